Context: an optimization exercise on an open-source flow, tuned for small area. The choices shown serve that exercise and are no tape-out recipe. RTL that was checked went through simulation tests only; none was proved equivalent to the original. Order is by start time. A run may have started before the one above it ended, and the first run may already hold edits. Some runs may be left out. An edit can pass the tests and still lose a function that they never use. Function not checked in runs 2 and 10: the RTL went through the layout flow alone. The clock port is modelled as an ideal driver; clocking choices that lean on that would not hold on a real chip. Power is estimated from default activity; no workload was simulated.

### flow/config.mk
export PLATFORM = sky130hd
export DESIGN_NAME = SDR_tx_rx_ctr
export DESIGN_NICKNAME = SDR_tx_rx_ctr
export VERILOG_FILES = /design/flow/design.v
export SDC_FILE = /design/flow/constraint.sdc
export NUM_CORES = 4
export LEC_CHECK = 0
export CAP_MARGIN = 20
export CORE_MARGIN = 2
export CORE_UTILIZATION = 40
export PLACE_DENSITY = 0.6
export SLEW_MARGIN = 20
### flow/constraint.sdc
create_clock -name core_clock -period 10.0 [get_ports {clk}]
set_input_delay 2.0000 -clock core_clock [delete_from_list [all_inputs] [get_ports {clk}]]
set_output_delay 2.0000 -clock core_clock [all_outputs]
set_load 0.01 [all_outputs]
### flow/design.v
module SDR_tx_rx_ctr(
					input clk,                                   
					input rst,    			                     
					input [20:0] tod_h,					         
					input [10:0] tod_l,                   
					input TEST_EN,
					output reg tx_rx_switch,					 
					output reg[7:0] read_addr_0,                 
					input read_ram0_en,
					input [31:0] read_data_0,
					input [9:0] data_addr_in,
					input [9:0] freq_addr_in,
					output reg[9:0] data_addr_out,
					output reg[9:0] freq_addr_out,
					output reg [31:0]  Tl_r,                     
					output reg [15:0]  Tr,                        
					output reg PTT,                              
					output reg AD_SHDN,							 
					output reg led1								 
					);
parameter sdr_idle = 3'b001;          
parameter sdr_rx   = 3'b010;          
parameter sdr_tx   = 3'b100;          
reg [2:0] sdr_state;  
reg [31:0] Tx,Tl;                
reg [9:0] Tx_r;
reg [20:0] Tx_begin;             
reg [20:0] Tx_end;               
always@(posedge clk or posedge rst)
begin
	if(rst)
		begin
			read_addr_0 <= 8'd0;
		end
	else
		begin
			if(read_ram0_en)
				begin
					read_addr_0 <= read_addr_0 + 8'd1;
					if(read_addr_0 == 8'd10)
						begin
							read_addr_0 <= read_addr_0;
						end
				end
			else
				begin
					read_addr_0 <= 8'd0;
				end
		end
end
always@(posedge clk or posedge rst)
begin
	if(rst)
		begin
			Tx <= 32'd0;
			Tl <= 32'd0;
		end
	else
		begin
			if(TEST_EN)
				begin
					Tl <= 32'hFFFF0380;    
					Tx <= 32'h03800000;
				end
			else
				begin
					if(read_ram0_en)
						begin
							case(read_addr_0)
						9'd2:  Tl <= read_data_0;                        
						9'd5:  Tx <= read_data_0;		    
							endcase
						end
					else
						begin
							Tx <= Tx;
							Tl <= Tl;
						end
				end
		end
end
always@(posedge clk or posedge rst)
	begin
		if(rst)
			begin
				sdr_state <= sdr_idle;
				Tx_r <= 10'd0;
				Tl_r <= 32'd0;
				Tr   <= 16'd0;
				Tx_begin <= 21'd0;
				Tx_end <= 21'd0;				
			end
		else
			begin
				if((tod_h == 21'd975) && (tod_l == 11'd0))               
				    begin
					    Tx_r <= Tx[9:0];
						Tl_r <= Tl;
						Tr   <= Tx[31:16];
						if (Tx[9:0] == 10'd0)                                 
						    Tx_begin <= 21'd976;
						else
						    Tx_begin <= Tx[9:0] - 21'd1; 
						Tx_end <= Tx[9:0] + Tl[9:0];                     
					end
				else
				    begin 
					    Tx_r <= Tx_r;
						Tl_r <= Tl_r;
						Tr   <= Tr;
						Tx_begin <= Tx_begin;
						Tx_end <= Tx_end;
					end
				case(sdr_state)
			sdr_idle:
				begin
					if(Tl_r[31:16] == 16'hffff)       
						begin
							if(Tl_r[15:0] == 16'h0)  
								begin
									sdr_state <= sdr_rx;
								end
							else
								begin
									if((tod_h == 21'd976) && (tod_l < 11'd449))           
										begin
											sdr_state <= sdr_idle;         
										end
									else
										begin
											sdr_state <= sdr_tx;			 
										end
								end
						end
					else
						begin
							sdr_state <= sdr_idle;
						end				
				end
			sdr_rx:
				begin
					if(Tl_r[15:0] == 16'h0)			                           
						begin	
							sdr_state <= sdr_state;
                        end
					else
						if((tod_h == Tx_begin) && (tod_l == 11'd0))           
						    begin
							    sdr_state <= sdr_tx;
						    end
					    else
						    begin
							    sdr_state <= sdr_state;
						    end
				end
			sdr_tx:
				begin
					if((tod_h == Tx_end) && (tod_l == 11'd0))               
						begin
							sdr_state <= sdr_rx;
						end
					else
						begin
							sdr_state <= sdr_state;	
						end
				end
			default:
				begin
					sdr_state <= sdr_idle;	
				end
				endcase
			end
	end
always@(posedge clk or posedge rst)
	begin
		if(rst)
			begin
			    tx_rx_switch <= 1'b0;
				PTT <= 1'b0;
                AD_SHDN <= 1'b0;
				data_addr_out <= 10'd0;			
                freq_addr_out <= 10'd0;				
			end
		else 
			begin
			case(sdr_state)
		sdr_idle:
					begin
			            tx_rx_switch <= 1'b0;
				        PTT <= 1'b0;
                        AD_SHDN <= 1'b0;
				        data_addr_out <= data_addr_in;			
                        freq_addr_out <= freq_addr_in;							    
					end
		sdr_rx:		
					begin
			            tx_rx_switch <= 1'b0;
				        PTT <= 1'b0;
                        AD_SHDN <= 1'b0;
				        data_addr_out <= data_addr_in;			
                        freq_addr_out <= freq_addr_in;							
					end
		sdr_tx:
					begin
			            tx_rx_switch <= 1'b1;
				        PTT <= 1'b1;
                        AD_SHDN <= 1'b0;
				        data_addr_out <= data_addr_in - Tx_r;			
                        freq_addr_out <= freq_addr_in - Tx_r;							
					end
			endcase
			end
	end
reg [25:0] led_cnt;									 
always@(posedge clk or posedge rst)
	begin
		if(rst)
			begin
				led1 <= 1'b1;
				led_cnt <= 26'd0;
			end
		else 
			begin
			case(sdr_state)
		sdr_idle:
					begin
					if(led_cnt == 26'd20000000)
						begin
							led_cnt <= 26'd0;
							led1 <= ~led1;
						end
					else
						begin
							led_cnt <= led_cnt +26'd1;
						end
					end
		sdr_rx:		
					begin
						led_cnt <= 26'd0;
						led1 <= 1'b1;
					end
		sdr_tx:
					begin
						led_cnt <= 26'd0;
						led1 <= 1'b0;
					end
			endcase
			end
	end
endmodule 
### flow/run.sh
#!/bin/bash
# synth_recipe.tcl (not shown) runs the flow's synth.tcl, then flattens the netlist and writes it again
# the make line also repeats each setting of config.mk as NAME=value (left out here)
make -C /OpenROAD-flow-scripts/flow DESIGN_CONFIG=/design/flow/config.mk WORK_HOME=/design/flow/orfs CLKGATE_MAP_FILE= SYNTH_SCRIPT=/design/flow/synth_recipe.tcl finish
==> results of run 1 <==
## final cells by class
cell class | count | area share [%]
clock buffers | 17 | 3.42
flip-flops and latches | 197 | 39.6
multi-input cells | 744 | 37.7
inverters | 29 | 0.934
clock inverters | 14 | 1.14
diodes | 1 | 0.0201
well taps | 324 | 3.25
repair buffers | 176 | 13.9
## cell usage after synthesis, types with 2 or more instances
cell type / n / share of area, %
dfrtp_1: 195 / 49
nand2_1: 189 / 7.1
a21oi_1: 68 / 3.4
nor2_1: 68 / 2.6
mux2_2: 57 / 6.4
o21ai_0: 45 / 2.3
xnor2_1: 39 / 3.4
xor2_1: 38 / 3.3
ha_1: 34 / 4.3
clkbuf_1: 31 / 1.2
inv_1: 29 / 1.1
nand3b_1: 28 / 2.1
nand4_1: 21 / 1.3
nand3_1: 18 / 0.90
nor3_1: 15 / 0.75
nor4_1: 15 / 0.94
and3_1: 12 / 0.75
and2_1: 10 / 0.63
o21ai_1: 9 / 0.45
nand2b_1: 7 / 0.44
a31oi_1: 6 / 0.38
buf_6: 6 / 0.68
o21a_1: 6 / 0.45
or4_1: 6 / 0.45
a211oi_1: 4 / 0.30
a21o_1: 4 / 0.30
buf_2: 4 / 0.20
and4_1: 3 / 0.26
buf_4: 3 / 0.23
fa_1: 3 / 0.60
nor2b_1: 3 / 0.19
nor3b_1: 3 / 0.23
a22o_1: 2 / 0.18
dfstp_2: 2 / 0.53
nor2_2: 2 / 0.13
nor4b_1: 2 / 0.18
o21bai_1: 2 / 0.15
o41ai_1: 2 / 0.18
or2_2: 2 / 0.13
or3_1: 2 / 0.13
## path summary, 6_finish.rpt
path / start / to / slack (ns) / depth (start not counted)
max: tod_h[16] / Tx_begin[7] / 5.33 / 8
min: data_addr_out[2] / data_addr_out[2] / 0.48 / 2
max reg2reg: sdr_state[2] / led_cnt[22] / 7.21 / 8
min reg2reg: data_addr_out[2] / data_addr_out[2] / 0.48 / 2
max in group asynchronous: rst / Tl_r[25] / 6.35 / 3
min in group asynchronous: rst / Tr[15] / 2.12 / 2
## report_power, final
group | leakage, nW | switching [mW] | internal [mW]
logic | 2.55 | 0.0750 | 0.0757
clock network | 0.273 | 0.336 | 0.330
registers | 2.57 | 0.0108 | 0.811
## flip-flops by register name, summed over array words and instances (netlist names)
name	cells
Tl	32
freq_addr_out	10
led1	1
Tx_end	11
Tx_r	10
read_addr_0	8
Tx	26
Tx_begin	11
Tl_r	32
PTT	1
Tr	16
sdr_state	3
data_addr_out	10
led_cnt	26
## per-layer routing
metal  track usage [%]  vias up
met3              5.44       23
met4              4.71        0
li1                  -     3796
met1              26.0     3610
met5                 0        -
met2              31.4      136
## cells by family after synthesis
| group | count (synthesis) | share of synthesized area [%] |
|---|---|---|
| flops | 197 | 49.5 |
| buf+inv | 75 | 3.45 |
| simple gates | 410 | 19.6 |
| other cells | 1 | 0.0376 |
| compound gates | 161 | 9.30 |
| fa+ha+maj | 37 | 4.87 |
| xor+xnor | 77 | 6.76 |
| mux | 58 | 6.54 |
## worst register-to-register path, delay by kind of cell (launching register included)
| family | cells | cell delay [ns] |
|---|---|---|
| buffers and inverters | 1 | 0.27 |
| flip-flops | 1 | 0.47 |
| XOR/XNOR | 1 | 0.17 |
| AND/OR/NAND/NOR | 5 | 1.68 |
| AO/OA/AOI/OAI | 1 | 0.11 |
==> summary.md, run 1 <==
| Metric | Value |
|---|---|
| Total power | `1.64 mW` |
| CP Data Required Time | `10.28 ns` |
| Final-report setup violation count | `0` |
| Largest net degree at the start of global routing | `128` |
| First-pass GRT wire length | `40600 µm` |
| Syn_area_per_cell | `9.81 µm²` |
| Uppermost layer routed | `met4` |
| Place WS | `4.89 ns` |
| Layout Utilization | `51.1%` |
| H-tree depth | `4` |
| Setup ws final | `5.33 ns` |
| Peak VDD IR | `0.0000909 V` |
| Root buffer cell | `clkbuf_16` |
| Status | `complete, no violations` |
| Post-synthesis sequential area ratio | `49.5%` |
| Leak | `5.39 nW` |
| Fin cells | `1502` |
| Final nets | `1290` |
| Final period util | `46.7%` |
| WL met3 | `1270 µm` |
| YS warnings | `1` |
| Vias in the first global route | `7696` |
| Core ar. | `0.0244 mm²` |
| Fmax | `0.214 GHz` |
| Commonest non-fill, non-tap cell in the layout | `dfrtp_1` |
| Final min period | `4.67 ns` |
| Post-CTS Hold Fix Bufs | `0` |
| Hold Vio Cnt, Final | `0` |
| Crit path kind | `in -> reg` |
| Row cnt | `57` |
| Placed cell count | `1470` |
| Via-per-instance ratio | `5.04` |
| Clk latency of the worst-skew pair | `0.44 ns` |
| WL/cell | `16.6 µm` |
| Crit path capture type | `register` |
| CP startpoint kind | `input pin` |
| Post-route clock skew | `0.0161 ns` |
| Cell Pwr Density | `132 mW/mm²` |
| # port buffers | `166` |
| Clock Sinks | `197` |
| Most frequent cells in the layout | `dfrtp_1 (195), nand2_1 (189), clkdlybuf4s50_1 (165)` |
| Cells along the critical path | `clkdlybuf4s50_1, or4_1, nor2_2, nand3_1, or4_4, buf_4, a31o_4, a2bb2oi_1` |
| Wl on met1 | `11600 µm` |
| Routed WL | `24900 µm` |
| DRC | `0` |
| Share of cells above drive strength 1 | `9.43%` |
| Ys async rst share | `100%` |
| Die Height | `162 µm` |
| Number of synthesized flops with an enable pin | `0` |
| Post-CTS Resized | `0` |
| Main flop type after synthesis | `dfrtp_1` |
| Slew headroom | `26.7%` |
| Critical Path Fanout Max | `52` |
| CTS tree | `yes` |
| Filler instances | `2294` |
| Area of the die | `0.0262 mm²` |
| Worst-path clk slew | `0.07 ns` |
| Max Slew Vio Count | `0` |
| Slowest cell on crit path | `or4_4` |
| Clk buf depth | `2` |
| Synth-to-Final Area Change | `24.9%` |
| Synth Register Bits | `197` |
| Ports | `168` |
| Top Family by Delay on Critical Path | `simple AND/OR/NAND/NOR gates` |
| Fin Hold WS | `0.478 ns` |
| Setup TNS Final | `0 ns` |
| GRT Residual Overflow | `0` |
| FF+latch area | `0.00493 mm²` |
| Mapped Area | `0.00997 mm²` |
| Initial antenna violation count | `0` |
| Area of the multi-input gates | `0.00470 mm²` |
| Slowest stage delay, CP | `0.78 ns` |
| Postcts setup bufs | `0` |
| Hold Path Class | `reg -> reg` |
| First-pass DRT Iterations | `5` |
| Max-cap violations | `0` |
| Initial Util | `40.9%` |
| Routability cong. | `0.830` |
| Antenna Violating Nets Remaining | `0` |
| Worst path bufs/invs | `2` |
| Inserted Clock Buffers | `17` |
| DIE WIDTH | `162 µm` |
| Hpwl dp | `17400 µm` |
| Met2 wire length | `11600 µm` |
| Cells after synthesis | `1016` |
| Arr. time, crit path | `4.95 ns` |
| Worst-margin pin slew | `1.10 ns` |
| Drt initial violations | `342` |
| Dpl cell area | `0.0119 mm²` |
| Cell area after layout | `0.0125 mm²` |
| Unrepaired setup endpoints after global routing | `false` |
| Gr usage total | `19.4%` |
| Via count | `7565` |
| Netlist cell types | `61` |
==> inputs of run 2 (changes only) <==
==> flow/design.v (replaced) <==
module SDR_tx_rx_ctr(
	input clk,
	input rst,
	input [20:0] tod_h,
	input [10:0] tod_l,
	input TEST_EN,
	output tx_rx_switch,
	output [7:0] read_addr_0,
	input read_ram0_en,
	input [31:0] read_data_0,
	input [9:0] data_addr_in,
	input [9:0] freq_addr_in,
	output reg [9:0] data_addr_out,
	output reg [9:0] freq_addr_out,
	output reg [31:0] Tl_r,
	output reg [15:0] Tr,
	output PTT,
	output AD_SHDN,
	output reg led1
	);
reg [3:0] ra;
reg [31:0] Tl;
reg [15:0] Tx_hi;
reg [9:0] Tx_lo;
reg [9:0] Tx_r;
reg st_idle, st_tx;        
reg sw;
reg [24:0] lfsr;
assign read_addr_0 = {4'd0, ra};
assign tx_rx_switch = sw;
assign PTT = sw;
assign AD_SHDN = 1'b0;
always @(posedge clk or posedge rst)
	if (rst)
		ra <= 4'd0;
	else if (!read_ram0_en)
		ra <= 4'd0;
	else if (ra != 4'd10)
		ra <= ra + 4'd1;
always @(posedge clk or posedge rst)
	if (rst) begin
		Tl <= 32'd0;
		Tx_hi <= 16'd0;
		Tx_lo <= 10'd0;
	end else if (TEST_EN) begin
		Tl <= 32'hFFFF0380;
		Tx_hi <= 16'h0380;
		Tx_lo <= 10'd0;
	end else if (read_ram0_en) begin
		if (ra == 4'd2) Tl <= read_data_0;
		if (ra == 4'd5) begin
			Tx_hi <= read_data_0[31:16];
			Tx_lo <= read_data_0[9:0];
		end
	end
wire tod_l0 = (tod_l == 11'd0);
wire ev = (tod_h == 21'd975) && tod_l0;
always @(posedge clk or posedge rst)
	if (rst) begin
		Tl_r <= 32'd0;
		Tr <= 16'd0;
	end else if (ev) begin
		Tl_r <= Tl;
		Tr <= Tx_hi;
	end
always @(posedge clk)
	if (ev)
		Tx_r <= Tx_lo;
function [10:0] add10;           
	input [9:0] a, b;
	integer i;
	reg c;
	begin
		c = 1'b0;
		for (i = 0; i < 10; i = i + 1) begin
			add10[i] = a[i] ^ b[i] ^ c;
			c = (a[i] & b[i]) | (c & (a[i] ^ b[i]));
		end
		add10[10] = c;
	end
endfunction
function [9:0] sub10;            
	input [9:0] a, b;
	integer i;
	reg c;
	begin
		c = 1'b1;
		for (i = 0; i < 10; i = i + 1) begin
			sub10[i] = a[i] ^ ~b[i] ^ c;
			c = (a[i] & ~b[i]) | (c & (a[i] ^ ~b[i]));
		end
	end
endfunction
function [9:0] dec10;            
	input [9:0] a;
	integer i;
	reg z;
	begin
		z = 1'b1;
		for (i = 0; i < 10; i = i + 1) begin
			dec10[i] = a[i] ^ z;
			z = z & ~a[i];
		end
	end
endfunction
wire txr0 = (Tx_r == 10'd0);
wire [9:0] Tx_begin = txr0 ? 10'd976 : dec10(Tx_r);
wire [10:0] Tx_end = add10(Tx_r, Tl_r[9:0]);
wire tod_h_hi0 = (tod_h[20:11] == 10'd0);
wire begin_hit = tod_h_hi0 && !tod_h[10] && (tod_h[9:0] == Tx_begin) && tod_l0;
wire end_hit = tod_h_hi0 && (tod_h[10:0] == Tx_end) && tod_l0;
wire hi_ff = (Tl_r[31:16] == 16'hffff);
wire lo_0 = (Tl_r[15:0] == 16'h0);
wire hold976 = (tod_h == 21'd976) && (tod_l < 11'd449);
always @(posedge clk or posedge rst)
	if (rst) begin
		st_idle <= 1'b1;
		st_tx <= 1'b0;
	end else if (st_idle) begin
		if (hi_ff) begin
			if (lo_0) begin
				st_idle <= 1'b0;
			end else if (!hold976) begin
				st_idle <= 1'b0;
				st_tx <= 1'b1;
			end
		end
	end else if (st_tx) begin
		if (end_hit) st_tx <= 1'b0;
	end else begin
		if (!lo_0 && begin_hit) st_tx <= 1'b1;
	end
wire [9:0] off = st_tx ? Tx_r : 10'd0;
always @(posedge clk or posedge rst)
	if (rst) begin
		sw <= 1'b0;
		data_addr_out <= 10'd0;
		freq_addr_out <= 10'd0;
	end else begin
		sw <= st_tx;
		data_addr_out <= sub10(data_addr_in, off);
		freq_addr_out <= sub10(freq_addr_in, off);
	end
wire led_hit = (lfsr == 25'h0126024);
always @(posedge clk or posedge rst)
	if (rst) begin
		lfsr <= 25'h024c049;
		led1 <= 1'b1;
	end else begin
		lfsr <= {lfsr[23:0], lfsr[24] ^ lfsr[21] ^ led_hit};
		if (st_idle)
			led1 <= led1 ^ led_hit;
		else
			led1 <= !st_tx;
	end
endmodule
==> flow/flow/run.sh (new file) <==
#!/bin/bash
# Standard ORFS layout with area-oriented knobs: ports buffered with buf_1,
# clock tree without dummy loads, power/area recovery after global route.
set -euo pipefail
bash standard.sh \
  "BUFFER_PORTS_ARGS=-buffer_cell sky130_fd_sc_hd__buf_1" \
  "CTS_ARGS=-sink_clustering_enable -repair_clock_nets -dont_use_dummy_load" \
  RECOVER_POWER=100 \
  finish > flow_make.log 2>&1
==> flow/standard.sh (new file) <==
#!/bin/bash
# synth_recipe.tcl (not shown) runs the flow's synth.tcl, then flattens the netlist and writes it again
# the make line also repeats each setting of config.mk as NAME=value (left out here)
make -C /OpenROAD-flow-scripts/flow DESIGN_CONFIG=/design/flow/config.mk WORK_HOME=/design/flow/orfs CLKGATE_MAP_FILE= SYNTH_SCRIPT=/design/flow/synth_recipe.tcl "${@:-finish}"
removed: flow/run.sh
==> run 2 against run 1 <==
  * Now fails the layout checks on capacitance limit, slew limit
  * Combinational power shrank about 50%
  * Setup slack worse by 0.92 ns
  * Die area fell by 23%
  * Wire length decreased by 30%
  * Count of clock-buffer cells in the layout is the same
  * Hold slack worse by 0.11 ns
  * Via count is 32% lower
  * Clock skew about the same
  * Critical path depth decreased by 1
  * Synthesized area decreased by 24%
  * Sequential power fell by 14%
==> summary.md, run 2 <==
| Metric | Value |
|---|---|
| Root buffer cell | `clkbuf_16 (unchanged)` |
| CP Data Required Time | `10.05 ns (was 10.28 ns)` |
| Post-synth top area share | `49.6% (was 48.9%)` |
| GRT Residual Overflow | `0 (unchanged)` |
| RR Startpoint | `Tx_r[0] (was sdr_state[2])` |
| Number of synthesized flops with an enable pin | `10 (was 0)` |
| Initial antenna violation count | `4 (was 0)` |
| Synth-to-Final Area Change | `15.6% (was 24.9%)` |
| Synth Register Bits | `169 (was 197)` |
| Status | `complete, but fails checks (was complete, no violations)` |
| Via-per-instance ratio | `4.94 (was 5.04)` |
| Area contributors post-synth | `dfrtp_1 (50%), fa_1 (6.6%), nand2_1 (6.2%), mux2_2 (5.8%), edfxtp_1 (4.0%) (was dfrtp_1 (49%), nand2_1 (7.1%), mux2_2 (6.4%), ha_1 (4.3%), xnor2_1 (3.4%))` |
| Max Slew Vio Count | `176 (was 0)` |
| Final-report setup violation count | `0 (unchanged)` |
| Area of the die | `0.0201 mm² (was 0.0262 mm²)` |
| FF-to-FF path depth | `19 (was 8)` |
| Dpl cell area | `0.00838 mm² (was 0.0119 mm²)` |
| Count leader, synth | `dfrtp_1 (unchanged)` |
| Largest net degree at the start of global routing | `93 (was 128)` |
| CP startpoint kind | `input pin (unchanged)` |
| YS warnings | `1 (unchanged)` |
| First-pass DRT Iterations | `6 (was 5)` |
| Worst hold start | `lfsr[22] (was data_addr_out[2])` |
| Place WS | `4.13 ns (was 4.89 ns)` |
| Mapped Area | `0.00757 mm² (was 0.00997 mm²)` |
| Clock Sinks | `169 (was 197)` |
| Hpwl dp | `12000 µm (was 17400 µm)` |
| Final period util | `55.8% (was 46.7%)` |
| Gr usage total | `18.5% (was 19.4%)` |
| Violated checks | `capacitance limit, slew limit` |
| Post-CTS Hold Fix Bufs | `0 (unchanged)` |
| Final min period | `5.58 ns (was 4.67 ns)` |
| Final nets | `936 (was 1290)` |
| Internal power | `1.02 mW (was 1.22 mW)` |
| Die Height | `142 µm (was 162 µm)` |
| Worst-margin pin slew | `4.02 ns (was 1.10 ns)` |
| Crit path capture type | `register (unchanged)` |
| Fmax | `0.179 GHz (was 0.214 GHz)` |
| Hold Vio Cnt, Final | `0 (unchanged)` |
| CTS tree | `yes (unchanged)` |
| Most frequent cells in the layout | `buf_1 (161), dfrtp_1 (150), nand2_1 (126) (was dfrtp_1 (195), nand2_1 (189), clkdlybuf4s50_1 (165))` |
| Post-CTS Resized | `0 (unchanged)` |
| Slew headroom | `-170% (was 26.7%)` |
| Filler instances | `1762 (was 2294)` |
| Arr. time, crit path | `5.63 ns (was 4.95 ns)` |
| Postcts setup bufs | `0 (unchanged)` |
| Row cnt | `50 (was 57)` |
| Cell Pwr Density | `150 mW/mm² (was 132 mW/mm²)` |
| Setup TNS Final | `0 ns (unchanged)` |
| Main flop type after synthesis | `dfrtp_1 (unchanged)` |
| Share of cells above drive strength 1 | `8.43% (was 9.43%)` |
| First-pass GRT wire length | `28300 µm (was 40600 µm)` |
| Net switching power | `0.291 mW (was 0.421 mW)` |
| Initial Util | `40.6% (was 40.9%)` |
| Largest area contributor in the synthesized netlist | `dfrtp_1 (unchanged)` |
| Hold Path Class | `reg -> reg (unchanged)` |
| Drt initial violations | `287 (was 342)` |
| Vias in the first global route | `5263 (was 7696)` |
| Max-cap violations | `3 (was 0)` |
| Inserted Clock Buffers | `17 (unchanged)` |
| Clock Power Share | `40.3% (was 40.6%)` |
| Leak | `3.98 nW (was 5.39 nW)` |
| DIE WIDTH | `142 µm (was 162 µm)` |
| Clk latency of the worst-skew pair | `0.43 ns (was 0.44 ns)` |
| Unrepaired setup endpoints after global routing | `false (unchanged)` |
| Netlist cell types | `47 (was 61)` |
| Setup ws final | `4.42 ns (was 5.33 ns)` |
| Clk buf depth | `2 (unchanged)` |
| Post-synthesis sequential area ratio | `56.6% (was 49.5%)` |
| Seq pwr share | `53.9% (was 50.2%)` |
| Combinational Power Share | `5.8% (was 9.2%)` |
| Crit path kind | `in -> reg (unchanged)` |
| Cell area after layout | `0.00875 mm² (was 0.0125 mm²)` |
| Antenna Violating Nets Remaining | `0 (unchanged)` |
| Cells after synthesis | `649 (was 1016)` |
| Fin Hold WS | `0.368 ns (was 0.478 ns)` |
| Peak VDD IR | `0.000128 V (was 0.0000909 V)` |
| Routed WL | `17300 µm (was 24900 µm)` |
| Core ar. | `0.0186 mm² (was 0.0244 mm²)` |
| Routability cong. | `0.800 (was 0.830)` |
| DRC | `0 (unchanged)` |
| FF-to-FF End | `st_tx (was led_cnt[22])` |
| Worst-path clk slew | `0.07 ns (about the same)` |
| WL/cell | `16.6 µm (about the same)` |
| Syn_area_per_cell | `11.7 µm² (was 9.81 µm²)` |
| Layout Utilization | `47.0% (was 51.1%)` |
| Hold Path Depth | `0 (was 2)` |
| Commonest non-fill, non-tap cell in the layout | `buf_1 (was dfrtp_1)` |
| Switching fraction of total power | `22.2% (was 25.7%)` |
| Hold-critical path endpoint | `lfsr[23] (was data_addr_out[2])` |
| # port buffers | `162 (was 166)` |
| H-tree depth | `4 (unchanged)` |
| Reg2Reg Setup Slack | `5.11 ns (was 7.21 ns)` |
| Ys async rst share | `94.1% (was 100%)` |
| Ports | `168 (unchanged)` |
| Post-route clock skew | `0.0166 ns (was 0.0161 ns)` |
| Via count | `5144 (was 7565)` |
| Biggest regs | `Tl (32), Tl_r (32), lfsr (25) (was Tl (32), Tl_r (32))` |
| Most frequent cells after synthesis | `dfrtp_1 (150), nand2_1 (126), inv_1 (61), a21oi_1 (40), mux2_2 (39) (was dfrtp_1 (195), nand2_1 (189), a21oi_1 (68), nor2_1 (68), mux2_2 (57))` |
| Critical Path Fanout Max | `49 (was 52)` |
==> run 2: changes by cell type after synthesis, sizes merged, moves of 11 or more <==
cell    delta
a21oi     -28
clkbuf    -12
dfrtp     -45
fa        +22
ha        -20
inv       +32
nand2     -63
nand3     -13
nand4     -11
nor2      -61
o21ai     -52
xnor2     -27
xor2      -27
==> run 2: how the worst max path moves through the flow <==
stage | start | end | slack, ns | cells past startpoint
after floorplan | rst | Tl[0] | 3.72 | 1
after global placement | data_addr_in[0] | data_addr_out[9] | 4.16 | 13
after detailed placement | freq_addr_in[0] | freq_addr_out[9] | 4.13 | 13
after CTS | freq_addr_in[0] | freq_addr_out[9] | 4.56 | 13
after global routing | tod_h[5] | Tx_r[9] | 4.05 | 6
final | tod_h[14] | Tx_r[9] | 4.42 | 7
==> run 2: power groups by stage <==
stage	clock network [mW]	logic [mW]	registers, mW
floorplan	0	0.0423	0.721
global route	0.570	0.0881	0.708
CTS	0.543	0.0787	0.707
global placement	0	0.0775	0.719
finish	0.529	0.0759	0.707
detailed placement	0	0.0780	0.719
==> run 2: stage by stage <==
step / power (mW) / instances
after detailed placement: 0.797 / 1024
after CTS: 1.33 / 1041
after global routing: 1.37 / 1041
after global placement: 0.797 / 1024
final: 1.31 / 1042
after floorplan: 0.763 / 653
==> run 2: kinds of logic after synthesis <==
family / synth area share, %
simple gates: 14.3
flops: 56.6
buf+inv: 5.15
compound gates: 4.38
mux: 7.85
fa+ha+maj: 8.92
xor+xnor: 2.66
other cells: 0.0495
==> run 2: final cells by class <==
class / instances / area (µm²) / share of cell area [%]
inverters: 61 / 230 / 2.63
repair buffers: 168 / 647 / 7.39
diodes: 1 / 2.50 / 0.0286
clock buffers: 17 / 425 / 4.86
multi-input cells: 392 / 2870 / 32.7
flip-flops and latches: 169 / 4290 / 49.0
well taps: 234 / 293 / 3.34
==> run 2: metal layers <==
layer  vias to the layer above  track usage (%)  wire length, µm
li1                       2444                -                -
met2                       142             29.1             8110
met5                         -                0               29
met4                         6             3.95              143
met1                      2534             24.3             7660
met3                        18             7.29             1390
==> run 2: worst max-delay path, stage by stage <==
cell and delay, ns:
buf_1 0.07, nor4_1 0.29, nand3_1 0.17, or4_1 0.55
or4_2 0.64, clkbuf_1 1.09, inv_1 0.79
==> inputs of run 3 (changes only) <==
--- a/flow/design.v
+++ b/flow/design.v
@@ -22,7 +22,7 @@
 reg [31:0] Tl;
 reg [15:0] Tx_hi;
 reg [9:0] Tx_lo;
-reg [9:0] Tx_r;
+reg [9:0] Tx_rn;           
 reg st_idle, st_tx;        
 reg sw;
 reg [24:0] lfsr;
@@ -30,6 +30,19 @@
 assign tx_rx_switch = sw;
 assign PTT = sw;
 assign AD_SHDN = 1'b0;
+function [10:0] addp1;
+	input [9:0] a, b;
+	integer i;
+	reg c;
+	begin
+		c = 1'b1;
+		for (i = 0; i < 10; i = i + 1) begin
+			addp1[i] = a[i] ^ b[i] ^ c;
+			c = (a[i] & b[i]) | (c & (a[i] ^ b[i]));
+		end
+		addp1[10] = c;
+	end
+endfunction
 always @(posedge clk or posedge rst)
 	if (rst)
 		ra <= 4'd0;
@@ -65,50 +78,13 @@
 	end
 always @(posedge clk)
 	if (ev)
-		Tx_r <= Tx_lo;
-function [10:0] add10;           
-	input [9:0] a, b;
-	integer i;
-	reg c;
-	begin
-		c = 1'b0;
-		for (i = 0; i < 10; i = i + 1) begin
-			add10[i] = a[i] ^ b[i] ^ c;
-			c = (a[i] & b[i]) | (c & (a[i] ^ b[i]));
-		end
-		add10[10] = c;
-	end
-endfunction
-function [9:0] sub10;            
-	input [9:0] a, b;
-	integer i;
-	reg c;
-	begin
-		c = 1'b1;
-		for (i = 0; i < 10; i = i + 1) begin
-			sub10[i] = a[i] ^ ~b[i] ^ c;
-			c = (a[i] & ~b[i]) | (c & (a[i] ^ ~b[i]));
-		end
-	end
-endfunction
-function [9:0] dec10;            
-	input [9:0] a;
-	integer i;
-	reg z;
-	begin
-		z = 1'b1;
-		for (i = 0; i < 10; i = i + 1) begin
-			dec10[i] = a[i] ^ z;
-			z = z & ~a[i];
-		end
-	end
-endfunction
-wire txr0 = (Tx_r == 10'd0);
-wire [9:0] Tx_begin = txr0 ? 10'd976 : dec10(Tx_r);
-wire [10:0] Tx_end = add10(Tx_r, Tl_r[9:0]);
+		Tx_rn <= ~Tx_lo;
+wire [10:0] s = addp1(tod_h[9:0], Tx_rn);
+wire txr0 = (Tx_rn == 10'h3ff);
 wire tod_h_hi0 = (tod_h[20:11] == 10'd0);
-wire begin_hit = tod_h_hi0 && !tod_h[10] && (tod_h[9:0] == Tx_begin) && tod_l0;
-wire end_hit = tod_h_hi0 && (tod_h[10:0] == Tx_end) && tod_l0;
+wire begin_hit = tod_h_hi0 && !tod_h[10] && tod_l0 &&
+	(txr0 ? (s[9:0] == 10'd976) : (s[9:0] == 10'h3ff && !s[10]));
+wire end_hit = tod_h_hi0 && tod_l0 && (s[9:0] == Tl_r[9:0]) && (s[10] != tod_h[10]);
 wire hi_ff = (Tl_r[31:16] == 16'hffff);
 wire lo_0 = (Tl_r[15:0] == 16'h0);
 wire hold976 = (tod_h == 21'd976) && (tod_l < 11'd449);
@@ -130,7 +106,9 @@
 	end else begin
 		if (!lo_0 && begin_hit) st_tx <= 1'b1;
 	end
-wire [9:0] off = st_tx ? Tx_r : 10'd0;
+wire [9:0] noff = Tx_rn | {10{!st_tx}};
+wire [10:0] dsum = addp1(data_addr_in, noff);
+wire [10:0] fsum = addp1(freq_addr_in, noff);
 always @(posedge clk or posedge rst)
 	if (rst) begin
 		sw <= 1'b0;
@@ -138,8 +116,8 @@
 		freq_addr_out <= 10'd0;
 	end else begin
 		sw <= st_tx;
-		data_addr_out <= sub10(data_addr_in, off);
-		freq_addr_out <= sub10(freq_addr_in, off);
+		data_addr_out <= dsum[9:0];
+		freq_addr_out <= fsum[9:0];
 	end
 wire led_hit = (lfsr == 25'h0126024);
 always @(posedge clk or posedge rst)
==> flow/flow/run.sh (replaced) <==
#!/bin/bash
# Own layout flow, area-oriented:
#  1. standard synthesis (synth_recipe.tcl), with ABC_AREA=1, an area-oriented
#     ABC script (flow/abc_area.script) in a copy of ORFS's scripts folder,
#     no early "abc -fast" in yosys synth, and a few mux/oai cells kept out of
#     ABC's mapping only;
#  2. the standard layout, with ports buffered by buf_1 and a clock tree
#     of small buffers without dummy loads, leaf buffers upsized where the
#     flip-flop clock slew would be high (flow/post_cts.tcl).
set -euo pipefail
W=$PWD
mkdir -p $W/myscripts
cp -r $FLOW_HOME/scripts/. $W/myscripts/
cp $W/flow/abc_area.script $W/myscripts/abc_area.script
DU=$(make -s -C $FLOW_HOME DESIGN_CONFIG=$W/config.mk WORK_HOME=$W/orfs_q print-DONT_USE_CELLS | sed 's/^DONT_USE_CELLS = //')
rm -rf $W/orfs_q
XDU="sky130_fd_sc_hd__mux2_1 sky130_fd_sc_hd__mux2_2 sky130_fd_sc_hd__mux2i_1 sky130_fd_sc_hd__o22ai_1 sky130_fd_sc_hd__o221ai_1 sky130_fd_sc_hd__o21ai_0"
bash standard.sh SCRIPTS_DIR=$W/myscripts ABC_AREA=1 SYNTH_ARGS=-noabc "DONT_USE_CELLS=$DU $XDU" synth > $W/synth_make.log 2>&1
bash standard.sh \
  "BUFFER_PORTS_ARGS=-buffer_cell sky130_fd_sc_hd__buf_1" \
  "CTS_ARGS=-sink_clustering_enable -repair_clock_nets -dont_use_dummy_load -buf_list sky130_fd_sc_hd__clkbuf_4" \
  POST_CTS_TCL=$W/flow/post_cts.tcl \
  finish > $W/flow_make.log 2>&1
==> flow/flow/abc_area.script (new file) <==
strash
dc2
dch -f
amap
topo
==> flow/flow/post_cts.tcl (new file) <==
estimate_parasitics -placement
array set worst {}
foreach pin [all_registers -clock_pins] {
  set net [get_nets -of_objects $pin]
  set drv [get_cells -of_objects [lindex [get_pins -of_objects $net -filter "direction==output"] 0]]
  set name [get_full_name $drv]
  set s [get_property $pin slew_max]
  if {![info exists worst($name)] || $s > $worst($name)} { set worst($name) $s }
}
set changed 0
foreach name [array names worst] {
  set ref [get_property [get_cells $name] ref_name]
  if {$worst($name) > 0.112 && $ref eq "sky130_fd_sc_hd__clkbuf_4"} {
    puts "post_cts: $name ($ref) worst sink slew $worst($name) -> clkbuf_8"
    replace_cell [get_cells $name] sky130_fd_sc_hd__clkbuf_8
    incr changed
  }
}
if {$changed} {
  detailed_placement
  check_placement -verbose
  estimate_parasitics -placement
}
==> run 3 against run 2 <==
  * Now clean on timing, DRC and antenna
  * Clock skew rose by 0.024 ns
  * Sequential power is 0.6% higher
  * Hold slack got worse by 0.0041 ns
  * Critical path depth rose by 11
  * Register-to-register slack got worse by 0.65 ns
  * Non-clock buffer count stayed put
  * Core utilization is 0.63 points higher
  * Clock power is about 40% lower
  * Synthesized area is 10% lower
  * Wire length is 7.2% lower
==> summary.md, run 3 <==
| Metric | Value |
|---|---|
| Status | `complete, no violations (was complete, but fails checks)` |
| Die Height | `135 µm (was 142 µm)` |
| Gr usage total | `18.6% (was 18.5%)` |
| # port buffers | `162 (unchanged)` |
| Share of cells above drive strength 1 | `4.92% (was 8.43%)` |
| DIE WIDTH | `135 µm (was 142 µm)` |
| Main flop type after synthesis | `dfrtp_1 (unchanged)` |
| Row cnt | `47 (was 50)` |
| Arr. time, crit path | `7.03 ns (was 5.63 ns)` |
| DRC | `0 (unchanged)` |
| Final-report setup violation count | `0 (unchanged)` |
| Routability cong. | `0.856 (was 0.800)` |
| Leak | `3.11 nW (was 3.98 nW)` |
| Routed WL | `16100 µm (was 17300 µm)` |
| Crit path capture type | `register (unchanged)` |
| GRT Residual Overflow | `0 (unchanged)` |
| Vias in the first global route | `5031 (was 5263)` |
| Crit path kind | `in -> reg (unchanged)` |
| Number of synthesized flops with an enable pin | `10 (unchanged)` |
| Clk latency of the worst-skew pair | `0.59 ns (was 0.43 ns)` |
| Fmax | `0.151 GHz (was 0.179 GHz)` |
| Largest net degree at the start of global routing | `88 (was 93)` |
| CP startpoint kind | `input pin (unchanged)` |
| Final nets | `853 (was 936)` |
| Largest area contributor in the synthesized netlist | `dfrtp_1 (unchanged)` |
| Cells along the critical path | `buf_1, clkinv_1, ha_1, clkinv_1, fa_1, fa_1, fa_1, fa_1, fa_1, fa_1, fa_1, fa_1, fa_1, nor2_1, a21oi_1, a211o_1, nor4b_1, a32oi_1 (was buf_1, nor4_1, nand3_1, or4_1, or4_2, clkbuf_1, inv_1)` |
| Most frequent cells after synthesis | `dfrtp_1 (150), clkinv_1 (66), nand2_1 (52), o21ai_1 (51), nor2_1 (31) (was dfrtp_1 (150), nand2_1 (126), inv_1 (61), a21oi_1 (40), mux2_2 (39))` |
| Worst-margin pin slew | `0.946 ns (was 4.02 ns)` |
| Peak VDD IR | `0.0000648 V (was 0.000128 V)` |
| Antenna cells | `0 (was 1)` |
| Setup TNS Final | `0 ns (unchanged)` |
| Via-per-instance ratio | `5.16 (was 4.94)` |
| Initial Util | `41.0% (was 40.6%)` |
| Core ar. | `0.0166 mm² (was 0.0186 mm²)` |
| Drt initial violations | `328 (was 287)` |
| Most frequent cells in the layout | `buf_1 (161), dfrtp_1 (150), clkinv_1 (64) (was buf_1 (161), dfrtp_1 (150), nand2_1 (126))` |
| Worst-path clk slew | `0.10 ns (was 0.07 ns)` |
| Post-synthesis sequential area ratio | `62.9% (was 56.6%)` |
| Clock Sinks | `169 (unchanged)` |
| Area contributors post-synth | `dfrtp_1 (55%), fa_1 (7.3%), edfxtp_1 (4.4%), o21ai_1 (3.7%), clkinv_1 (3.6%) (was dfrtp_1 (50%), fa_1 (6.6%), nand2_1 (6.2%), mux2_2 (5.8%), edfxtp_1 (4.0%))` |
| Via count | `4917 (was 5144)` |
| Layout Utilization | `47.6% (was 47.0%)` |
| CP startpoint | `tod_h[0] (was tod_h[14])` |
| Final min period | `6.62 ns (was 5.58 ns)` |
| CTS tree | `yes (unchanged)` |
| Cell Pwr Density | `141 mW/mm² (was 150 mW/mm²)` |
| Hpwl dp | `11500 µm (was 12000 µm)` |
| Slowest stage delay, CP | `0.49 ns (was 1.09 ns)` |
| WL/cell | `16.9 µm (was 16.6 µm)` |
| RR Startpoint | `Tx_rn[0] (was Tx_r[0])` |
| Worst path bufs/invs | `3 (unchanged)` |
| Fin cells | `952 (was 1042)` |
| Initial antenna violation count | `1 (was 4)` |
| Cells after synthesis | `549 (was 649)` |
| Critical Path Fanout Max | `3 (was 49)` |
| Final period util | `66.2% (was 55.8%)` |
| Cell area after layout | `0.00792 mm² (was 0.00875 mm²)` |
| Synth Register Bits | `169 (unchanged)` |
| Ys async rst share | `94.1% (unchanged)` |
| Max Slew Vio Count | `0 (was 176)` |
| Hold Path Class | `reg -> reg (unchanged)` |
| Mapped Area | `0.00682 mm² (was 0.00757 mm²)` |
| Most frequent cell on the critical path | `fa_1` |
| Max-cap violations | `0 (was 3)` |
| Commonest non-fill, non-tap cell in the layout | `buf_1 (unchanged)` |
| CP Data Required Time | `10.41 ns (was 10.05 ns)` |
| Count leader, synth | `dfrtp_1 (unchanged)` |
| Hold Vio Cnt, Final | `0 (unchanged)` |
| Biggest regs | `Tl (32), Tl_r (32), lfsr (25) (unchanged)` |
| YS warnings | `1 (unchanged)` |
| Syn_area_per_cell | `12.4 µm² (was 11.7 µm²)` |
| Ports | `168 (unchanged)` |
| Dpl cell area | `0.00773 mm² (was 0.00838 mm²)` |
| Netlist cell types | `36 (was 47)` |
| Placed cell count | `935 (was 1024)` |
| Antenna Violating Nets Remaining | `0 (unchanged)` |
| Worst hold start | `lfsr[8] (was lfsr[22])` |
| Area of the die | `0.0181 mm² (was 0.0201 mm²)` |
| Top Family by Delay on Critical Path | `adder cells (was buffers and inverters)` |
| Post-synth top area share | `55.1% (was 49.6%)` |
| First-pass GRT wire length | `26000 µm (was 28300 µm)` |
| First-pass DRT Iterations | `5 (was 6)` |
| Slowest cell on crit path | `fa_1 (was clkbuf_1)` |
| Synth-to-Final Area Change | `16.1% (was 15.6%)` |
| Unrepaired setup endpoints after global routing | `false (unchanged)` |
| Post-route clock skew | `0.0405 ns (was 0.0166 ns)` |
| Slew headroom | `36.9% (was -170%)` |
## run 3: area by class of cell
class / instances / area, µm²
Inverter: 66 / 253
Timing Repair Buffer: 168 / 662
Sequential cell: 169 / 4290
Fill cell: 1546 / 8720
Multi-Input combinational cell: 312 / 2250
Clock buffer: 17 / 184
Tap cell: 220 / 275
## run 3: metrics by stage
stage / hold WS (ns) / power [mW] / setup slack (ns)
global placement: 0.354 / 0.812 / 3.19
floorplan: 0.347 / 0.775 / 2.17
finish: 0.364 / 1.12 / 3.38
global route: 0.370 / 1.17 / 3.20
detailed placement: 0.358 / 0.817 / 2.88
## run 3: layer usage
layer | wire length, µm | GRT usage, %
met5 | 13 | 0
met4 | 231 | 6.32
met3 | 1200 | 5.48
met2 | 7580 | 29.5
met1 | 7060 | 24.7
## run 3: final timing paths
kind / endpoint / depth (start not counted) / slack [ns]
setup / recovery: st_tx / 18 / 3.38
hold / removal: lfsr[9] / 0 / 0.36
setup reg to reg: st_tx / 17 / 4.46
hold reg to reg: lfsr[9] / 0 / 0.36
max in group asynchronous: Tx_hi[15] / 3 / 7.01
min in group asynchronous: freq_addr_out[0] / 2 / 1.57
## run 3: kinds of logic (layout without fill, tap and decap cells)
kind of cell | after synthesis | after routing | synth area share [%]
flip-flops | 169 | 169 | 62.9
AND/OR/NAND/NOR | 140 | 140 | 10.0
AO/OA/AOI/OAI | 134 | 134 | 14.0
buffers and inverters | 72 | 251 | 4.29
adder cells (fa/ha/maj) | 31 | 31 | 8.44
XOR/XNOR | 2 | 2 | 0.257
other | 1 | 5 | 0.0550
## run 3: where the power goes
group	internal, mW	total, mW	leakage (nW)	switching [mW]
Clock	0.115	0.318	0.102	0.203
Combinational	0.0316	0.0914	0.903	0.0598
Sequential	0.704	0.711	2.10	0.00679
Total	0.851	1.12	3.11	0.269
==> inputs of run 4 (changes only) <==
--- a/flow/design.v
+++ b/flow/design.v
@@ -119,7 +119,7 @@
 		data_addr_out <= dsum[9:0];
 		freq_addr_out <= fsum[9:0];
 	end
-wire led_hit = (lfsr == 25'h0126024);
+wire led_hit = ((lfsr & 25'h1ffff9d) == (25'h0126024 & 25'h1ffff9d));
 always @(posedge clk or posedge rst)
 	if (rst) begin
 		lfsr <= 25'h024c049;
==> flow/flow/abc_area.script (replaced) <==
strash
dc2
dch -f
amap
strash
dc2
dch -f
amap
topo
==> run 4 against run 3 <==
  * Still clean on timing, DRC and antenna
  * Maximum frequency down 0.23%
  * Non-clock buffer count is 2 higher
  * Final cell count grew 1.5%
  * Die area about the same
  * Clock skew fell by 0.0087 ns
  * Via count shrank 0.12%
  * Critical path depth is 1 higher
  * Wire length rose by 0.62%
  * Synthesized area hardly changed
  * Global-route usage up 0.22 points
  * Critical path type unchanged
  * Critical endpoint unchanged
==> summary.md, run 4 <==
| Metric | Value |
|---|---|
| Ys async rst share | `94.1% (unchanged)` |
| Leak | `3.17 nW (was 3.11 nW)` |
| Largest net degree at the start of global routing | `85 (was 88)` |
| Routability cong. | `0.942 (was 0.856)` |
| Place WS | `2.92 ns (was 2.88 ns)` |
| Post-Synth XOR/XNOR Area | `0% (was 0.257%)` |
| Area of the die | `0.0181 mm² (about the same)` |
| Mapped Area | `0.00682 mm² (about the same)` |
| Setup TNS Final | `0 ns (unchanged)` |
| Most frequent cells after synthesis | `dfrtp_1 (150), clkinv_1 (73), a22o_1 (53), nand2_1 (46), o21ai_1 (38) (was dfrtp_1 (150), clkinv_1 (66), nand2_1 (52), o21ai_1 (51), nor2_1 (31))` |
| WL/cell | `16.7 µm (was 16.9 µm)` |
| Fmax | `0.151 GHz (about the same)` |
| Row cnt | `47 (unchanged)` |
| Reg2Reg Setup Slack | `4.41 ns (was 4.46 ns)` |
| DIE WIDTH | `135 µm (about the same)` |
| CTS tree | `yes (unchanged)` |
| Fin cells | `966 (was 952)` |
| CP startpoint kind | `input pin (unchanged)` |
| Cell Pwr Density | `139 mW/mm² (was 141 mW/mm²)` |
| Vias in the first global route | `5136 (was 5031)` |
| Commonest non-fill, non-tap cell in the layout | `buf_1 (unchanged)` |
| Final period util | `66.4% (was 66.2%)` |
| First-pass GRT wire length | `26200 µm (was 26000 µm)` |
| Largest area contributor in the synthesized netlist | `dfrtp_1 (unchanged)` |
| Area contributors post-synth | `dfrtp_1 (55%), fa_1 (7.3%), a22o_1 (6.8%), edfxtp_1 (4.4%), clkinv_1 (4.0%) (was dfrtp_1 (55%), fa_1 (7.3%), edfxtp_1 (4.4%), o21ai_1 (3.7%), clkinv_1 (3.6%))` |
| Synth Area in Adders | `8.44% (about the same)` |
| YS warnings | `1 (unchanged)` |
| CP Data Required Time | `10.46 ns (was 10.41 ns)` |
| Hold Path Class | `reg -> reg (unchanged)` |
| Post-route clock skew | `0.0319 ns (was 0.0405 ns)` |
| Hold Vio Cnt, Final | `0 (unchanged)` |
| RR Startpoint | `Tx_rn[0] (unchanged)` |
| Max-cap violations | `0 (unchanged)` |
| Number of synthesized flops with an enable pin | `10 (unchanged)` |
| Cells after synthesis | `560 (was 549)` |
| Antenna Violating Nets Remaining | `0 (unchanged)` |
| Multiplexer area fraction after synthesis | `0% (unchanged)` |
| Final nets | `866 (was 853)` |
| CP startpoint | `tod_h[0] (unchanged)` |
| Max Slew Vio Count | `0 (unchanged)` |
| Slew headroom | `50.1% (was 36.9%)` |
| # port buffers | `162 (unchanged)` |
| Total power | `1.10 mW (was 1.12 mW)` |
| Hpwl dp | `11800 µm (was 11500 µm)` |
| Drt initial violations | `287 (was 328)` |
| Via-per-instance ratio | `5.08 (was 5.16)` |
| Post-synth top area share | `55.1% (about the same)` |
| Compound-Gate Fraction of Synth Area | `13.6% (was 14.0%)` |
| Syn_area_per_cell | `12.2 µm² (was 12.4 µm²)` |
| Routed WL | `16200 µm (was 16100 µm)` |
| Unrepaired setup endpoints after global routing | `false (unchanged)` |
| Biggest regs | `Tl (32), Tl_r (32), lfsr (25) (unchanged)` |
| Placed cell count | `948 (was 935)` |
| Initial Util | `41.0% (about the same)` |
| Netlist cell types | `32 (was 36)` |
| Layout Utilization | `47.8% (was 47.6%)` |
| Setup ws final | `3.36 ns (was 3.38 ns)` |
| Crit path kind | `in -> reg (unchanged)` |
| Clk latency of the worst-skew pair | `0.58 ns (was 0.59 ns)` |
| Initial antenna violation count | `1 (unchanged)` |
| Count leader, synth | `dfrtp_1 (unchanged)` |
| Ports | `168 (unchanged)` |
| Die Height | `135 µm (about the same)` |
| Post-Synth Simple-Gate Area | `10.3% (was 10.0%)` |
| DRC | `0 (unchanged)` |
| Most frequent cells in the layout | `buf_1 (162), dfrtp_1 (150), clkinv_1 (72) (was buf_1 (161), dfrtp_1 (150), clkinv_1 (64))` |
| Filler instances | `1544 (was 1546)` |
| GRT Residual Overflow | `0 (unchanged)` |
| Post-synthesis sequential area ratio | `62.9% (about the same)` |
| Synth-to-Final Area Change | `16.6% (was 16.1%)` |
| Worst-path clk slew | `0.09 ns (was 0.10 ns)` |
| Final min period | `6.64 ns (was 6.62 ns)` |
| Via count | `4911 (was 4917)` |
| Worst-margin pin slew | `0.748 ns (was 0.946 ns)` |
| Main flop type after synthesis | `dfrtp_1 (unchanged)` |
| Worst hold start | `lfsr[14] (was lfsr[8])` |
| Crit path capture type | `register (unchanged)` |
| Largest family of logic cells by synthesized area | `compound AO/OA/AOI/OAI gates (unchanged)` |
| Critical Path Fanout Max | `2 (was 3)` |
| Clock Sinks | `169 (unchanged)` |
| Status | `complete, no violations (unchanged)` |
| Cell area after layout | `0.00795 mm² (was 0.00792 mm²)` |
| Gr usage total | `18.8% (was 18.6%)` |
| Share of cells above drive strength 1 | `5.37% (was 4.92%)` |
| First-pass DRT Iterations | `5 (unchanged)` |
| Peak VDD IR | `0.0000633 V (was 0.0000648 V)` |
| Synth Register Bits | `169 (unchanged)` |
| Core ar. | `0.0166 mm² (unchanged)` |
| Fin Hold WS | `0.343 ns (was 0.364 ns)` |
| Dpl cell area | `0.00776 mm² (was 0.00773 mm²)` |
| Final-report setup violation count | `0 (unchanged)` |
| Arr. time, crit path | `7.09 ns (was 7.03 ns)` |
==> run 4: power breakdown <==
group	switching [mW]	total [mW]	internal (mW)
Clock	0.203	0.319	0.115
Sequential	0.00545	0.705	0.700
Combinational	0.0538	0.0801	0.0263
Total	0.263	1.10	0.841
==> run 4: cell families after synthesis <==
kind of cell	Yosys count
flip-flops	169
other	1
buffers and inverters	79
AND/OR/NAND/NOR	146
AO/OA/AOI/OAI	134
adder cells (fa/ha/maj)	31
==> run 4: final cells by class <==
cell class	count	area, µm²	share of cell area, %
antenna	1	2.50	0.0315
clock buffer	17	184	2.31
inverter	73	279	3.51
multi-input combinational	316	2250	28.3
sequential	169	4290	54.0
tap	220	275	3.46
timing repair buffer	170	672	8.45
==> run 4: path summary, 6_finish.rpt <==
path / to / cells past startpoint
min reg2reg: lfsr[15] / 0
max: st_tx / 19
min in group asynchronous: Tl_r[11] / 2
min: lfsr[15] / 0
max reg2reg: st_tx / 18
max in group asynchronous: data_addr_out[4] / 3
==> run 4: worst max-delay path, stage by stage <==
cell and delay [ns]:
buf_1 0.10, clkinv_1 0.07, ha_1 0.14, clkinv_1 0.08, fa_1 0.39, fa_1 0.40, fa_1 0.40, fa_1 0.41
fa_1 0.39, fa_1 0.39, fa_1 0.39, fa_1 0.39, fa_1 0.41, clkinv_1 0.09, a22oi_1 0.07, a2111oi_0 0.49
o211ai_1 0.17, nor4_1 0.26, a21oi_1 0.07
==> run 4: routing by layer <==
layer / track usage, % / vias to the layer above / wire, µm
met3: 5.63 / 25 / 1170
li1: - / 2296 / -
met2: 30.8 / 177 / 7830
met4: 6.37 / 0 / 270
met5: 0 / - / 0
met1: 24.0 / 2413 / 6900
==> inputs of run 5 (changes only) <==
--- a/flow/flow/run.sh
+++ b/flow/flow/run.sh
@@ -14,7 +14,7 @@
 cp $W/flow/abc_area.script $W/myscripts/abc_area.script
 DU=$(make -s -C $FLOW_HOME DESIGN_CONFIG=$W/config.mk WORK_HOME=$W/orfs_q print-DONT_USE_CELLS | sed 's/^DONT_USE_CELLS = //')
 rm -rf $W/orfs_q
-XDU="sky130_fd_sc_hd__mux2_1 sky130_fd_sc_hd__mux2_2 sky130_fd_sc_hd__mux2i_1 sky130_fd_sc_hd__o22ai_1 sky130_fd_sc_hd__o221ai_1 sky130_fd_sc_hd__o21ai_0"
+XDU="sky130_fd_sc_hd__mux2_1 sky130_fd_sc_hd__mux2_2 sky130_fd_sc_hd__mux2i_1 sky130_fd_sc_hd__o22ai_1 sky130_fd_sc_hd__o221ai_1 sky130_fd_sc_hd__o21ai_0 sky130_fd_sc_hd__o21ai_1 sky130_fd_sc_hd__o32ai_1"
 bash standard.sh SCRIPTS_DIR=$W/myscripts ABC_AREA=1 SYNTH_ARGS=-noabc "DONT_USE_CELLS=$DU $XDU" synth > $W/synth_make.log 2>&1
 bash standard.sh \
   "BUFFER_PORTS_ARGS=-buffer_cell sky130_fd_sc_hd__buf_1" \
==> run 5 against run 4 <==
  * Still clean on timing, DRC and antenna
  * Setup slack improved by 0.22 ns
  * Wire length grew 1.4%
  * Hold slack improved by 0.0086 ns
  * Via count fell by 4.1%
  * Core utilization shrank 0.22 points
  * Global-route usage grew 0.45 points
  * Sequential power grew 4.1%
  * Count of clock-buffer cells in the layout is the same
  * Clock skew rose by 0.0063 ns
  * First-iteration DRC count down 21%
  * Largest cell class unchanged
==> summary.md, run 5 <==
| Metric | Value |
|---|---|
| Hold-critical path endpoint | `lfsr[2] (was lfsr[15])` |
| Vias in the first global route | `5063 (was 5136)` |
| Final period util | `64.1% (was 66.4%)` |
| Slew headroom | `37.1% (was 50.1%)` |
| Setup TNS Final | `0 ns (unchanged)` |
| Cell Pwr Density | `150 mW/mm² (was 139 mW/mm²)` |
| Fmax | `0.156 GHz (was 0.151 GHz)` |
| Main flop type after synthesis | `dfrtp_1 (unchanged)` |
| Ys async rst share | `94.1% (unchanged)` |
| Final min period | `6.41 ns (was 6.64 ns)` |
| Max-cap violations | `0 (unchanged)` |
| Worst-path clk slew | `0.10 ns (was 0.09 ns)` |
| Clock Sinks | `169 (unchanged)` |
| Post-synth top area share | `55.9% (was 55.1%)` |
| First-pass DRT Iterations | `4 (was 5)` |
| Placed cell count | `879 (was 948)` |
| Routability cong. | `0.869 (was 0.942)` |
| Synth Register Bits | `169 (unchanged)` |
| Dpl cell area | `0.00767 mm² (was 0.00776 mm²)` |
| Largest net degree at the start of global routing | `108 (was 85)` |
| Number of synthesized flops with an enable pin | `10 (unchanged)` |
| Hold Path Class | `reg -> reg (unchanged)` |
| First-pass GRT wire length | `26400 µm (was 26200 µm)` |
| Count leader, synth | `dfrtp_1 (unchanged)` |
| Gr usage total | `19.3% (was 18.8%)` |
| Netlist cell types | `34 (was 32)` |
| Via count | `4708 (was 4911)` |
| Hold Vio Cnt, Final | `0 (unchanged)` |
| FF-to-FF path depth | `18 (unchanged)` |
| Top Family by Delay on Critical Path | `adder cells (unchanged)` |
| Arr. time, crit path | `6.91 ns (was 7.09 ns)` |
| Routed WL | `16400 µm (was 16200 µm)` |
| Initial Util | `40.6% (was 41.0%)` |
| Peak VDD IR | `0.000113 V (was 0.0000633 V)` |
| Reg2Reg Setup Slack | `4.72 ns (was 4.41 ns)` |
| DIE WIDTH | `134 µm (was 135 µm)` |
| Cells after synthesis | `490 (was 560)` |
| Row cnt | `47 (unchanged)` |
| Cell area after layout | `0.00786 mm² (was 0.00795 mm²)` |
| Commonest non-fill, non-tap cell in the layout | `buf_1 (unchanged)` |
| Initial antenna violation count | `0 (was 1)` |
| Via-per-instance ratio | `5.25 (was 5.08)` |
| CTS tree | `yes (unchanged)` |
| Max Slew Vio Count | `0 (unchanged)` |
| Leak | `3.19 nW (was 3.17 nW)` |
| Fin Hold WS | `0.352 ns (was 0.343 ns)` |
| Share of cells above drive strength 1 | `5.92% (was 5.37%)` |
| Largest area contributor in the synthesized netlist | `dfrtp_1 (unchanged)` |
| Status | `complete, no violations (unchanged)` |
| WL/cell | `18.3 µm (was 16.7 µm)` |
| Die Height | `134 µm (was 135 µm)` |
| Filler instances | `1553 (was 1544)` |
| Worst hold start | `lfsr[1] (was lfsr[14])` |
| Post-route clock skew | `0.0381 ns (was 0.0319 ns)` |
| Final-report setup violation count | `0 (unchanged)` |
| Syn_area_per_cell | `13.7 µm² (was 12.2 µm²)` |
| Ports | `168 (unchanged)` |
| Most frequent cell on the critical path | `fa_1 (unchanged)` |
| Area contributors post-synth | `dfrtp_1 (56%), a22o_1 (10%), fa_1 (7.5%), edfxtp_1 (4.5%), dfstp_2 (3.5%) (was dfrtp_1 (55%), fa_1 (7.3%), a22o_1 (6.8%), edfxtp_1 (4.4%), clkinv_1 (4.0%))` |
| Unrepaired setup endpoints after global routing | `false (unchanged)` |
| RR Startpoint | `Tx_rn[0] (unchanged)` |
| Clk latency of the worst-skew pair | `0.58 ns (about the same)` |
| Hpwl dp | `11600 µm (was 11800 µm)` |
| Slowest cell on crit path | `fa_1 (was a2111oi_0)` |
| Synth-to-Final Area Change | `17.0% (was 16.6%)` |
| Critical Path Fanout Max | `3 (was 2)` |
| Crit path capture type | `register (unchanged)` |
| CP startpoint | `tod_h[0] (unchanged)` |
| Drt initial violations | `227 (was 287)` |
| Crit path kind | `in -> reg (unchanged)` |
| # port buffers | `162 (unchanged)` |
| Area of the die | `0.0178 mm² (was 0.0181 mm²)` |
| Most frequent cells after synthesis | `dfrtp_1 (150), a22o_1 (77), clkinv_1 (49), nor2_1 (32), fa_1 (25) (was dfrtp_1 (150), clkinv_1 (73), a22o_1 (53), nand2_1 (46), o21ai_1 (38))` |
| Hold Path Depth | `0 (unchanged)` |
| Slowest stage delay, CP | `0.42 ns (was 0.49 ns)` |
| CP startpoint kind | `input pin (unchanged)` |
| DRC | `0 (unchanged)` |
| Core ar. | `0.0165 mm² (was 0.0166 mm²)` |
| FF-to-FF End | `st_tx (unchanged)` |
| Antenna cells | `0 (was 1)` |
| Biggest regs | `Tl (32), Tl_r (32), lfsr (25) (unchanged)` |
| Antenna Violating Nets Remaining | `0 (unchanged)` |
| Cells along the critical path | `buf_1, clkinv_1, ha_1, clkinv_1, fa_1, fa_1, fa_1, fa_1, fa_1, fa_1, fa_1, fa_1, fa_1, nor3_1, a31oi_1, a21oi_1, a41o_1, a31oi_1, a41oi_1 (was buf_1, clkinv_1, ha_1, clkinv_1, fa_1, fa_1, fa_1, fa_1, fa_1, fa_1, fa_1, fa_1, fa_1, clkinv_1, a22oi_1, a2111oi_0, o211ai_1, nor4_1, a21oi_1)` |
| Worst-margin pin slew | `0.944 ns (was 0.748 ns)` |
| Most frequent cells in the layout | `buf_1 (162), dfrtp_1 (150), a22o_1 (77) (was buf_1 (162), dfrtp_1 (150), clkinv_1 (72))` |
| Post-synthesis sequential area ratio | `63.9% (was 62.9%)` |
| GRT Residual Overflow | `0 (unchanged)` |
| Mapped Area | `0.00672 mm² (was 0.00682 mm²)` |
| YS warnings | `1 (unchanged)` |
| Final nets | `797 (was 866)` |
| Fin cells | `896 (was 966)` |
| Worst path bufs/invs | `3 (was 4)` |
| CP Data Required Time | `10.49 ns (was 10.46 ns)` |
run 5: power by group:
| part | switching, mW | internal [mW] |
|---|---|---|
| clock network | 0.206 | 0.120 |
| registers | 0.0195 | 0.715 |
| logic | 0.0766 | 0.0426 |
| total | 0.302 | 0.877 |
run 5: cell type report:
type | count | area (µm²) | area share [%]
well taps | 220 | 275 | 3.50
inverters | 49 | 189 | 2.40
flip-flops and latches | 169 | 4290 | 54.6
clock buffers | 17 | 190 | 2.42
repair buffers | 171 | 676 | 8.60
multi-input cells | 270 | 2240 | 28.5
run 5: routing by layer:
layer | share of wire, % | up-vias | global-route usage, %
met4 | 1.8 | 0 | 6.03
li1 | - | 2162 | -
met5 | 0 | - | 0
met3 | 8.1 | 24 | 6.39
met1 | 44 | 2327 | 25.4
met2 | 46 | 195 | 30.5
run 5: cell families (layout without fill, tap and decap cells):
kind of cell,count (synthesis),count (layout),share of synthesized area (%)
other,1,5,0.0558
flip-flops,169,169,63.9
AND/OR/NAND/NOR,99,99,7.69
adder cells (fa/ha/maj),31,31,8.57
XOR/XNOR,1,1,0.130
buffers and inverters,55,237,3.41
AO/OA/AOI/OAI,134,134,16.3
run 5: worst max-delay path by stage:
| stage | end | slack (ns) | depth (start not counted) |
|---|---|---|---|
| after floorplan | Tl_r[0] | 2.09 | 6 |
| final | st_tx | 3.59 | 19 |
| after detailed placement | st_tx | 3.05 | 17 |
| after global routing | st_tx | 3.51 | 17 |
| after global placement | st_tx | 3.25 | 18 |
run 5: worst reg2reg max path, cell delays in order, from the launching register on:
cell	delay (ns)
edfxtp_1	0.45
clkinv_1	0.07
ha_1	0.14
clkinv_1	0.07
fa_1	0.38
fa_1	0.40
fa_1	0.39
fa_1	0.39
fa_1	0.39
fa_1	0.40
fa_1	0.40
fa_1	0.39
fa_1	0.42
nor3_1	0.24
a31oi_1	0.11
a21oi_1	0.16
a41o_1	0.19
a31oi_1	0.09
a41oi_1	0.16
run 5: stage by stage:
stage | power (mW) | worst slack, ns | utilization (%)
floorplan | 0.812 | 2.09 | -
global placement | 0.862 | 3.25 | 46.4
detailed placement | 0.869 | 3.05 | 46.4
global route | 1.24 | 3.51 | 47.6
finish | 1.18 | 3.59 | 47.6
==> inputs of run 6 (changes only) <==
--- a/flow/config.mk
+++ b/flow/config.mk
@@ -7,6 +7,6 @@
 export LEC_CHECK = 0
 export CAP_MARGIN = 20
 export CORE_MARGIN = 2
-export CORE_UTILIZATION = 40
-export PLACE_DENSITY = 0.6
+export CORE_UTILIZATION = 70
+export PLACE_DENSITY = 0.8
 export SLEW_MARGIN = 20
==> run 6 against run 5 <==
  * Still clean on timing, DRC and antenna
  * Via count increased by 3.3%
  * Maximum frequency increased by 1.3%
  * Clock skew decreased by 0.0095 ns
  * Critical path depth unchanged
  * Critical endpoint unchanged
==> summary.md, run 6 <==
| Metric | Value |
|---|---|
| Worst hold start | `lfsr[5] (was lfsr[1])` |
| Netlist cell types | `34 (unchanged)` |
| Number of synthesized flops with an enable pin | `10 (unchanged)` |
| Routed WL | `15400 µm (was 16400 µm)` |
| Worst-margin pin slew | `0.806 ns (was 0.944 ns)` |
| Worst-path clk slew | `0.09 ns (was 0.10 ns)` |
| Status | `complete, no violations (unchanged)` |
| Max Slew Vio Count | `0 (unchanged)` |
| Cells after synthesis | `490 (unchanged)` |
| Crit path kind | `in -> reg (unchanged)` |
| GRT Residual Overflow | `0 (unchanged)` |
| Setup TNS Final | `0 ns (unchanged)` |
| FF-to-FF End | `st_tx (unchanged)` |
| Core ar. | `0.00928 mm² (was 0.0165 mm²)` |
| Slowest cell on crit path | `fa_1 (unchanged)` |
| Mapped Area | `0.00672 mm² (unchanged)` |
| Via count | `4864 (was 4708)` |
| Hold-critical path endpoint | `lfsr[6] (was lfsr[2])` |
| Most frequent cells after synthesis | `dfrtp_1 (150), a22o_1 (77), clkinv_1 (49), nor2_1 (32), fa_1 (25) (unchanged)` |
| RR Startpoint | `Tx_rn[0] (unchanged)` |
| Post-route clock skew | `0.0286 ns (was 0.0381 ns)` |
| Hpwl dp | `11000 µm (was 11600 µm)` |
| WL/cell | `19.3 µm (was 18.3 µm)` |
| Reg2Reg Setup Slack | `4.79 ns (was 4.72 ns)` |
| Die Height | `102 µm (was 134 µm)` |
| Count leader, synth | `dfrtp_1 (unchanged)` |
| Cell Pwr Density | `149 mW/mm² (was 150 mW/mm²)` |
| Via-per-instance ratio | `6.06 (was 5.25)` |
| Vias in the first global route | `4873 (was 5063)` |
| Gr usage total | `31.5% (was 19.3%)` |
| Ports | `168 (unchanged)` |
| Commonest non-fill, non-tap cell in the layout | `buf_1 (unchanged)` |
| Peak VDD IR | `0.000134 V (was 0.000113 V)` |
| Drt initial violations | `241 (was 227)` |
| Crit path capture type | `register (unchanged)` |
| Slew headroom | `45.8% (was 37.1%)` |
| Post-synth top area share | `55.9% (unchanged)` |
| Clk latency of the worst-skew pair | `0.56 ns (was 0.58 ns)` |
| Row cnt | `35 (was 47)` |
| Leak | `3.17 nW (was 3.19 nW)` |
| Final period util | `63.3% (was 64.1%)` |
| CP Data Required Time | `10.45 ns (was 10.49 ns)` |
| DIE WIDTH | `102 µm (was 134 µm)` |
| First-pass DRT Iterations | `6 (was 4)` |
| Antenna cells | `0 (unchanged)` |
| Final min period | `6.33 ns (was 6.41 ns)` |
| CTS tree | `yes (unchanged)` |
| Final nets | `794 (was 797)` |
| # port buffers | `162 (unchanged)` |
| Routability cong. | `0.883 (was 0.869)` |
| Area of the die | `0.0104 mm² (was 0.0178 mm²)` |
| Antenna Violating Nets Remaining | `0 (unchanged)` |
| Clock Sinks | `169 (unchanged)` |
| Largest net degree at the start of global routing | `84 (was 108)` |
| Post-synthesis sequential area ratio | `63.9% (unchanged)` |
| Cells along the critical path | `buf_1, clkinv_1, ha_1, clkinv_1, fa_1, fa_1, fa_1, fa_1, fa_1, fa_1, fa_1, fa_1, fa_1, nor3_1, a31oi_1, a21oi_1, a41o_1, a31oi_1, a41oi_1 (unchanged)` |
| First-pass GRT wire length | `24400 µm (was 26400 µm)` |
| Initial antenna violation count | `0 (unchanged)` |
| Biggest regs | `Tl (32), Tl_r (32), lfsr (25) (unchanged)` |
| YS warnings | `1 (unchanged)` |
| DRC | `0 (unchanged)` |
| Synth Register Bits | `169 (unchanged)` |
| Share of cells above drive strength 1 | `5.65% (was 5.92%)` |
| Max-cap violations | `0 (unchanged)` |
| Critical Path Fanout Max | `3 (unchanged)` |
| Fin cells | `802 (was 896)` |
| Main flop type after synthesis | `dfrtp_1 (unchanged)` |
| Hold Path Depth | `0 (unchanged)` |
| FF-to-FF path depth | `18 (unchanged)` |
| Synth-to-Final Area Change | `14.8% (was 17.0%)` |
| Ys async rst share | `94.1% (unchanged)` |
| Hold Vio Cnt, Final | `0 (unchanged)` |
| Syn_area_per_cell | `13.7 µm² (unchanged)` |
| CP startpoint kind | `input pin (unchanged)` |
| Final-report setup violation count | `0 (unchanged)` |
| Initial Util | `72.3% (was 40.6%)` |
| Fin Hold WS | `0.360 ns (was 0.352 ns)` |
| Unrepaired setup endpoints after global routing | `false (unchanged)` |
| Fmax | `0.158 GHz (was 0.156 GHz)` |
| Hold Path Class | `reg -> reg (unchanged)` |
| Most frequent cells in the layout | `buf_1 (162), dfrtp_1 (150), a22o_1 (77) (unchanged)` |
| Arr. time, crit path | `6.78 ns (was 6.91 ns)` |
| Placed cell count | `785 (was 879)` |
| Largest area contributor in the synthesized netlist | `dfrtp_1 (unchanged)` |
| Area contributors post-synth | `dfrtp_1 (56%), a22o_1 (10%), fa_1 (7.5%), edfxtp_1 (4.5%), dfstp_2 (3.5%) (unchanged)` |
| Slowest stage delay, CP | `0.43 ns (was 0.42 ns)` |
| Most frequent cell on the critical path | `fa_1 (unchanged)` |
## run 6: layer usage
| layer | up-vias | routed length, µm | global-route usage [%] |
|---|---|---|---|
| met3 | 29 | 1300 | 7.87 |
| met5 | - | 0 | 0 |
| met1 | 2428 | 6100 | 42.7 |
| li1 | 2160 | - | - |
| met2 | 247 | 7710 | 50.7 |
| met4 | 0 | 332 | 11.9 |
## run 6: power breakdown
part | internal [mW] | switching, mW | total [mW] | leakage (nW)
logic | 0.0412 | 0.0764 | 0.118 | 0.988
clock network | 0.103 | 0.196 | 0.299 | 0.0937
registers | 0.715 | 0.0184 | 0.733 | 2.09
total | 0.859 | 0.291 | 1.15 | 3.17
## run 6: worst max path at each step
| stage | from | to |
|---|---|---|
| 3_5_place_dp | tod_h[0] | st_tx |
| 6_report | tod_h[0] | st_tx |
| 5_1_grt | tod_h[0] | st_tx |
| 2_1_floorplan | tod_h[17] | Tl_r[0] |
| 3_3_place_gp | tod_h[0] | st_tx |
## run 6: logic make-up after synthesis
kind of cell | after synthesis | synth area share, %
DFF | 169 | 63.9
buffers and inverters | 55 | 3.41
AOI/OAI and AO/OA | 134 | 16.3
and+or+nand+nor | 99 | 7.69
xor gates and xnor gates | 1 | 0.130
adders and majority gates | 31 | 8.57
other | 1 | 0.0558
## run 6: final cells by class
type                            instances  area, µm²
Fill cell                             554       1570
Multi-Input combinational cell        270       2250
Tap cell                              129        161
Inverter                               49        189
Clock buffer                           17        165
Sequential cell                       169       4290
Timing Repair Buffer                  168        657
## run 6: worst max-delay path: cells and delay by family
| family | cells | cell delay [ns] |
|---|---|---|
| buffers and inverters | 3 | 0.23 |
| AND/OR/NAND/NOR | 1 | 0.19 |
| adder cells (fa/ha/maj) | 10 | 3.70 |
| AO/OA/AOI/OAI | 5 | 0.65 |
## run 6: per-stage QoR
| step | setup slack, ns | utilization (%) | power, mW | instance area [µm²] |
|---|---|---|---|---|
| final | 3.67 | 83.1 | 1.15 | 7710 |
| after global routing | 3.53 | 83.1 | 1.20 | 7710 |
| after detailed placement | 3.16 | 81.2 | 0.864 | 7530 |
| after global placement | 3.26 | 81.1 | 0.856 | 7530 |
| after floorplan | 2.09 | - | 0.812 | 6740 |
==> inputs of run 7 (changes only) <==
==> flow/config.mk (replaced) <==
export PLATFORM = sky130hd
export DESIGN_NAME = SDR_tx_rx_ctr
export DESIGN_NICKNAME = SDR_tx_rx_ctr
export VERILOG_FILES = /design/flow/design.v
export SDC_FILE = /design/flow/constraint.sdc
export NUM_CORES = 4
export LEC_CHECK = 0
export CAP_MARGIN = 5
export CORE_MARGIN = 2
export CORE_UTILIZATION = 85
export PLACE_DENSITY = 0.9
export SLEW_MARGIN = 5
==> run 7 against run 6 <==
  * The run now fails in detailed placement (3_5_place_dp)
  * Synthesized area did not move
  * Synthesized cell count is the same
==> summary.md, run 7 <==
| Metric | Value |
|---|---|
| Status | `stopped before the end (was complete, no violations)` |
| Last stage | `detailed placement (3_5_place_dp)` |
| Error | `[ERROR DPL-0033] detailed placement checks failed during check placement.` |
| Mapped Area | `0.00672 mm² (unchanged)` |
| Netlist cell types | `34 (unchanged)` |
| Routability cong. | `0.918 (was 0.883)` |
| Post-synthesis sequential area ratio | `63.9% (unchanged)` |
| # port buffers | `162 (unchanged)` |
| Main flop type after synthesis | `dfrtp_1 (unchanged)` |
| Cells after synthesis | `490 (unchanged)` |
| Row cnt | `32 (was 35)` |
| Count leader, synth | `dfrtp_1 (unchanged)` |
| Post-synth top area share | `55.9% (unchanged)` |
| Ports | `168 (unchanged)` |
| Syn_area_per_cell | `13.7 µm² (unchanged)` |
| YS warnings | `1 (unchanged)` |
| Area contributors post-synth | `dfrtp_1 (56%), a22o_1 (10%), fa_1 (7.5%), edfxtp_1 (4.5%), dfstp_2 (3.5%) (unchanged)` |
| Largest area contributor in the synthesized netlist | `dfrtp_1 (unchanged)` |
| Die Height | `92.9 µm (was 102 µm)` |
| DIE WIDTH | `92.9 µm (was 102 µm)` |
| Hpwl dp | `17700 µm (was 11000 µm)` |
| Synth Register Bits | `169 (unchanged)` |
| Most frequent cells after synthesis | `dfrtp_1 (150), a22o_1 (77), clkinv_1 (49), nor2_1 (32), fa_1 (25) (unchanged)` |
| Ys async rst share | `94.1% (unchanged)` |
| Number of synthesized flops with an enable pin | `10 (unchanged)` |
| Initial Util | `87.4% (was 72.3%)` |
-- run 7: cell counts after synthesis --
No cell type changed its count.
-- run 7: power groups by stage --
stage	logic, mW	registers (mW)	clock network [mW]
after floorplan	0.0639	0.748	0
after global placement	0.109	0.744	0
-- run 7: cells by family after synthesis --
| kind of cell | share of synthesized area [%] |
|---|---|
| flops | 63.9 |
| other cells | 0.0558 |
| compound gates | 16.3 |
| fa+ha+maj | 8.57 |
| buf+inv | 3.41 |
| simple gates | 7.69 |
| xor+xnor | 0.130 |
-- run 7: worst min path at each step --
stage | startpoint | end
after floorplan | lfsr[1] | lfsr[2]
after global placement | lfsr[1] | lfsr[2]
==> inputs of run 8 (changes only) <==
--- a/flow/config.mk
+++ b/flow/config.mk
@@ -7,6 +7,6 @@
 export LEC_CHECK = 0
 export CAP_MARGIN = 5
 export CORE_MARGIN = 2
-export CORE_UTILIZATION = 85
-export PLACE_DENSITY = 0.9
+export CORE_UTILIZATION = 75
+export PLACE_DENSITY = 0.85
 export SLEW_MARGIN = 5
==> run 8 against run 7 <==
  * The run now finishes clean
  * Synthesized area unchanged
  * Synthesized cell count unchanged
==> summary.md, run 8 <==
| Metric | Value |
|---|---|
| Dpl cell area | `0.00751 mm²` |
| FF-to-FF path depth | `18` |
| Hold Vio Cnt, Final | `0` |
| Main flop type after synthesis | `dfrtp_1 (unchanged)` |
| RR Startpoint | `Tx_rn[0]` |
| Synth Register Bits | `169 (unchanged)` |
| Clk latency of the worst-skew pair | `0.58 ns` |
| Biggest regs | `Tl (32), Tl_r (32), lfsr (25)` |
| Synth-to-Final Area Change | `14.1%` |
| Ports | `168 (unchanged)` |
| CP startpoint kind | `input pin` |
| Syn_area_per_cell | `13.7 µm² (unchanged)` |
| Final period util | `64.3%` |
| Fin Hold WS | `0.366 ns` |
| Fin cells | `781` |
| Final nets | `794` |
| Final-report setup violation count | `0` |
| Placed cell count | `764` |
| First-pass GRT wire length | `26800 µm` |
| Via-per-instance ratio | `6.38` |
| Slew headroom | `15.0%` |
| Antenna cells | `0` |
| Mapped Area | `0.00672 mm² (unchanged)` |
| Routed WL | `16600 µm` |
| Clock Power Share | `26.1%` |
| Max Slew Vio Count | `0` |
| Initial Util | `77.0% (was 87.4%)` |
| Net switching power | `0.304 mW` |
| Hold Path Class | `reg -> reg` |
| Row cnt | `34 (was 32)` |
| Worst-margin pin slew | `1.27 ns` |
| Layout Utilization | `87.9%` |
| Routability cong. | `0.922 (was 0.918)` |
| # port buffers | `162 (unchanged)` |
| Largest area contributor in the synthesized netlist | `dfrtp_1 (unchanged)` |
| First-pass DRT Iterations | `5` |
| Setup ws final | `3.57 ns` |
| Area of the die | `0.00973 mm²` |
| Hold-critical path endpoint | `lfsr[2]` |
| Initial antenna violation count | `0` |
| Cell area after layout | `0.00766 mm²` |
| Arr. time, crit path | `6.88 ns` |
| Via count | `4984` |
| Cells after synthesis | `490 (unchanged)` |
| Fmax | `0.155 GHz` |
| Post-synth top area share | `55.9% (unchanged)` |
| Worst hold start | `lfsr[1]` |
| Combinational Power Share | `10.4%` |
| Die Height | `98.6 µm (was 92.9 µm)` |
| DRC | `0` |
| Setup TNS Final | `0 ns` |
| Switching fraction of total power | `26.2%` |
| Peak VDD IR | `0.000174 V` |
| Crit path capture type | `register` |
| CTS tree | `yes` |
| Commonest non-fill, non-tap cell in the layout | `buf_1` |
| FF-to-FF End | `st_tx` |
| Leak | `3.16 nW` |
| Clock Sinks | `169` |
| Hold Path Depth | `0` |
| Worst-path clk slew | `0.10 ns` |
| Most frequent cells in the layout | `buf_1 (162), dfrtp_1 (150), a22o_1 (77)` |
| Area contributors post-synth | `dfrtp_1 (56%), a22o_1 (10%), fa_1 (7.5%), edfxtp_1 (4.5%), dfstp_2 (3.5%) (unchanged)` |
| Drt initial violations | `361` |
| GRT Residual Overflow | `0` |
| Filler instances | `415` |
| Hpwl dp | `11400 µm (was 17700 µm)` |
| Netlist cell types | `34 (unchanged)` |
| Final min period | `6.43 ns` |
| Place WS | `3.06 ns` |
| Ys async rst share | `94.1% (unchanged)` |
| Largest net degree at the start of global routing | `90` |
| Crit path kind | `in -> reg` |
| Status | `complete, no violations (was stopped before the end)` |
| Antenna Violating Nets Remaining | `0` |
| Cell Pwr Density | `151 mW/mm²` |
| YS warnings | `1 (unchanged)` |
| Seq pwr share | `63.5%` |
| Post-synthesis sequential area ratio | `63.9% (unchanged)` |
| Critical Path Fanout Max | `3` |
| Count leader, synth | `dfrtp_1 (unchanged)` |
| Gr usage total | `36.6%` |
| Unrepaired setup endpoints after global routing | `false` |
| Reg2Reg Setup Slack | `4.66 ns` |
| Core ar. | `0.00872 mm²` |
| Share of cells above drive strength 1 | `5.50%` |
| DIE WIDTH | `98.6 µm (was 92.9 µm)` |
| Total power | `1.16 mW` |
| CP Data Required Time | `10.45 ns` |
| Post-route clock skew | `0.0450 ns` |
| Number of synthesized flops with an enable pin | `10 (unchanged)` |
| Max-cap violations | `0` |
| Most frequent cells after synthesis | `dfrtp_1 (150), a22o_1 (77), clkinv_1 (49), nor2_1 (32), fa_1 (25) (unchanged)` |
| WL/cell | `21.2 µm` |
| Vias in the first global route | `5144` |
| Internal power | `0.855 mW` |
==> run 8: cells by family (layout without fill, tap and decap cells) <==
family | after synthesis | in the layout | share of synthesized area [%]
other | 1 | 5 | 0.0558
and+or+nand+nor | 99 | 99 | 7.69
xor gates and xnor gates | 1 | 1 | 0.130
adders and majority gates | 31 | 31 | 8.57
AOI/OAI and AO/OA | 134 | 134 | 16.3
buffers and inverters | 55 | 234 | 3.41
DFF | 169 | 169 | 63.9
==> run 8: layout make-up <==
class                      instances  area (µm²)  share of cell area, %
timing repair buffer             168         653                   8.52
multi-input combinational        270        2240                   29.2
sequential                       169        4290                   56.0
tap                              108         135                   1.76
inverter                          49         189                   2.46
clock buffer                      17         159                   2.07
==> run 8: critical path, stage by stage <==
cell	delay (ns)
buf_1	0.10
clkinv_1	0.07
ha_1	0.15
clkinv_1	0.08
fa_1	0.38
fa_1	0.40
fa_1	0.40
fa_1	0.41
fa_1	0.40
fa_1	0.39
fa_1	0.39
fa_1	0.40
fa_1	0.44
nor3_1	0.20
a31oi_1	0.10
a21oi_1	0.14
a41o_1	0.19
a31oi_1	0.08
a41oi_1	0.17
==> run 8: power groups by stage <==
stage / registers (mW) / logic, mW / clock network [mW]
after floorplan: 0.748 / 0.0639 / 0
after global placement: 0.744 / 0.111 / 0
after detailed placement: 0.746 / 0.117 / 0
after global routing: 0.739 / 0.134 / 0.328
final: 0.735 / 0.121 / 0.303
==> run 8: worst max-delay path by stage <==
| stage | from | to | slack, ns |
|---|---|---|---|
| 6_report | tod_h[0] | st_tx | 3.57 |
| 5_1_grt | tod_h[0] | st_tx | 3.46 |
| 3_5_place_dp | tod_h[0] | st_tx | 3.06 |
| 3_3_place_gp | tod_h[0] | st_tx | 3.26 |
| 2_1_floorplan | tod_h[17] | Tl_r[0] | 2.09 |
==> run 8: routing by layer <==
layer | share of wire, % | wire length, µm | global-route usage, %
met1 | 36 | 5980 | 47.0
met3 | 9.2 | 1520 | 10.9
met5 | 0 | 0 | 0
met2 | 52 | 8690 | 61.4
met4 | 2.4 | 405 | 11.7
==> inputs of run 9 (changes only) <==
--- a/flow/design.v
+++ b/flow/design.v
@@ -43,13 +43,16 @@
 		addp1[10] = c;
 	end
 endfunction
+wire ra_10 = ra[3] & ra[1];
+wire ld_tl = (ra == 4'd2);
+wire ld_tx = ra[2] & !ra[1] & ra[0];
 always @(posedge clk or posedge rst)
 	if (rst)
 		ra <= 4'd0;
 	else if (!read_ram0_en)
 		ra <= 4'd0;
-	else if (ra != 4'd10)
-		ra <= ra + 4'd1;
+	else if (!ra_10)
+		ra <= {ra[3] | (ra[2] & ra[1] & ra[0]), ra[2] ^ (ra[1] & ra[0]), ra[1] ^ ra[0], !ra[0]};
 always @(posedge clk or posedge rst)
 	if (rst) begin
 		Tl <= 32'd0;
@@ -60,8 +63,8 @@
 		Tx_hi <= 16'h0380;
 		Tx_lo <= 10'd0;
 	end else if (read_ram0_en) begin
-		if (ra == 4'd2) Tl <= read_data_0;
-		if (ra == 4'd5) begin
+		if (ld_tl) Tl <= read_data_0;
+		if (ld_tx) begin
 			Tx_hi <= read_data_0[31:16];
 			Tx_lo <= read_data_0[9:0];
 		end
==> flow/flow/run.sh (replaced) <==
#!/bin/bash
# Own layout flow, area-oriented.
#  1. Synthesis: the standard synthesis script (synth_recipe.tcl) with
#     ABC_AREA=1, SYNTH_ARGS=-noabc (no early "abc -fast" inside yosys synth,
#     so the ripple adders keep their polarity when full adders are
#     extracted), and ABC's area script replaced by one of flow/abc_*.script,
#     with a few cells kept out of ABC's mapping only (mux2 and some o*ai
#     cells, which ABC tends to pair with extra inverters). Each recipe
#     (script x cell set) is tried in a scratch folder and the one giving the
#     smallest synthesised area is then run for real through standard.sh.
#  2. the standard layout (standard.sh finish), with ports buffered by
#     buf_1 and a clock tree of clkbuf_4 without dummy loads; leaf buffers
#     whose flip-flop clock slew would be high are upsized (flow/post_cts.tcl).
# Each tool run's output goes to a log file in this folder.
set -euo pipefail
W=$PWD
DU=$(make -s -C $FLOW_HOME DESIGN_CONFIG=$W/config.mk WORK_HOME=$W/orfs_q print-DONT_USE_CELLS | sed 's/^DONT_USE_CELLS = //')
rm -rf $W/orfs_q
X2="sky130_fd_sc_hd__mux2_1 sky130_fd_sc_hd__mux2_2 sky130_fd_sc_hd__mux2i_1 sky130_fd_sc_hd__o22ai_1 sky130_fd_sc_hd__o221ai_1 sky130_fd_sc_hd__o21ai_0"
X3="$X2 sky130_fd_sc_hd__o21ai_1 sky130_fd_sc_hd__o32ai_1"
for s in $W/flow/abc_*.script; do
  n=$(basename $s .script)
  mkdir -p $W/scripts_$n
  cp -r $FLOW_HOME/scripts/. $W/scripts_$n/
  cp $s $W/scripts_$n/abc_area.script
done
# the make command of standard.sh, in a scratch WORK_HOME
grep '^make ' standard.sh > $W/make_line.txt
try() { # name scriptdir xdu
  sed "s|WORK_HOME=[^ ]*|WORK_HOME=$W/try_$1|" $W/make_line.txt > $W/try_$1.sh
  set +e
  bash -c "set -euo pipefail; $(cat $W/try_$1.sh)" _ SCRIPTS_DIR=$2 ABC_AREA=1 SYNTH_ARGS=-noabc "DONT_USE_CELLS=$DU $3" synth > $W/try_$1.log 2>&1
  set -e
}
recipes=()
for s in $W/flow/abc_*.script; do
  n=$(basename $s .script)
  recipes+=("${n}_x2|$W/scripts_$n|$X2" "${n}_x3|$W/scripts_$n|$X3")
done
i=0
for r in "${recipes[@]}"; do
  IFS='|' read -r name dir xdu <<< "$r"
  try $name $dir "$xdu" &
  i=$((i+1))
  if (( i % ${NUM_CORES:-4} == 0 )); then wait; fi
done
wait
best=""; bestarea=""
for r in "${recipes[@]}"; do
  IFS='|' read -r name dir xdu <<< "$r"
  a=$(grep -h "Chip area" $W/try_$name/reports/*/SDR_tx_rx_ctr/base/synth_stat.txt 2>/dev/null | awk '{print $NF}' || true)
  echo "recipe $name area ${a:-failed}" >> $W/recipes.log
  if [[ -n "$a" ]] && { [[ -z "$bestarea" ]] || awk "BEGIN{exit !($a < $bestarea)}"; }; then best=$r; bestarea=$a; fi
done
echo "best $best $bestarea" >> $W/recipes.log
IFS='|' read -r name dir xdu <<< "$best"
rm -rf $W/try_*/objects $W/try_*/results
bash standard.sh SCRIPTS_DIR=$dir ABC_AREA=1 SYNTH_ARGS=-noabc "DONT_USE_CELLS=$DU $xdu" synth > $W/synth_make.log 2>&1
grep -h "Chip area" $W/orfs/reports/*/SDR_tx_rx_ctr/base/synth_stat.txt >> $W/recipes.log
bash standard.sh \
  "BUFFER_PORTS_ARGS=-buffer_cell sky130_fd_sc_hd__buf_1" \
  "CTS_ARGS=-sink_clustering_enable -repair_clock_nets -dont_use_dummy_load -buf_list sky130_fd_sc_hd__clkbuf_4" \
  POST_CTS_TCL=$W/flow/post_cts.tcl \
  finish > $W/flow_make.log 2>&1
==> flow/flow/abc_b3.script (new file) <==
strash
dc2
dch -f
amap
topo
==> flow/flow/abc_c5.script (new file) <==
strash
dc2
dch -f
amap -F 4 -A 4
topo
==> flow/flow/abc_d1.script (new file) <==
strash
dc2
dch -f
amap
strash
dc2
dch -f
amap
topo
==> flow/flow/abc_d7.script (new file) <==
strash
dc2
dch -f
amap
strash
dch -f
amap
strash
dch -f
amap
topo
--- a/flow/flow/post_cts.tcl
+++ b/flow/flow/post_cts.tcl
@@ -10,7 +10,7 @@
 set changed 0
 foreach name [array names worst] {
   set ref [get_property [get_cells $name] ref_name]
-  if {$worst($name) > 0.112 && $ref eq "sky130_fd_sc_hd__clkbuf_4"} {
+  if {$worst($name) > 0.095 && $ref eq "sky130_fd_sc_hd__clkbuf_4"} {
     puts "post_cts: $name ($ref) worst sink slew $worst($name) -> clkbuf_8"
     replace_cell [get_cells $name] sky130_fd_sc_hd__clkbuf_8
     incr changed
--- a/flow/config.mk
+++ b/flow/config.mk
@@ -5,8 +5,8 @@
 export SDC_FILE = /design/flow/constraint.sdc
 export NUM_CORES = 4
 export LEC_CHECK = 0
-export CAP_MARGIN = 5
+export CAP_MARGIN = 10
 export CORE_MARGIN = 2
 export CORE_UTILIZATION = 75
 export PLACE_DENSITY = 0.85
-export SLEW_MARGIN = 5
+export SLEW_MARGIN = 10
removed: flow/flow/abc_area.script
==> run 9 against run 8 <==
  * Critical path depth down 2
  * Clock power is 3% higher
  * Design area is 0.20% higher
  * Largest cell class unchanged
  * Largest power group unchanged
  * Synthesized cell count down 3.5%
  * Still clean
  * Core utilization increased by 0.17 points
  * Highest routed layer unchanged
  * Maximum frequency fell by 3.4%
  * Die area about the same
==> summary.md, run 9 <==
| Metric | Value |
|---|---|
| Status | `complete, no violations (unchanged)` |
| Routed WL | `16900 µm (was 16600 µm)` |
| Cell Pwr Density | `143 mW/mm² (was 151 mW/mm²)` |
| Hold Path Class | `reg -> reg (unchanged)` |
| Share of cells above drive strength 1 | `5.34% (was 5.50%)` |
| Gr usage total | `36.8% (was 36.6%)` |
| Filler instances | `419 (was 415)` |
| Post-route clock skew | `0.0357 ns (was 0.0450 ns)` |
| Via-per-instance ratio | `6.55 (was 6.38)` |
| YS warnings | `1 (unchanged)` |
| Max-cap violations | `0 (unchanged)` |
| Slowest stage delay, CP | `0.57 ns (was 0.44 ns)` |
| CP Data Required Time | `10.49 ns (was 10.45 ns)` |
| Leak | `3.08 nW (was 3.16 nW)` |
| Setup TNS Final | `0 ns (unchanged)` |
| Synth Register Bits | `169 (unchanged)` |
| Most frequent cells in the layout | `buf_1 (162), dfrtp_1 (150), a22o_1 (62) (was buf_1 (162), dfrtp_1 (150), a22o_1 (77))` |
| Fin Hold WS | `0.332 ns (was 0.366 ns)` |
| Cells along the critical path | `buf_1, clkinv_1, ha_1, clkinv_1, fa_1, fa_1, fa_1, fa_1, fa_1, fa_1, fa_1, fa_1, fa_1, nand3_1, a2111oi_0, nand2_1, a32oi_1 (was buf_1, clkinv_1, ha_1, clkinv_1, fa_1, fa_1, fa_1, fa_1, fa_1, fa_1, fa_1, fa_1, fa_1, nor3_1, a31oi_1, a21oi_1, a41o_1, a31oi_1, a41oi_1)` |
| First-pass GRT wire length | `27100 µm (was 26800 µm)` |
| Clock Sinks | `169 (unchanged)` |
| Worst path bufs/invs | `3 (unchanged)` |
| CTS tree | `yes (unchanged)` |
| Post-synth top area share | `55.8% (was 55.9%)` |
| Initial antenna violation count | `1 (was 0)` |
| Slowest cell on crit path | `fa_1 (unchanged)` |
| DRC | `0 (unchanged)` |
| Commonest non-fill, non-tap cell in the layout | `buf_1 (unchanged)` |
| Place WS | `2.89 ns (was 3.06 ns)` |
| Area contributors post-synth | `dfrtp_1 (56%), a22o_1 (8.1%), fa_1 (7.4%), edfxtp_1 (4.5%), dfstp_2 (3.5%) (was dfrtp_1 (56%), a22o_1 (10%), fa_1 (7.5%), edfxtp_1 (4.5%), dfstp_2 (3.5%))` |
| Crit path capture type | `register (unchanged)` |
| FF+latch area | `0.00429 mm² (unchanged)` |
| Area of the die | `0.00974 mm² (was 0.00973 mm²)` |
| Worst-margin pin slew | `1.15 ns (was 1.27 ns)` |
| Ports | `168 (unchanged)` |
| Biggest regs | `Tl (32), Tl_r (32), lfsr (25) (unchanged)` |
| Final min period | `6.66 ns (was 6.43 ns)` |
| Clk latency of the worst-skew pair | `0.56 ns (was 0.58 ns)` |
| Peak VDD IR | `0.000123 V (was 0.000174 V)` |
| WL/cell | `22.1 µm (was 21.2 µm)` |
| Ys async rst share | `94.1% (unchanged)` |
| Hpwl dp | `11100 µm (was 11400 µm)` |
| Most frequent cells after synthesis | `dfrtp_1 (150), a22o_1 (62), clkinv_1 (50), fa_1 (25), nor2_1 (23) (was dfrtp_1 (150), a22o_1 (77), clkinv_1 (49), nor2_1 (32), fa_1 (25))` |
| Post-synthesis sequential area ratio | `63.8% (was 63.9%)` |
| Unrepaired setup endpoints after global routing | `false (unchanged)` |
| Main flop type after synthesis | `dfrtp_1 (unchanged)` |
| DIE WIDTH | `98.7 µm (was 98.6 µm)` |
| Synth-to-Final Area Change | `14.2% (was 14.1%)` |
| Core ar. | `0.00872 mm² (unchanged)` |
| Largest net degree at the start of global routing | `103 (was 90)` |
| Vias in the first global route | `5281 (was 5144)` |
| Drt initial violations | `429 (was 361)` |
| Mapped Area | `0.00672 mm² (about the same)` |
| CP startpoint kind | `input pin (unchanged)` |
| Slew headroom | `23.5% (was 15.0%)` |
| Initial Util | `77.1% (was 77.0%)` |
| Largest area contributor in the synthesized netlist | `dfrtp_1 (unchanged)` |
| Die Height | `98.7 µm (was 98.6 µm)` |
| Setup ws final | `3.34 ns (was 3.57 ns)` |
| Netlist cell types | `38 (was 34)` |
| Final nets | `776 (was 794)` |
| Hold Vio Cnt, Final | `0 (unchanged)` |
| Cells after synthesis | `473 (was 490)` |
| Count leader, synth | `dfrtp_1 (unchanged)` |
| Antenna Violating Nets Remaining | `0 (unchanged)` |
| Top Family by Delay on Critical Path | `adder cells (unchanged)` |
| Routability cong. | `0.894 (was 0.922)` |
| Via count | `5008 (was 4984)` |
| Final period util | `66.6% (was 64.3%)` |
| Critical Path Fanout Max | `3 (unchanged)` |
| Area of the multi-input gates | `0.00222 mm² (was 0.00224 mm²)` |
| Worst-path clk slew | `0.10 ns (about the same)` |
| Row cnt | `34 (unchanged)` |
| # port buffers | `162 (unchanged)` |
| First-pass DRT Iterations | `5 (unchanged)` |
| Max Slew Vio Count | `0 (unchanged)` |
| Number of synthesized flops with an enable pin | `10 (unchanged)` |
| Fmax | `0.150 GHz (was 0.155 GHz)` |
| Crit path kind | `in -> reg (unchanged)` |
| Syn_area_per_cell | `14.2 µm² (was 13.7 µm²)` |
| Arr. time, crit path | `7.15 ns (was 6.88 ns)` |
| Final-report setup violation count | `0 (unchanged)` |
| GRT Residual Overflow | `0 (unchanged)` |
| Most frequent cell on the critical path | `fa_1 (unchanged)` |
## run 9: layer usage
metal	share of wire [%]	track usage, %
met1	36	48.0
met2	51	60.2
met3	9.3	9.50
met4	3.8	15.2
met5	0	0
## run 9: cell type report
cell class / count / share of cell area, %
inverter: 50 / 2.51
sequential: 169 / 55.9
antenna: 1 / 0.0326
clock buffer: 17 / 2.39
multi-input combinational: 252 / 28.9
timing repair buffer: 168 / 8.50
tap: 108 / 1.76
## run 9: final timing paths
path | from | endpoint | slack, ns | cells after the start
min in group asynchronous | rst | lfsr[16] | 1.64 | 2
max in group asynchronous | rst | Tl[14] | 7.12 | 3
hold / removal | lfsr[5] | lfsr[6] | 0.33 | 0
hold reg to reg | lfsr[5] | lfsr[6] | 0.33 | 0
setup reg to reg | Tx_rn[0] | st_tx | 4.46 | 16
setup / recovery | tod_h[0] | st_tx | 3.34 | 17
## run 9: cells by family after synthesis
| group | Yosys count | synth area share [%] |
|---|---|---|
| flip-flops | 169 | 63.8 |
| AND/OR/NAND/NOR | 83 | 6.83 |
| XOR/XNOR | 3 | 0.391 |
| adder cells (fa/ha/maj) | 30 | 8.38 |
| buffers and inverters | 56 | 3.46 |
| other | 1 | 0.0558 |
| AO/OA/AOI/OAI | 131 | 17.1 |
## run 9: worst reg2reg max path, delay by kind of cell (launching register included)
kind	cells	cell delay (ns)
fa+ha+maj	10	3.93
compound gates	2	0.76
flops	1	0.42
simple gates	2	0.23
buf+inv	2	0.16
## run 9: where the power goes
part	switching, mW	internal [mW]	total [mW]
sequential	0.00751	0.701	0.709
combinational	0.0522	0.0251	0.0773
clock	0.198	0.115	0.313
total	0.258	0.842	1.10
## run 9: stage by stage
step           power, mW  area (µm²)  instances  util, %
2_1_floorplan      0.760        6740        477        -
6_report            1.10        7680        765     88.1
3_3_place_gp       0.792        7490        747     85.9
3_5_place_dp       0.797        7490        747     85.9
5_1_grt             1.14        7680        765     88.1
==> inputs of run 10 (changes only) <==
--- a/flow/design.v
+++ b/flow/design.v
@@ -21,7 +21,7 @@
 reg [3:0] ra;
 reg [31:0] Tl;
 reg [15:0] Tx_hi;
-reg [9:0] Tx_lo;
+reg [9:0] Tx_lon;          
 reg [9:0] Tx_rn;           
 reg st_idle, st_tx;        
 reg sw;
@@ -57,16 +57,16 @@
 	if (rst) begin
 		Tl <= 32'd0;
 		Tx_hi <= 16'd0;
-		Tx_lo <= 10'd0;
+		Tx_lon <= 10'h3ff;
 	end else if (TEST_EN) begin
 		Tl <= 32'hFFFF0380;
 		Tx_hi <= 16'h0380;
-		Tx_lo <= 10'd0;
+		Tx_lon <= 10'h3ff;
 	end else if (read_ram0_en) begin
 		if (ld_tl) Tl <= read_data_0;
 		if (ld_tx) begin
 			Tx_hi <= read_data_0[31:16];
-			Tx_lo <= read_data_0[9:0];
+			Tx_lon <= ~read_data_0[9:0];
 		end
 	end
 wire tod_l0 = (tod_l == 11'd0);
@@ -81,7 +81,7 @@
 	end
 always @(posedge clk)
 	if (ev)
-		Tx_rn <= ~Tx_lo;
+		Tx_rn <= Tx_lon;
 wire [10:0] s = addp1(tod_h[9:0], Tx_rn);
 wire txr0 = (Tx_rn == 10'h3ff);
 wire tod_h_hi0 = (tod_h[20:11] == 10'd0);
==> flow/flow/abc_e1.script (new file) <==
strash
dc2
dch -f
amap -m
topo
==> flow/flow/abc_e7.script (new file) <==
strash
ifraig
dc2
dch -f
amap
topo
removed: flow/flow/abc_d1.script
removed: flow/flow/abc_d7.script
==> run 10 against run 9 <==
  * Register-to-register slack gained 0.07 ns
  * Global-route usage about the same
  * Combinational power decreased by 0.9%
  * First-iteration DRC count grew 9.3%
  * Flip-flop and latch count unchanged
  * Die area down 0.37%
  * Clock power rose by 7.0%
  * Hold slack improved by 0.011 ns
  * Critical path depth is 1 lower
  * Synthesized cell count rose by 0.63%
  * Largest power group unchanged
  * Highest routed layer unchanged
==> summary.md, run 10 <==
| Metric | Value |
|---|---|
| Slowest cell on crit path | `fa_1 (unchanged)` |
| Switching fraction of total power | `23.8% (was 23.4%)` |
| Routability cong. | `1.03 (was 0.894)` |
| Final nets | `779 (was 776)` |
| Routed WL | `17300 µm (was 16900 µm)` |
| Layout Utilization | `88.5% (was 88.1%)` |
| Critical Path Fanout Max | `3 (unchanged)` |
| Mapped Area | `0.00670 mm² (was 0.00672 mm²)` |
| Netlist cell types | `31 (was 38)` |
| Count leader, synth | `dfrtp_1 (unchanged)` |
| Commonest non-fill, non-tap cell in the layout | `buf_1 (unchanged)` |
| Worst-margin pin slew | `1.24 ns (was 1.15 ns)` |
| Slew headroom | `17.0% (was 23.5%)` |
| YS warnings | `1 (unchanged)` |
| Post-synthesis sequential area ratio | `64.3% (was 63.8%)` |
| Drt initial violations | `469 (was 429)` |
| Vias in the first global route | `5234 (was 5281)` |
| Hpwl dp | `11700 µm (was 11100 µm)` |
| DRC | `0 (unchanged)` |
| Die Height | `98.5 µm (was 98.7 µm)` |
| Status | `complete, no violations (unchanged)` |
| Main flop type after synthesis | `dfrtp_1 (unchanged)` |
| WL/cell | `22.6 µm (was 22.1 µm)` |
| Hold Vio Cnt, Final | `0 (unchanged)` |
| First-pass DRT Iterations | `8 (was 5)` |
| Post-route clock skew | `0.0322 ns (was 0.0357 ns)` |
| Via count | `5107 (was 5008)` |
| Ys async rst share | `94.1% (unchanged)` |
| Fin Hold WS | `0.343 ns (was 0.332 ns)` |
| Post-synth top area share | `52.3% (was 55.8%)` |
| Final-report setup violation count | `0 (unchanged)` |
| Via-per-instance ratio | `6.66 (was 6.55)` |
| Most frequent cell on the critical path | `fa_1 (unchanged)` |
| Final min period | `6.57 ns (was 6.66 ns)` |
| Largest area contributor in the synthesized netlist | `dfrtp_1 (unchanged)` |
| Most frequent cells in the layout | `buf_1 (162), dfrtp_1 (140), a22o_1 (73) (was buf_1 (162), dfrtp_1 (150), a22o_1 (62))` |
| CP startpoint kind | `input pin (unchanged)` |
| Number of synthesized flops with an enable pin | `10 (unchanged)` |
| Hold Path Class | `reg -> reg (unchanged)` |
| First-pass GRT wire length | `27000 µm (was 27100 µm)` |
| DIE WIDTH | `98.5 µm (was 98.7 µm)` |
| Net switching power | `0.266 mW (was 0.258 mW)` |
| CTS tree | `yes (unchanged)` |
| Fmax | `0.152 GHz (was 0.150 GHz)` |
| Top Family by Delay on Critical Path | `adder cells (unchanged)` |
| Crit path kind | `in -> reg (unchanged)` |
| Gr usage total | `36.8% (about the same)` |
| Largest net degree at the start of global routing | `83 (was 103)` |
| Clk latency of the worst-skew pair | `0.56 ns (about the same)` |
| Setup TNS Final | `0 ns (unchanged)` |
| Crit path capture type | `register (unchanged)` |
| Slowest stage delay, CP | `0.57 ns (about the same)` |
| Worst path depth | `16 (was 17)` |
| Most frequent cells after synthesis | `dfrtp_1 (140), a22o_1 (73), clkinv_1 (43), nor2_1 (27), fa_1 (25) (was dfrtp_1 (150), a22o_1 (62), clkinv_1 (50), fa_1 (25), nor2_1 (23))` |
| Max-cap violations | `0 (unchanged)` |
| Synth-to-Final Area Change | `14.7% (was 14.2%)` |
| Cell Pwr Density | `145 mW/mm² (was 143 mW/mm²)` |
| Internal power | `0.851 mW (was 0.842 mW)` |
| Antenna cells | `0 (was 1)` |
| Arr. time, crit path | `7.05 ns (was 7.15 ns)` |
| Reg2Reg Setup Slack | `4.53 ns (was 4.46 ns)` |
| Max Slew Vio Count | `0 (unchanged)` |
| CP startpoint | `tod_h[0] (unchanged)` |
| Place WS | `2.97 ns (was 2.89 ns)` |
| Row cnt | `34 (unchanged)` |
| Cells along the critical path | `buf_1, clkinv_1, ha_1, clkinv_1, fa_1, fa_1, fa_1, fa_1, fa_1, fa_1, fa_1, fa_1, fa_1, or4b_1, nor4_1, o32a_1 (was buf_1, clkinv_1, ha_1, clkinv_1, fa_1, fa_1, fa_1, fa_1, fa_1, fa_1, fa_1, fa_1, fa_1, nand3_1, a2111oi_0, nand2_1, a32oi_1)` |
| Share of cells above drive strength 1 | `6.98% (was 5.34%)` |
| Peak VDD IR | `0.000106 V (was 0.000123 V)` |
| GRT Residual Overflow | `0 (unchanged)` |
| # port buffers | `162 (unchanged)` |
| Syn_area_per_cell | `14.1 µm² (was 14.2 µm²)` |
| Cells after synthesis | `476 (was 473)` |
| Final period util | `65.7% (was 66.6%)` |
| Synth Register Bits | `169 (unchanged)` |
| Initial Util | `77.2% (was 77.1%)` |
| Setup ws final | `3.43 ns (was 3.34 ns)` |
| Initial antenna violation count | `0 (was 1)` |
| CP Data Required Time | `10.47 ns (was 10.49 ns)` |
| Worst-path clk slew | `0.10 ns (about the same)` |
| Area of the die | `0.00970 mm² (was 0.00974 mm²)` |
| Core ar. | `0.00868 mm² (was 0.00872 mm²)` |
| RR Startpoint | `Tx_rn[0] (unchanged)` |
| Unrepaired setup endpoints after global routing | `false (unchanged)` |
| Clock Sinks | `169 (unchanged)` |
| Seq pwr share | `63.2% (was 64.5%)` |
| Antenna Violating Nets Remaining | `0 (unchanged)` |
| Biggest regs | `Tl (32), Tl_r (32), lfsr (25) (unchanged)` |
| Worst path bufs/invs | `3 (unchanged)` |
| End of the critical path | `st_tx (unchanged)` |
| Ports | `168 (unchanged)` |
| FF-to-FF End | `st_tx (unchanged)` |
| Combinational Power Share | `6.9% (was 7.0%)` |
| Clock Power Share | `30.0% (was 28.5%)` |
| FF-to-FF path depth | `15 (was 16)` |
| Leak | `3.10 nW (was 3.08 nW)` |
| Area contributors post-synth | `dfrtp_1 (52%), a22o_1 (9.5%), fa_1 (7.5%), dfstp_2 (7.5%), edfxtp_1 (4.5%) (was dfrtp_1 (56%), a22o_1 (8.1%), fa_1 (7.4%), edfxtp_1 (4.5%), dfstp_2 (3.5%))` |
## run 10: cell types whose count changed after synthesis, moves of 4 or more
cell      before  now
o32a_1         0   17
a221o_1       16    0
o221a_1        6    0
a21oi_1       12   16
clkinv_1      50   43
a32oi_1        4    0
a32o_1        14    0
a22oi_1        4   14
a22o_1        62   73
dfstp_2        9   19
or4_1          8   12
nor2_1        23   27
dfrtp_1      150  140
## run 10: cell families after synthesis
group	count (synthesis)	synth area share [%]
other cells	1	0.0560
simple gates	95	7.77
flops	169	64.3
fa+ha+maj	30	8.41
buf+inv	49	3.08
compound gates	132	16.4
## run 10: layout make-up
| class | count | area [µm²] |
|---|---|---|
| inverter | 43 | 166 |
| multi-input combinational | 262 | 2210 |
| timing repair buffer | 168 | 661 |
| clock buffer | 17 | 203 |
| sequential | 169 | 4300 |
| tap | 108 | 135 |
| fill | 399 | 997 |
## run 10: power by group through the flow
stage | clock [mW] | sequential (mW) | combinational (mW)
final | 0.335 | 0.705 | 0.0766
after global routing | 0.358 | 0.706 | 0.0848
after detailed placement | 0 | 0.718 | 0.0744
after global placement | 0 | 0.717 | 0.0699
after floorplan | 0 | 0.721 | 0.0353
## run 10: worst min-delay path by stage
stage / from / end / cells after the start
after floorplan: lfsr[1] / lfsr[2] / 0
after detailed placement: lfsr[5] / lfsr[6] / 0
final: lfsr[14] / lfsr[15] / 0
after global placement: lfsr[1] / lfsr[2] / 0
after global routing: lfsr[5] / lfsr[6] / 0
## run 10: layer usage
metal / vias to the layer above / GRT usage [%] / share of wire (%) / routed length (µm)
met4: 0 / 13.8 / 2.8 / 492
met5: - / 0 / 0 / 0
met1: 2569 / 47.9 / 36 / 6200
met3: 52 / 7.52 / 8.7 / 1500
li1: 2129 / - / - / -
met2: 357 / 62.7 / 53 / 9120
## run 10: metrics by stage
stage                     std cells  total power [mW]  instance area (µm²)
after detailed placement        749             0.793                 7460
final                           767              1.12                 7680
after floorplan                 480             0.756                 6710
after global placement          749             0.787                 7460
after global routing            767              1.15                 7680
==> inputs of run 11 (changes only) <==
--- a/flow/design.v
+++ b/flow/design.v
@@ -21,7 +21,7 @@
 reg [3:0] ra;
 reg [31:0] Tl;
 reg [15:0] Tx_hi;
-reg [9:0] Tx_lon;          
+reg [9:0] Tx_lo;
 reg [9:0] Tx_rn;           
 reg st_idle, st_tx;        
 reg sw;
@@ -57,16 +57,16 @@
 	if (rst) begin
 		Tl <= 32'd0;
 		Tx_hi <= 16'd0;
-		Tx_lon <= 10'h3ff;
+		Tx_lo <= 10'd0;
 	end else if (TEST_EN) begin
 		Tl <= 32'hFFFF0380;
 		Tx_hi <= 16'h0380;
-		Tx_lon <= 10'h3ff;
+		Tx_lo <= 10'd0;
 	end else if (read_ram0_en) begin
 		if (ld_tl) Tl <= read_data_0;
 		if (ld_tx) begin
 			Tx_hi <= read_data_0[31:16];
-			Tx_lon <= ~read_data_0[9:0];
+			Tx_lo <= read_data_0[9:0];
 		end
 	end
 wire tod_l0 = (tod_l == 11'd0);
@@ -81,7 +81,7 @@
 	end
 always @(posedge clk)
 	if (ev)
-		Tx_rn <= Tx_lon;
+		Tx_rn <= ~Tx_lo;
 wire [10:0] s = addp1(tod_h[9:0], Tx_rn);
 wire txr0 = (Tx_rn == 10'h3ff);
 wire tod_h_hi0 = (tod_h[20:11] == 10'd0);
--- a/flow/flow/run.sh
+++ b/flow/flow/run.sh
@@ -10,7 +10,8 @@
 #     smallest synthesised area is then run for real through standard.sh.
 #  2. the standard layout (standard.sh finish), with ports buffered by
 #     buf_1 and a clock tree of clkbuf_4 without dummy loads; leaf buffers
-#     whose flip-flop clock slew would be high are upsized (flow/post_cts.tcl).
+#     whose flip-flop clock slew would be high are upsized (flow/post_cts.tcl);
+#     one tie cell drives all constant outputs.
 # Each tool run's output goes to a log file in this folder.
 set -euo pipefail
 W=$PWD
@@ -61,4 +62,5 @@
   "BUFFER_PORTS_ARGS=-buffer_cell sky130_fd_sc_hd__buf_1" \
   "CTS_ARGS=-sink_clustering_enable -repair_clock_nets -dont_use_dummy_load -buf_list sky130_fd_sc_hd__clkbuf_4" \
   POST_CTS_TCL=$W/flow/post_cts.tcl \
+  SKIP_REPAIR_TIE_FANOUT=1 \
   finish > $W/flow_make.log 2>&1
==> flow/flow/abc_d1.script (new file) <==
strash
dc2
dch -f
amap
strash
dc2
dch -f
amap
topo
==> flow/flow/abc_d7.script (new file) <==
strash
dc2
dch -f
amap
strash
dch -f
amap
strash
dch -f
amap
topo
removed: flow/flow/abc_e1.script
removed: flow/flow/abc_e7.script
==> run 11 against run 10 <==
  * Maximum frequency is essentially flat
  * Die area grew 0.38%
  * Still clean on timing, DRC and antenna
  * Wire length shrank 6.5%
  * Critical path depth grew 3
  * Synthesized cell count shrank 0.63%
  * Combinational power grew 2%
  * Core utilization shrank 0.63 points
==> summary.md, run 11 <==
| Metric | Value |
|---|---|
| Worst-margin pin slew | `1.25 ns (was 1.24 ns)` |
| CTS tree | `yes (unchanged)` |
| Worst hold start | `lfsr[1] (was lfsr[14])` |
| Largest net degree at the start of global routing | `89 (was 83)` |
| Core ar. | `0.00872 mm² (was 0.00868 mm²)` |
| Initial Util | `77.1% (was 77.2%)` |
| Final min period | `6.57 ns (about the same)` |
| FF+latch area | `0.00429 mm² (was 0.00430 mm²)` |
| Synth-to-Final Area Change | `14.0% (was 14.7%)` |
| Arr. time, crit path | `6.97 ns (was 7.05 ns)` |
| Antenna cells | `0 (unchanged)` |
| Count leader, synth | `dfrtp_1 (unchanged)` |
| Syn_area_per_cell | `14.2 µm² (was 14.1 µm²)` |
| RR Startpoint | `Tx_rn[0] (unchanged)` |
| Main flop type after synthesis | `dfrtp_1 (unchanged)` |
| Routed WL | `16200 µm (was 17300 µm)` |
| Max Slew Vio Count | `0 (unchanged)` |
| Hpwl dp | `11600 µm (was 11700 µm)` |
| YS warnings | `1 (unchanged)` |
| Area of the multi-input gates | `0.00221 mm² (about the same)` |
| Place WS | `2.93 ns (was 2.97 ns)` |
| Fin cells | `761 (was 767)` |
| Crit path capture type | `register (unchanged)` |
| Gr usage total | `34.7% (was 36.8%)` |
| Ys async rst share | `94.1% (unchanged)` |
| Most frequent cells after synthesis | `dfrtp_1 (150), a22o_1 (62), clkinv_1 (50), fa_1 (25), nor2_1 (23) (was dfrtp_1 (140), a22o_1 (73), clkinv_1 (43), nor2_1 (27), fa_1 (25))` |
| Clock Sinks | `169 (unchanged)` |
| Filler instances | `423 (was 399)` |
| Share of cells above drive strength 1 | `5.51% (was 6.98%)` |
| Post-route clock skew | `0.0304 ns (was 0.0322 ns)` |
| Row cnt | `34 (unchanged)` |
| Unrepaired setup endpoints after global routing | `false (unchanged)` |
| Reg2Reg Setup Slack | `4.54 ns (was 4.53 ns)` |
| Leak | `3.07 nW (was 3.10 nW)` |
| Ports | `168 (unchanged)` |
| Commonest non-fill, non-tap cell in the layout | `buf_1 (unchanged)` |
| FF-to-FF path depth | `18 (was 15)` |
| Via-per-instance ratio | `6.57 (was 6.66)` |
| Crit path kind | `in -> reg (unchanged)` |
| # port buffers | `162 (unchanged)` |
| Area of the die | `0.00974 mm² (was 0.00970 mm²)` |
| Hold Vio Cnt, Final | `0 (unchanged)` |
| Mapped Area | `0.00672 mm² (was 0.00670 mm²)` |
| Max-cap violations | `0 (unchanged)` |
| Area contributors post-synth | `dfrtp_1 (56%), a22o_1 (8.1%), fa_1 (7.4%), edfxtp_1 (4.5%), dfstp_2 (3.5%) (was dfrtp_1 (52%), a22o_1 (9.5%), fa_1 (7.5%), dfstp_2 (7.5%), edfxtp_1 (4.5%))` |
| WL/cell | `21.3 µm (was 22.6 µm)` |
| Routability cong. | `0.900 (was 1.03)` |
| Setup ws final | `3.43 ns (about the same)` |
| Antenna Violating Nets Remaining | `0 (unchanged)` |
| Status | `complete, no violations (unchanged)` |
| Slew headroom | `16.4% (was 17.0%)` |
| Initial antenna violation count | `0 (unchanged)` |
| FF-to-FF End | `st_tx (unchanged)` |
| Final nets | `773 (was 779)` |
| First-pass GRT wire length | `25700 µm (was 27000 µm)` |
| Cells after synthesis | `473 (was 476)` |
| Biggest regs | `Tl (32), Tl_r (32), lfsr (25) (unchanged)` |
| CP Data Required Time | `10.40 ns (was 10.47 ns)` |
| Vias in the first global route | `5143 (was 5234)` |
| Fmax | `0.152 GHz (about the same)` |
| Placed cell count | `744 (was 749)` |
| Post-synthesis sequential area ratio | `63.8% (was 64.3%)` |
| Final period util | `65.7% (about the same)` |
| Drt initial violations | `477 (was 469)` |
| Post-synth top area share | `55.8% (was 52.3%)` |
| Via count | `4997 (was 5107)` |
| Die Height | `98.7 µm (was 98.5 µm)` |
| Critical Path Fanout Max | `3 (unchanged)` |
| DRC | `0 (unchanged)` |
| Largest area contributor in the synthesized netlist | `dfrtp_1 (unchanged)` |
| GRT Residual Overflow | `0 (unchanged)` |
| CP startpoint | `tod_h[0] (unchanged)` |
| Most frequent cells in the layout | `buf_1 (162), dfrtp_1 (150), a22o_1 (62) (was buf_1 (162), dfrtp_1 (140), a22o_1 (73))` |
| Worst-path clk slew | `0.09 ns (was 0.10 ns)` |
| Peak VDD IR | `0.000132 V (was 0.000106 V)` |
| Hold Path Class | `reg -> reg (unchanged)` |
| Cell Pwr Density | `142 mW/mm² (was 145 mW/mm²)` |
| Final-report setup violation count | `0 (unchanged)` |
| Netlist cell types | `38 (was 31)` |
| Synth Register Bits | `169 (unchanged)` |
| DIE WIDTH | `98.7 µm (was 98.5 µm)` |
| CP startpoint kind | `input pin (unchanged)` |
| Clk latency of the worst-skew pair | `0.54 ns (was 0.56 ns)` |
| End of the critical path | `st_tx (unchanged)` |
| Setup TNS Final | `0 ns (unchanged)` |
| Number of synthesized flops with an enable pin | `10 (unchanged)` |
| First-pass DRT Iterations | `5 (was 8)` |
==> run 11: worst min path at each step <==
stage               endpoint  slack, ns  depth (start not counted)
floorplan            lfsr[2]       0.33                          0
global placement     lfsr[6]       0.33                          0
detailed placement   lfsr[2]       0.35                          0
global route         lfsr[7]       0.36                          0
finish               lfsr[2]       0.36                          0
==> run 11: power breakdown <==
part           switching, mW  leakage, nW  total [mW]  internal [mW]
clock                  0.194       0.0989       0.305          0.111
sequential           0.00718         2.06       0.708          0.701
combinational         0.0523        0.911      0.0778         0.0254
==> run 11: routing by layer <==
metal | GRT usage, % | vias to the layer above | wire length, µm
met4 | 12.5 | 0 | 352
met3 | 8.23 | 35 | 1420
li1 | - | 2130 | -
met5 | 0 | - | 0
met2 | 59.3 | 308 | 8500
met1 | 44.3 | 2524 | 5920
==> run 11: logic make-up after synthesis <==
logic type,synth area share [%]
buffers and inverters,3.46
adders and majority gates,8.38
and+or+nand+nor,6.83
xor gates and xnor gates,0.391
AOI/OAI and AO/OA,17.1
other,0.0558
DFF,63.8
==> run 11: layout make-up <==
cell class	instances	share of cell area, %
tap	108	1.76
clock buffer	17	2.32
timing repair buffer	169	8.62
inverter	50	2.51
multi-input combinational	248	28.8
sequential	169	56.0
==> run 11: critical path, stage by stage <==
cell	delay (ns)
buf_1	0.10
clkinv_1	0.06
ha_1	0.15
clkinv_1	0.07
fa_1	0.38
fa_1	0.40
fa_1	0.41
fa_1	0.39
fa_1	0.39
fa_1	0.40
fa_1	0.40
fa_1	0.39
fa_1	0.42
nor2_1	0.12
a21oi_1	0.05
a211o_1	0.22
or4_1	0.40
nor3_1	0.14
a32oi_1	0.07
==> run 11: metrics by stage <==
step / utilization, % / power [mW] / area (µm²) / hold WS, ns
5_1_grt: 87.9 / 1.13 / 7660 / 0.359
3_3_place_gp: 85.8 / 0.793 / 7490 / 0.334
2_1_floorplan: - / 0.760 / 6720 / 0.331
6_report: 87.9 / 1.09 / 7660 / 0.357
3_5_place_dp: 85.8 / 0.799 / 7490 / 0.347
==> inputs of run 12 (changes only) <==
--- a/flow/flow/post_cts.tcl
+++ b/flow/flow/post_cts.tcl
@@ -10,7 +10,7 @@
 set changed 0
 foreach name [array names worst] {
   set ref [get_property [get_cells $name] ref_name]
-  if {$worst($name) > 0.095 && $ref eq "sky130_fd_sc_hd__clkbuf_4"} {
+  if {$worst($name) > 0.10 && $ref eq "sky130_fd_sc_hd__clkbuf_4"} {
     puts "post_cts: $name ($ref) worst sink slew $worst($name) -> clkbuf_8"
     replace_cell [get_cells $name] sky130_fd_sc_hd__clkbuf_8
     incr changed
==> run 12 against run 11 <==
  * Via count is 0.68% higher
  * Non-clock buffer count unchanged
  * Sequential power is essentially flat
  * Clock power shrank 2%
  * Final cell count did not move
  * Flip-flop and latch count unchanged
  * Critical path depth did not move
  * Critical path type unchanged
  * Largest cell class unchanged
  * Largest power group unchanged
==> summary.md, run 12 <==
| Metric | Value |
|---|---|
| DRC | `0 (unchanged)` |
| Max Slew Vio Count | `0 (unchanged)` |
| Dpl cell area | `0.00749 mm² (unchanged)` |
| First-pass DRT Iterations | `5 (unchanged)` |
| CP startpoint | `tod_h[0] (unchanged)` |
| Layout Utilization | `87.8% (was 87.9%)` |
| Via count | `5031 (was 4997)` |
| Post-synthesis sequential area ratio | `63.8% (unchanged)` |
| Mapped Area | `0.00672 mm² (unchanged)` |
| Setup TNS Final | `0 ns (unchanged)` |
| Hpwl dp | `11600 µm (unchanged)` |
| Arr. time, crit path | `6.97 ns (about the same)` |
| Most frequent cells after synthesis | `dfrtp_1 (150), a22o_1 (62), clkinv_1 (50), fa_1 (25), nor2_1 (23) (unchanged)` |
| Area of the multi-input gates | `0.00221 mm² (unchanged)` |
| Cell Pwr Density | `142 mW/mm² (about the same)` |
| Slowest cell on crit path | `fa_1 (unchanged)` |
| Row cnt | `34 (unchanged)` |
| Count leader, synth | `dfrtp_1 (unchanged)` |
| FF-to-FF path depth | `18 (unchanged)` |
| Clk latency of the worst-skew pair | `0.53 ns (was 0.54 ns)` |
| Biggest regs | `Tl (32), Tl_r (32), lfsr (25) (unchanged)` |
| Cell area after layout | `0.00766 mm² (about the same)` |
| CP Data Required Time | `10.38 ns (was 10.40 ns)` |
| Met3 Usage GRT | `8.23% (unchanged)` |
| Met1 Use GR | `44.3% (unchanged)` |
| Cells after synthesis | `473 (unchanged)` |
| Synth-to-Final Area Change | `13.9% (was 14.0%)` |
| Main flop type after synthesis | `dfrtp_1 (unchanged)` |
| Status | `complete, no violations (unchanged)` |
| Cells along the critical path | `buf_1, clkinv_1, ha_1, clkinv_1, fa_1, fa_1, fa_1, fa_1, fa_1, fa_1, fa_1, fa_1, fa_1, nor2_1, a21oi_1, a211o_1, or4_1, nor3_1, a32oi_1 (unchanged)` |
| Critical Path Fanout Max | `3 (unchanged)` |
| Initial antenna violation count | `0 (unchanged)` |
| CP startpoint kind | `input pin (unchanged)` |
| Peak VDD IR | `0.000133 V (was 0.000132 V)` |
| Filler instances | `422 (was 423)` |
| Final-report setup violation count | `0 (unchanged)` |
| Slew headroom | `17.5% (was 16.4%)` |
| Worst path bufs/invs | `3 (unchanged)` |
| Largest area contributor in the synthesized netlist | `dfrtp_1 (unchanged)` |
| Gr usage total | `34.7% (unchanged)` |
| Antenna Violating Nets Remaining | `0 (unchanged)` |
| Top Family by Delay on Critical Path | `adder cells (unchanged)` |
| Post-route clock skew | `0.0281 ns (was 0.0304 ns)` |
| Hold Path Class | `reg -> reg (unchanged)` |
| CTS tree | `yes (unchanged)` |
| GRT Residual Overflow | `0 (unchanged)` |
| First-pass GRT wire length | `25700 µm (unchanged)` |
| Netlist cell types | `38 (unchanged)` |
| WL/cell | `21.2 µm (was 21.3 µm)` |
| Final period util | `65.9% (was 65.7%)` |
| Crit path kind | `in -> reg (unchanged)` |
| Final nets | `773 (unchanged)` |
| End of the critical path | `st_tx (unchanged)` |
| Grt met2 use | `59.3% (unchanged)` |
| Initial Util | `77.1% (unchanged)` |
| Placed cell count | `744 (unchanged)` |
| Commonest non-fill, non-tap cell in the layout | `buf_1 (unchanged)` |
| Fin Hold WS | `0.357 ns (about the same)` |
| Synth Register Bits | `169 (unchanged)` |
| Vias in the first global route | `5143 (unchanged)` |
| Ys async rst share | `94.1% (unchanged)` |
| Fin cells | `761 (unchanged)` |
| FF+latch area | `0.00429 mm² (unchanged)` |
| Reg2Reg Setup Slack | `4.54 ns (about the same)` |
| Slowest stage delay, CP | `0.41 ns (was 0.42 ns)` |
| Routed WL | `16200 µm (about the same)` |
| Share of cells above drive strength 1 | `5.51% (unchanged)` |
| Final min period | `6.59 ns (was 6.57 ns)` |
| FF-to-FF End | `st_tx (unchanged)` |
| Leak | `3.07 nW (about the same)` |
| Unrepaired setup endpoints after global routing | `false (unchanged)` |
| Largest net degree at the start of global routing | `89 (unchanged)` |
| Crit path capture type | `register (unchanged)` |
| Worst-path clk slew | `0.09 ns (about the same)` |
| Syn_area_per_cell | `14.2 µm² (unchanged)` |
| Area contributors post-synth | `dfrtp_1 (56%), a22o_1 (8.1%), fa_1 (7.4%), edfxtp_1 (4.5%), dfstp_2 (3.5%) (unchanged)` |
| Worst-margin pin slew | `1.24 ns (was 1.25 ns)` |
| Hold Vio Cnt, Final | `0 (unchanged)` |
| Max-cap violations | `0 (unchanged)` |
| Via-per-instance ratio | `6.61 (was 6.57)` |
| RR Startpoint | `Tx_rn[0] (unchanged)` |
| Antenna cells | `0 (unchanged)` |
| Area of the die | `0.00974 mm² (unchanged)` |
| Fmax | `0.152 GHz (about the same)` |
| Most frequent cell on the critical path | `fa_1 (unchanged)` |
| Clock Sinks | `169 (unchanged)` |
| Routability cong. | `0.900 (unchanged)` |
| Drt initial violations | `477 (unchanged)` |
| Most frequent cells in the layout | `buf_1 (162), dfrtp_1 (150), a22o_1 (62) (unchanged)` |
| Core ar. | `0.00872 mm² (unchanged)` |
| Number of synthesized flops with an enable pin | `10 (unchanged)` |
| # port buffers | `162 (unchanged)` |
| Ports | `168 (unchanged)` |
| Gr busiest metal | `met2 (unchanged)` |
| DIE WIDTH | `98.7 µm (unchanged)` |
| Worst path depth | `19 (unchanged)` |
| YS warnings | `1 (unchanged)` |
| Die Height | `98.7 µm (unchanged)` |
| Post-synth top area share | `55.8% (unchanged)` |
[run 12: cell counts after synthesis]
Identical to the previous run, type by type.
[run 12: worst min-delay path by stage]
stage	from	endpoint	slack [ns]	depth (start not counted)
6_report	lfsr[1]	lfsr[2]	0.36	0
5_1_grt	lfsr[6]	lfsr[7]	0.36	0
3_5_place_dp	lfsr[1]	lfsr[2]	0.35	0
3_3_place_gp	lfsr[5]	lfsr[6]	0.33	0
2_1_floorplan	lfsr[1]	lfsr[2]	0.33	0
[run 12: kinds of logic after synthesis]
family	Yosys count	share of synthesized area, %
flip-flops	169	63.8
AND/OR/NAND/NOR	83	6.83
AO/OA/AOI/OAI	131	17.1
XOR/XNOR	3	0.391
other	1	0.0558
buffers and inverters	56	3.46
adder cells (fa/ha/maj)	30	8.38
[run 12: cell type report]
class / instances / share of cell area [%]
Clock buffer: 17 / 2.24
Inverter: 50 / 2.52
Sequential cell: 169 / 56.0
Timing Repair Buffer: 169 / 8.63
Multi-Input combinational cell: 248 / 28.8
Tap cell: 108 / 1.76
[run 12: where the power goes]
part | leakage [nW] | internal [mW] | switching, mW | total (mW)
sequential | 2.06 | 0.701 | 0.00722 | 0.708
clock | 0.0963 | 0.107 | 0.193 | 0.300
combinational | 0.911 | 0.0254 | 0.0522 | 0.0776
total | 3.07 | 0.834 | 0.252 | 1.09
[run 12: metrics by stage]
| step | setup WS [ns] | power (mW) |
|---|---|---|
| 6_report | 3.41 | 1.09 |
| 5_1_grt | 3.27 | 1.12 |
| 3_5_place_dp | 2.93 | 0.799 |
| 3_3_place_gp | 3.09 | 0.793 |
| 2_1_floorplan | 0.484 | 0.760 |
[run 12: layer usage]
metal	part of all wire [%]	vias up	routed length, µm
met5	0	-	0
met4	2.5	0	410
met3	8.7	40	1410
met2	52	330	8450
met1	36	2531	5900
li1	-	2130	-
==> inputs of run 13 (changes only) <==
--- a/flow/config.mk
+++ b/flow/config.mk
@@ -7,6 +7,6 @@
 export LEC_CHECK = 0
 export CAP_MARGIN = 10
 export CORE_MARGIN = 2
-export CORE_UTILIZATION = 75
-export PLACE_DENSITY = 0.85
+export CORE_UTILIZATION = 80
+export PLACE_DENSITY = 0.88
 export SLEW_MARGIN = 10
==> run 13 against run 12 <==
  * Via count rose by 16%
  * Hold slack barely moved
  * Still clean
  * Setup slack got worse by 1.0 ns
  * First-iteration DRC count rose by 120%
  * Highest routed layer is now met5
  * Critical endpoint unchanged
  * Clock power rose by 12%
  * Critical path type unchanged
  * Design area barely moved
  * Synthesized cell count did not move
  * Flip-flop and latch count did not move
  * Combinational power rose by 9.0%
  * Sequential share of layout area barely moved
==> summary.md, run 13 <==
| Metric | Value |
|---|---|
| Status | `complete, no violations (unchanged)` |
| Cell Pwr Density | `148 mW/mm² (was 142 mW/mm²)` |
| Die Height | `95.7 µm (was 98.7 µm)` |
| Clock Power Share | `29.7% (was 27.6%)` |
| CP startpoint | `tod_h[0] (unchanged)` |
| Slew headroom | `15.2% (was 17.5%)` |
| Dpl cell area | `0.00747 mm² (was 0.00749 mm²)` |
| Unrepaired setup endpoints after global routing | `false (unchanged)` |
| Share of cells above drive strength 1 | `5.37% (was 5.51%)` |
| Routed WL | `23000 µm (was 16200 µm)` |
| Area contributors post-synth | `dfrtp_1 (56%), a22o_1 (8.1%), fa_1 (7.4%), edfxtp_1 (4.5%), dfstp_2 (3.5%) (unchanged)` |
| Critical Path Fanout Max | `3 (unchanged)` |
| CP Data Required Time | `10.37 ns (was 10.38 ns)` |
| Commonest non-fill, non-tap cell in the layout | `buf_1 (unchanged)` |
| WL/cell | `30.3 µm (was 21.2 µm)` |
| Final-report setup violation count | `0 (unchanged)` |
| Most frequent cells after synthesis | `dfrtp_1 (150), a22o_1 (62), clkinv_1 (50), fa_1 (25), nor2_1 (23) (unchanged)` |
| Hpwl dp | `13100 µm (was 11600 µm)` |
| Net switching power | `0.289 mW (was 0.252 mW)` |
| Ys async rst share | `94.1% (unchanged)` |
| Max-cap violations | `0 (unchanged)` |
| Crit path kind | `in -> reg (unchanged)` |
| Largest net degree at the start of global routing | `83 (was 89)` |
| Gr usage total | `55.9% (was 34.7%)` |
| Hold Path Class | `reg -> reg (unchanged)` |
| CTS tree | `yes (unchanged)` |
| Final min period | `7.58 ns (was 6.59 ns)` |
| Leak | `3.07 nW (about the same)` |
| Routability cong. | `0.941 (was 0.900)` |
| Combinational Power Share | `7.5% (was 7.1%)` |
| Synth-to-Final Area Change | `14.0% (was 13.9%)` |
| Cells after synthesis | `473 (unchanged)` |
| DRC | `0 (unchanged)` |
| Setup TNS Final | `0 ns (unchanged)` |
| Clk latency of the worst-skew pair | `0.59 ns (was 0.53 ns)` |
| Post-route clock skew | `0.0427 ns (was 0.0281 ns)` |
| Number of synthesized flops with an enable pin | `10 (unchanged)` |
| Initial Util | `82.2% (was 77.1%)` |
| Netlist cell types | `38 (unchanged)` |
| Worst-path clk slew | `0.10 ns (was 0.09 ns)` |
| CP startpoint kind | `input pin (unchanged)` |
| Syn_area_per_cell | `14.2 µm² (unchanged)` |
| Vias in the first global route | `6146 (was 5143)` |
| Internal power | `0.842 mW (was 0.834 mW)` |
| Largest area contributor in the synthesized netlist | `dfrtp_1 (unchanged)` |
| Synth Register Bits | `169 (unchanged)` |
| Antenna Violating Nets Remaining | `0 (unchanged)` |
| RR Startpoint | `Tx_rn[0] (unchanged)` |
| Fmax | `0.132 GHz (was 0.152 GHz)` |
| Max Slew Vio Count | `0 (unchanged)` |
| YS warnings | `1 (unchanged)` |
| Initial antenna violation count | `0 (unchanged)` |
| Peak VDD IR | `0.000127 V (was 0.000133 V)` |
| Final period util | `75.8% (was 65.9%)` |
| Cell area after layout | `0.00766 mm² (about the same)` |
| Core ar. | `0.00818 mm² (was 0.00872 mm²)` |
| Post-synthesis sequential area ratio | `63.8% (unchanged)` |
| Worst-margin pin slew | `1.27 ns (was 1.24 ns)` |
| DIE WIDTH | `95.7 µm (was 98.7 µm)` |
| Worst hold start | `lfsr[22] (was lfsr[1])` |
| Count leader, synth | `dfrtp_1 (unchanged)` |
| Switching fraction of total power | `25.5% (was 23.2%)` |
| Clock Sinks | `169 (unchanged)` |
| Post-synth top area share | `55.8% (unchanged)` |
| Via-per-instance ratio | `7.68 (was 6.61)` |
| Row cnt | `33 (was 34)` |
| Hold Vio Cnt, Final | `0 (unchanged)` |
| # port buffers | `162 (unchanged)` |
| Arr. time, crit path | `7.95 ns (was 6.97 ns)` |
| First-pass DRT Iterations | `7 (was 5)` |
| Final nets | `772 (was 773)` |
| Seq pwr share | `62.8% (was 65.2%)` |
| Via count | `5818 (was 5031)` |
| Main flop type after synthesis | `dfrtp_1 (unchanged)` |
| GRT Residual Overflow | `0 (unchanged)` |
| Ports | `168 (unchanged)` |
| Most frequent cells in the layout | `buf_1 (162), dfrtp_1 (150), a22o_1 (62) (unchanged)` |
| Biggest regs | `Tl (32), Tl_r (32), lfsr (25) (unchanged)` |
| Mapped Area | `0.00672 mm² (unchanged)` |
| Area of the die | `0.00915 mm² (was 0.00974 mm²)` |
| First-pass GRT wire length | `35400 µm (was 25700 µm)` |
| Crit path capture type | `register (unchanged)` |
| Drt initial violations | `1073 (was 477)` |
-- run 13: cell count changes in the layout (fill, tap and decap cells not counted) --
cell | previous run | this run
clkbuf_8 | 7 | 9
buf_4 | 7 | 6
clkbuf_4 | 10 | 8
diode_2 | 0 | 1
-- run 13: per-layer routing --
metal | part of all wire [%] | global-route usage [%] | vias to the layer above
met4 | 10 | 42.7 | 2
met5 | 0.17 | 4.76 | -
li1 | - | - | 2124
met3 | 15 | 30.6 | 250
met1 | 29 | 59.5 | 2722
met2 | 46 | 82.2 | 720
-- run 13: critical path, stage by stage --
cell and delay (ns):
buf_1 0.10, clkinv_1 0.08, ha_1 0.17, clkinv_1 0.09, fa_1 0.39, fa_1 0.39
fa_1 0.39, fa_1 0.42, fa_1 0.40, fa_1 0.40, fa_1 0.43, fa_1 0.43
fa_1 0.47, nor2_1 0.19, a21oi_1 0.08, a211o_1 0.26, or4_1 0.57, nor3_1 0.41
a32oi_1 0.25
-- run 13: cell type report --
cell class | count | area [µm²]
sequential | 169 | 4290
inverter | 50 | 193
tap | 105 | 131
clock buffer | 17 | 184
multi-input combinational | 248 | 2210
antenna | 1 | 2.50
timing repair buffer | 168 | 653
fill | 233 | 514
-- run 13: path summary, 6_finish.rpt --
path,endpoint,slack [ns],cells after the start
setup / recovery,st_tx,2.42,19
hold / removal,lfsr[23],0.36,0
hold reg to reg,lfsr[23],0.36,0
min in group asynchronous,Tl[10],1.53,2
max in group asynchronous,Tl_r[30],6.99,3
setup reg to reg,st_tx,3.47,18
-- run 13: cell families after synthesis --
logic type	count (synthesis)	share of synthesized area, %
other	1	0.0558
buffers and inverters	56	3.46
AO/OA/AOI/OAI	131	17.1
adder cells (fa/ha/maj)	30	8.38
XOR/XNOR	3	0.391
flip-flops	169	63.8
AND/OR/NAND/NOR	83	6.83
-- run 13: power by group through the flow --
stage	clock network, mW	registers (mW)	logic (mW)
global route	0.355	0.711	0.0921
detailed placement	0	0.722	0.0776
floorplan	0	0.723	0.0372
finish	0.336	0.710	0.0846
global placement	0	0.720	0.0712
-- run 13: through the flow --
stage	setup slack [ns]	hold WS (ns)	total power [mW]	util, %	instances
floorplan	0.484	0.331	0.760	-	473
global placement	3.12	0.336	0.792	91.4	740
detailed placement	2.62	0.346	0.800	91.4	740
global route	2.19	0.362	1.16	93.7	757
finish	2.42	0.357	1.13	93.7	758

-- static timing again, ports no longer ideal --
How much do the figures lean on ideal ports? The routed layouts below were timed once more, with nothing changed but the port constraints. Step 1: set_driving_cell puts a clkbuf_16 on clk and a buf_2 on each other input, an assumption about the parent block. Step 2 also shifts input and output timing later by t, the mid clock arrival at the registers, as if the neighbouring blocks saw the same clock. a / b / c = no drivers / after step 1 / after step 2; a / b = the first two.
| run | shift t [ns] | slack for setup (ns) | worst setup path after step 2 | latest minus earliest clock arrival (ns) | worst data-port slew with drivers (ns) |
|---|---|---|---|---|---|
| run 1 | 0.480 | 5.334 / 5.358 / 4.878 | input to register | 0.016 / 0.016 | 0.07 |
| run 2 | 0.457 | 4.419 / 4.435 / 3.978 | input to register | 0.020 / 0.020 | 0.08 |
| run 3 | 0.599 | 3.380 / 3.394 / 2.795 | input to register | 0.043 / 0.043 | 0.06 |
| run 4 | 0.597 | 3.365 / 3.378 / 2.781 | input to register | 0.037 / 0.037 | 0.06 |
| run 5 | 0.597 | 3.589 / 3.605 / 3.008 | input to register | 0.039 / 0.039 | 0.06 |
| run 6 | 0.571 | 3.673 / 3.683 / 3.112 | input to register | 0.040 / 0.041 | 0.05 |
| run 8 | 0.589 | 3.566 / 3.576 / 2.987 | input to register | 0.045 / 0.045 | 0.06 |
| run 9 | 0.579 | 3.341 / 3.353 / 2.774 | input to register | 0.036 / 0.036 | 0.07 |
| run 10 | 0.580 | 3.425 / 3.438 / 2.858 | input to register | 0.035 / 0.035 | 0.08 |
| run 11 | 0.560 | 3.427 / 3.439 / 2.879 | input to register | 0.034 / 0.033 | 0.06 |
| run 12 | 0.549 | 3.413 / 3.424 / 2.875 | input to register | 0.029 / 0.030 | 0.06 |
| run 13 | 0.603 | 2.417 / 2.424 / 1.822 | input to register | 0.043 / 0.043 | 0.15 |
For run 13, which loses most, drivers alone change the setup slack by +0.007 ns; drivers and shift together by -0.595 ns.
